Context: an optimization exercise on an open-source flow, tuned for small area and a short achievable clock period. The choices shown serve that exercise and are no tape-out recipe. In this exercise RTL edits were held to simulation tests only and were not proved equivalent to the original. The runs stand in the order in which they began. Some may have run side by side, so a run need not build on the results above it, and the first need not be the original design. The series may have gaps, and a smaller design here may also do less where the tests do not look. No activity file was given, so power comes from the tool's default toggle rates.

**config.mk**
```make
export PLATFORM = sky130hd
export DESIGN_NAME = riscv_cpu
export DESIGN_NICKNAME = riscv_cpu
export VERILOG_FILES = /design/flow/design.v
export SDC_FILE = /design/flow/constraint.sdc
export NUM_CORES = 4
export LEC_CHECK = 0
export CAP_MARGIN = 20
export CORE_MARGIN = 2
export CORE_UTILIZATION = 40
export PLACE_DENSITY = 0.6
export SETUP_SLACK_MARGIN = 0.5
export SLEW_MARGIN = 20
```
**constraint.sdc**
```tcl
create_clock -name core_clock -period 13.0 [get_ports {clk}]
set_input_delay 2.6000 -clock core_clock [delete_from_list [all_inputs] [get_ports {clk}]]
set_output_delay 2.6000 -clock core_clock [all_outputs]
set_load 0.01 [all_outputs]
```
**design.v**
```verilog
module reset_ff #(parameter WIDTH = 8) (
    input       clk, rst,
    input       [WIDTH-1:0] d,
    output reg  [WIDTH-1:0] q
);
always @(posedge clk or posedge rst) begin
    if (rst) q <= 0;
    else     q <= d;
end
endmodule
module adder #(parameter WIDTH = 32) (
    input       [WIDTH-1:0] a, b,
    output      [WIDTH-1:0] sum
);
assign sum = a + b;
endmodule
module mux2 #(parameter WIDTH = 8) (
    input       [WIDTH-1:0] d0, d1,
    input       sel,
    output      [WIDTH-1:0] y
);
assign y = sel ? d1 : d0;
endmodule
module mux4 #(parameter WIDTH = 8) (
    input       [WIDTH-1:0] d0, d1, d2, d3,
    input       [1:0] sel,
    output      [WIDTH-1:0] y
);
assign y = sel[1] ? (sel[0] ? d3 : d2) : (sel[0] ? d1 : d0);
endmodule
module imm_extend (
    input  [31:7]     instr,
    input  [ 1:0]     immsrc,
    output reg [31:0] immext
);
always @(*) begin
    case(immsrc)
        2'b00:   immext = {{20{instr[31]}}, instr[31:20]};
        2'b01:   immext = {{20{instr[31]}}, instr[31:25], instr[11:7]};
        2'b10:   immext = {{20{instr[31]}}, instr[7], instr[30:25], instr[11:8], 1'b0};
        2'b11:   immext = {{12{instr[31]}}, instr[19:12], instr[20], instr[30:21], 1'b0};
        default: immext = 32'bx;  
    endcase
end
endmodule
module reg_file #(parameter DATA_WIDTH = 32) (
    input       clk,
    input       wr_en,
    input       [4:0] rd_addr1, rd_addr2, wr_addr,
    input       [DATA_WIDTH-1:0] wr_data,
    output      [DATA_WIDTH-1:0] rd_data1, rd_data2
);
reg [DATA_WIDTH-1:0] reg_file_arr [0:31];
always @(posedge clk) begin
    if (wr_en) reg_file_arr[wr_addr] <= wr_data;
end
assign rd_data1 = ( rd_addr1 != 0 ) ? reg_file_arr[rd_addr1] : 0;
assign rd_data2 = ( rd_addr2 != 0 ) ? reg_file_arr[rd_addr2] : 0;
endmodule
module alu #(parameter WIDTH = 32) (
    input       [WIDTH-1:0] a, b,        
    input       [3:0] alu_ctrl,          
    output reg  [WIDTH-1:0] alu_out,     
    output      zero                     
);
always @(a, b, alu_ctrl) begin
    case (alu_ctrl)
        4'b0000:  alu_out <= a + b;        
        4'b0001:  alu_out <= a + ~b + 1;   
        4'b0010:  alu_out <= a & b;        
        4'b0011:  alu_out <= a | b;        
		  4'b0110:  alu_out <= ({1'b0 , a} < {1'b0 , b}) ? 3'd1 : 3'd0;  
		  4'b0100:  alu_out <= a << b;       
		  4'b0111:  alu_out <= a ^ b;        
		  4'b0101:  alu_out <= ($signed(a)   < $signed(b)) ? 3'd1 : 3'd0;  
		  4'b1111:  alu_out <= ($signed(a)  >> $signed(b));  
		  4'b1101:  alu_out <= ($signed(a) >>> $signed(b));  
		  4'b1001:  alu_out <= a << b;  
        4'b0101:  begin                    
                     if (a[31] != b[31]) alu_out <= a[31] ? 0 : 1;
                     else alu_out <= a < b ? 1 : 0;
                 end
        default: alu_out = 0;
    endcase
end
assign zero = (alu_out == 0) ? 1'b1 : 1'b0;
endmodule
module alu_decoder (
    input            opb5,
    input [2:0]      funct3,
    input            funct7b5,
    input [1:0]      ALUOp,
    output reg [3:0] ALUControl
);
always @(*) begin
    case (ALUOp)
        2'b00: ALUControl = 4'b0000;              
        2'b01: ALUControl = 4'b0001;              
        default:
            case (funct3)  
                3'b000: begin
                    if   (funct7b5 & opb5) ALUControl = 4'b0001;  
                    else ALUControl = 4'b0000;  
                end
					 3'b001: begin
									if (!funct7b5 & !opb5) ALUControl = 4'b0100;  
							      else                   ALUControl = 4'b1001;  
								end
					 3'b101:  begin
			                  if (!funct7b5 & !opb5) ALUControl = 4'b1111;  
								   else ALUControl = 4'b1101;  
						       end 			
					 3'b100:  ALUControl = 4'b0111;  
					 3'b011:  ALUControl = 4'b0110;  
                3'b010:  ALUControl = 4'b0101;  
                3'b110:  ALUControl = 4'b0011;  
                3'b111:  ALUControl = 4'b0010;  
                default: ALUControl = 4'b0000;  
            endcase
    endcase
end
endmodule
module main_decoder (
    input  [6:0] op,
	 input  [2:0] funct3, 
	 input        Zero, ALUR31,
    output [1:0] ResultSrc,
    output       MemWrite, Branch, ALUSrc,
    output       RegWrite, Jump, Jalr,
    output [1:0] ImmSrc,
    output [1:0] ALUOp
);
reg [10:0] controls;
reg TakeBranch;
always @(*) begin
TakeBranch = 0;
    casez (op)
        7'b0000011: controls = 11'b1_00_1_0_01_00_0_0;  
        7'b0100011: controls = 11'b0_01_1_1_00_00_0_0;  
        7'b0110011: controls = 11'b1_00_0_0_00_10_0_0;  
        7'b1100011: begin  
						  controls = 11'b0_10_0_0_00_01_0_0;
							  case(funct3)
								  3'b000: TakeBranch =    Zero;
								  3'b001: TakeBranch =   !Zero;
								  3'b101: TakeBranch = !ALUR31;
								  3'b100: TakeBranch =  ALUR31;
								  3'b111: TakeBranch = !ALUR31;
								  3'b110: TakeBranch =  ALUR31;
							  endcase
						  end
        7'b0010011: controls = 11'b1_00_1_0_00_10_0_0;  
        7'b1101111: controls = 11'b1_11_0_0_10_00_1_0;  
		  7'b1100111: controls = 11'b1_00_1_0_10_00_0_1;  
		  7'b0?10111: controls = 11'b1_00_0_0_11_00_0_0;  
        default:    controls = 11'b0_00_0_0_00_00_0_0;  
    endcase
end
assign Branch = TakeBranch;
assign {RegWrite, ImmSrc, ALUSrc, MemWrite, ResultSrc, ALUOp, Jump, Jalr} = controls;
endmodule
module controller (
    input [6:0]  op,
    input [2:0]  funct3,
    input        funct7b5,
    input        Zero, ALUR31,
    output       [1:0] ResultSrc,
    output       MemWrite,
    output       PCSrc, ALUSrc,
    output       RegWrite, Jump, Jalr,
    output [1:0] ImmSrc,
    output [3:0] ALUControl
);
wire [1:0] ALUOp;
wire       Branch;
main_decoder    md (op, funct3, Zero, ALUR31, ResultSrc, MemWrite, Branch,
                    ALUSrc, RegWrite, Jump, Jalr, ImmSrc, ALUOp);
alu_decoder     ad (op[5], funct3, funct7b5, ALUOp, ALUControl);
assign PCSrc = Branch | Jump;
endmodule
module datapath (
    input         clk, reset,
    input [1:0]   ResultSrc,
    input         PCSrc, ALUSrc,
    input         RegWrite,
    input [1:0]   ImmSrc,
    input [3:0]   ALUControl,
	 input         Jalr,
    output        Zero, ALUR31,
    output [31:0] PC,
    input  [31:0] Instr,
    output [31:0] Mem_WrAddr, Mem_WrData,
    input  [31:0] ReadData,
    output [31:0] Result
);
wire [31:0] PCNext, PCJalr, PCPlus4, PCTarget, AuiPC, LAuiPC;
wire [31:0] ImmExt, SrcA, SrcB, WriteData, ALUResult;
mux2 #(32) pcmux (PCPlus4, PCTarget, PCSrc, PCNext);
mux2 #(32) jalmux (PCNext, ALUResult, Jalr, PCJalr);
reset_ff #(32) pcreg (clk, reset, PCJalr, PC);
adder pcadd4 (PC, 32'd4, PCPlus4);
adder pcaddbranch (PC, ImmExt, PCTarget);
reg_file       rf (clk, RegWrite, Instr[19:15], Instr[24:20], Instr[11:7], Result, SrcA, WriteData);
imm_extend     ext (Instr[31:7], ImmSrc, ImmExt);
mux2 #(32)     srcbmux(WriteData, ImmExt, ALUSrc, SrcB);
alu            alu (SrcA, SrcB, ALUControl, ALUResult, Zero);
adder #(32) auipcadder ({Instr[31:12], 12'b0}, PC, AuiPC);
mux2 #(32) laaipcmux (AuiPC, {Instr[31:12], 12'b0},Instr[5], LAuiPC);
mux4 #(32)     resultmux(ALUResult, ReadData, PCPlus4, LAuiPC, ResultSrc, Result);
assign ALUR31     = ALUResult[31];
assign Mem_WrData = WriteData;
assign Mem_WrAddr = ALUResult;
endmodule
module riscv_cpu (
    input         clk, reset,
    output [31:0] PC,
    input  [31:0] Instr,
    output        MemWrite,
    output [31:0] Mem_WrAddr, Mem_WrData,
    input  [31:0] ReadData,
    output [31:0] Result
);
wire        ALUSrc, RegWrite, Jump, Jalr, Zero, ALUR31;
wire [1:0]  ResultSrc, ImmSrc;
wire [3:0]  ALUControl;
controller  c   (Instr[6:0], Instr[14:12], Instr[30], Zero, ALUR31,
                ResultSrc, MemWrite, PCSrc, ALUSrc, RegWrite, Jump, Jalr,
                ImmSrc, ALUControl);
datapath    dp  (clk, reset, ResultSrc, PCSrc,
                ALUSrc, RegWrite, ImmSrc, ALUControl, Jalr,
                Zero, ALUR31, PC, Instr, Mem_WrAddr, Mem_WrData, ReadData, Result);
endmodule
```
**run.sh**
```bash
#!/bin/bash
# synth_recipe.tcl (not shown) runs the flow's synth.tcl, then flattens the netlist and writes it again
# the make line also repeats each setting of config.mk as NAME=value (left out here)
make -C /OpenROAD-flow-scripts/flow DESIGN_CONFIG=/design/flow/config.mk WORK_HOME=/design/flow/orfs CLKGATE_MAP_FILE= SYNTH_SCRIPT=/design/flow/synth_recipe.tcl finish
```
==> results of run 1 <==
-- layout make-up --
| class | count | area (um2) |
|---|---|---|
| fillers | 14200 | 84900 |
| flip-flops and latches | 1056 | 31600 |
| multi-input cells | 3510 | 30700 |
| repair buffers | 522 | 4680 |
| clock buffers | 138 | 2870 |
| well taps | 2072 | 2590 |
| clock inverters | 67 | 729 |
| inverters | 136 | 510 |
| diodes | 16 | 40.0 |
-- state kept, by name, summed over array words and instances, names as in the netlist --
signal	cells
dp.pcreg.q	32
dp.rf.reg_file_arr	1024
-- through the flow --
step / power (W) / utilization [%] / setup WS [ns]
after floorplan: 0.00642 / - / 0.307
after global placement: 0.00824 / 44.1 / 0.0892
after detailed placement: 0.00825 / 44.1 / 0.0222
after CTS: 0.0114 / 46.4 / 0.515
after global routing: 0.0119 / 46.5 / 0.501
final: 0.0116 / 46.5 / 0.373
-- what timing repair did --
| item | in CTS | in global routing |
|---|---|---|
| pin swaps | 0 | 2 |
| hold buffers | 0 | 0 |
| setup buffers | 0 | 2 |
| gates resized for setup | 7 | 15 |
| endpoints found under the setup margin | 4 | 11 |
-- worst max path at each step --
| stage | start | endpoint | slack [ns] |
|---|---|---|---|
| after floorplan | Instr[21] | Result[31] | 0.31 |
| after global placement | Instr[21] | Result[31] | 0.09 |
| after detailed placement | Instr[21] | Result[31] | 0.02 |
| after CTS | Instr[20] | Result[31] | 0.51 |
| after global routing | Instr[21] | Result[31] | 0.50 |
| final | Instr[21] | Result[12] | 0.37 |
-- per-layer routing --
metal / GRT usage [%] / vias up / share of wire, %
li1: - / 21000 / -
met1: 43.8 / 26500 / 35
met2: 52.1 / 4029 / 43
met3: 10.2 / 1011 / 13
met4: 24.4 / 20 / 8.5
met5: 0 / - / 0.045
-- cell families after synthesis --
group	count (synthesis)	share of synthesized area, %
AO/OA/AOI/OAI	1288	14.1
XOR/XNOR	75	1.03
adder cells (fa/ha/maj)	152	3.02
buffers and inverters	512	3.54
flip-flops	1056	49.4
multiplexers	863	20.5
AND/OR/NAND/NOR	1132	8.47
-- synth_stat cells, types with 21 or more instances --
| master | instances | area, um2 |
|---|---|---|
| nor4_1 | 25 | 156 |
| buf_1 | 55 | 206 |
| nor2_1 | 317 | 1190 |
| o21ai_0 | 208 | 1040 |
| o31ai_1 | 26 | 195 |
| buf_4 | 28 | 210 |
| nand2_1 | 301 | 1130 |
| mux2_2 | 37 | 417 |
| nand2b_1 | 27 | 169 |
| inv_1 | 129 | 484 |
| mux2i_1 | 476 | 4760 |
| a22o_1 | 36 | 315 |
| nand4_1 | 30 | 188 |
| dfrtp_1 | 32 | 801 |
| edfxtp_1 | 1024 | 30700 |
| a21o_1 | 41 | 308 |
| and3_1 | 35 | 219 |
| clkbuf_1 | 174 | 653 |
| a211o_1 | 26 | 228 |
| or3_1 | 33 | 206 |
| nand3_1 | 133 | 666 |
| a21oi_1 | 202 | 1010 |
| mux4_2 | 350 | 7880 |
| buf_2 | 105 | 526 |
| nor2b_1 | 36 | 225 |
| xor2_1 | 23 | 201 |
| a31oi_1 | 55 | 344 |
| xnor2_1 | 52 | 455 |
| a22oi_1 | 219 | 1640 |
| ha_1 | 148 | 1850 |
| o21a_1 | 23 | 173 |
| a211oi_1 | 55 | 413 |
| nor3_1 | 90 | 450 |
| a221o_1 | 21 | 210 |
| o211ai_1 | 75 | 563 |
| and2_1 | 33 | 206 |
| o221ai_1 | 23 | 201 |
| o22ai_1 | 48 | 300 |
| a221oi_1 | 37 | 324 |
-- worst min-delay path, stage by stage, from the launching register on --
cell      delay [ns]
dfrtp_1         0.45
nand2_1         0.09
o211ai_1        0.07
-- where the power goes --
part           leakage (nW)  internal [W]  switching, W  total (W)
logic                  14.5       0.00136       0.00266    0.00402
registers              9.58       0.00421      0.000143    0.00436
clock network          1.75       0.00181       0.00139    0.00320
==> impl_metrics.json, run 1 <==
{
  "worstSetupPathType": "input pin to output port",
  "status": "timing/DRC/antenna clean",
  "final_max_slew_viol_count": 0,
  "cp-start-kind": "input pin",
  "nets": 5554,
  "synth_async_sr_flop_share_pct": 3.03,
  "path_buf_inv": 4,
  "period_needed_ns": 12.63,
  "reg2reg_to": "dp.pcreg.q[18]",
  "syn_area_um2": 63900,
  "fp.dieW_um": 404,
  "ant_nets": 0,
  "yosys_most_used_dff": "edfxtp_1",
  "viasPerCell": 6.99,
  "syn_to_final_growth_pct": 15.4,
  "drtIter0Drc": 8198,
  "mostFrequentLayoutCells": "edfxtp_1, mux2i_1, mux4_2",
  "routed_wl_um": 291000,
  "peakVddDrop_mv": 0.139,
  "hold_start": "dp.pcreg.q[1]",
  "dieArea_um2": 163000,
  "grt_pass1_wl_um": 399000,
  "vias": 52600,
  "clock_latency_ns": 0.77,
  "worst_path_most_repeated_cell": "buf_12",
  "final-hold-violation-count": 0,
  "initial_core_util_pct": 40.3,
  "crit_path_top_delay_cell": "a21oi_1",
  "whs_ns": 0.660,
  "antenna_found_initial": 24,
  "cts_buffer_depth": 3,
  "rsz0062_at_grt": "false",
  "fin_worst_skew_ns": 0.0693,
  "synth_cell_types": 97,
  "dpl_cell_area_um2": 69900,
  "ys_warn_count": 7,
  "ys_seq_area_share_pct": 49.4,
  "synth-edff-count": 1024,
  "leakage_nw": 25.9,
  "ys_ff_latch": 1056,
  "hold_end": "dp.pcreg.q[1]",
  "ctsRootBufferMaster": "clkbuf_16",
  "cp.arrival_ns": 10.03,
  "r2r_slack_ns": 4.24,
  "grt_overflow": 0,
  "path_cells": "buf_12 -> buf_12 -> mux4_2 -> a22o_1 -> a211oi_1 -> a2111oi_4 -> a21oi_1 -> and2_1 -> and2_0 -> nand3_2 -> buf_12 -> o221ai_1 -> o21ai_0 -> o21bai_1 -> mux2i_1 -> nor2_1 -> a21o_1 -> clkdlybuf4s50_1",
  "path_clk_slew_ns": 0.06,
  "layout-drive-gt1-share_pct": 19.2,
  "firstDrtPassIters": 6,
  "min_path_type": "register to register",
  "place.gp.congestion": 1.07,
  "cts_made_buffers": 110,
  "portBuffers": 194,
  "grt_pass1_vias": 49600,
  "rr_startpoint": "dp.rf.reg_file_arr[24][0]",
  "hold_depth": 2,
  "crit_path_max_incr_delay_ns": 0.88,
  "finalCritPeriodShare_pct": 97.1,
  "p_per_area_nw_per_um2": 157,
  "cp_top_family": "compound AO/OA/AOI/OAI gates",
  "cp_max_fo": 69,
  "drc": 0,
  "cts.sinks": 1056,
  "coreArea_um2": 159000,
  "slew_headroom_pct": 13.4,
  "route.detailed.wl_per_inst_um": 38.8,
  "cts_tree": "built",
  "maxCapViolations": 0,
  "synth_nets": 5296,
  "critical_path_depth": 18,
  "fin_cells": 7517,
  "post-place-cells": 7294,
  "syn_area_per_cell_um2": 12.6,
  "die_h_um": 404,
  "place_hpwl_um": 197000,
  "h-tree-depth": 3,
  "final.setup.tns_ns": 0,
  "final_common_cell": "edfxtp_1",
  "worstPathRequired_ns": 10.40,
  "endpoint_kind": "output port",
  "fmax_ghz": 0.0792,
  "setup_viol": 0,
  "fin_area_um2": 73700,
  "grt_max_degree": 102,
  "worst_pin_slew_ns": 1.29,
  "track_usage_pct": 35.0,
  "pin_count": 195,
  "r2r_cells": 27,
  "synth_cells": 5078,
  "rows": 146
}
==> run 2, diff against run 1 <==
==> design.v (replaced) <==
module reg_file (
    input         clk,
    input         wr_en,
    input  [4:0]  rd_addr1, rd_addr2, wr_addr,
    input  [31:0] wr_data,
    output [31:0] rd_data1, rd_data2
);
reg  [31:0] regs [1:31];
wire [31:0] sel1 = 32'd1 << rd_addr1;
wire [31:0] sel2 = 32'd1 << rd_addr2;
wire [31:0] wsel = 32'd1 << wr_addr;
genvar g;
generate
    for (g = 1; g < 32; g = g + 1) begin : r
        always @(posedge clk)
            if (wr_en & wsel[g]) regs[g] <= wr_data;
    end
endgenerate
reg [31:0] d1, d2;
integer i;
always @(*) begin
    d1 = 32'd0;
    d2 = 32'd0;
    for (i = 1; i < 32; i = i + 1) begin
        d1 = d1 | ({32{sel1[i]}} & regs[i]);
        d2 = d2 | ({32{sel2[i]}} & regs[i]);
    end
end
assign rd_data1 = d1;
assign rd_data2 = d2;
endmodule
module alu (
    input  [31:0] a,           
    input  [31:0] b,           
    input         sub,         
    input         shl,         
    input         arith,       
    output [31:0] sum,
    output        lt, ltu,
    output [31:0] sll_out, sr_out,
    output [31:0] xor_out, or_out, and_out
);
wire [32:0] s = {1'b0, a} + {1'b0, b ^ {32{sub}}} + {32'd0, sub};
assign sum = s[31:0];
assign ltu = ~s[32];
assign lt  = (a[31] ^ b[31]) ? a[31] : ~s[32];
wire big = |b[31:5];
wire fill = arith & a[31];
reg [31:0] a_rev, r_rev;
integer i;
always @(*)
    for (i = 0; i < 32; i = i + 1) a_rev[i] = a[31-i];
wire [31:0] sh_in = shl ? a_rev : a;
wire [63:0] sh_ext = {{32{fill}}, sh_in} >> b[4:0];
assign sr_out = big ? {32{fill}} : sh_ext[31:0];
always @(*)
    for (i = 0; i < 32; i = i + 1) r_rev[i] = sr_out[31-i];
assign sll_out = r_rev;
assign xor_out = a ^ b;
assign or_out  = a | b;
assign and_out = a & b;
endmodule
module riscv_cpu (
    input         clk, reset,
    output [31:0] PC,
    input  [31:0] Instr,
    output        MemWrite,
    output [31:0] Mem_WrAddr, Mem_WrData,
    input  [31:0] ReadData,
    output [31:0] Result
);
wire [6:0] op = Instr[6:0];
wire [2:0] f3 = Instr[14:12];
wire is_load  = (op == 7'b0000011);
wire is_store = (op == 7'b0100011);
wire is_r     = (op == 7'b0110011);
wire is_i     = (op == 7'b0010011);
wire is_br    = (op == 7'b1100011);
wire is_jal   = (op == 7'b1101111);
wire is_jalr  = (op == 7'b1100111);
wire is_lui   = (op == 7'b0110111);
wire is_auipc = (op == 7'b0010111);
wire is_alu   = is_r | is_i;
wire RegWrite = is_load | is_alu | is_jal | is_jalr | is_lui | is_auipc;
assign MemWrite = is_store;
wire [31:0] immI = {{20{Instr[31]}}, Instr[31:20]};
wire [31:0] immS = {{20{Instr[31]}}, Instr[31:25], Instr[11:7]};
wire [31:0] immB = {{20{Instr[31]}}, Instr[7], Instr[30:25], Instr[11:8], 1'b0};
wire [31:0] immJ = {{12{Instr[31]}}, Instr[19:12], Instr[20], Instr[30:21], 1'b0};
wire [31:0] immU = {Instr[31:12], 12'b0};
wire [31:0] rs1, rs2;
reg_file rf (.clk(clk), .wr_en(RegWrite), .rd_addr1(Instr[19:15]), .rd_addr2(Instr[24:20]),
             .wr_addr(Instr[11:7]), .wr_data(Result), .rd_data1(rs1), .rd_data2(rs2));
wire use_rs2 = is_r | is_br;
wire [31:0] bsel = use_rs2 ? rs2 : (is_store ? immS : immI);
wire sub = is_br | (is_alu & ((f3 == 3'b010) | (f3 == 3'b011))) |
           (is_r & (f3 == 3'b000) & Instr[30]);
wire [31:0] sum, sll_out, sr_out, xor_out, or_out, and_out;
wire lt, ltu;
alu alu (.a(rs1), .b(bsel), .sub(sub), .shl(~f3[2]), .arith(f3[2] & (is_r | Instr[30])),
         .sum(sum), .lt(lt), .ltu(ltu), .sll_out(sll_out), .sr_out(sr_out),
         .xor_out(xor_out), .or_out(or_out), .and_out(and_out));
reg  [31:0] pc_q;
wire [31:0] pc_plus4 = {pc_q[31:2] + 30'd1, pc_q[1:0]};
wire [31:0] pc_imm   = pc_q + (is_jal ? immJ : (is_br ? immB : immU));
wire eq = (rs1 == rs2);
reg  take;
always @(*) begin
    case (f3)
        3'b000:  take = eq;
        3'b001:  take = ~eq;
        3'b100,
        3'b110:  take = sum[31];
        3'b101,
        3'b111:  take = ~sum[31];
        default: take = 1'b0;
    endcase
end
wire [31:0] pc_next = is_jalr ? sum :
                      (is_jal | (is_br & take)) ? pc_imm : pc_plus4;
always @(posedge clk or posedge reset)
    if (reset) pc_q <= 32'd0;
    else       pc_q <= pc_next;
assign PC = pc_q;
wire s_add  = is_alu & (f3 == 3'b000);
wire s_sll  = is_alu & (f3 == 3'b001);
wire s_slt  = is_alu & (f3 == 3'b010);
wire s_sltu = is_alu & (f3 == 3'b011);
wire s_xor  = is_alu & (f3 == 3'b100);
wire s_sr   = is_alu & (f3 == 3'b101);
wire s_or   = is_alu & (f3 == 3'b110);
wire s_and  = is_alu & (f3 == 3'b111);
wire s_pc4  = is_jal | is_jalr;
assign Result = ({32{s_add}}    & sum)
              | ({32{s_sll}}    & sll_out)
              | ({32{s_sr}}     & sr_out)
              | ({32{s_xor}}    & xor_out)
              | ({32{s_or}}     & or_out)
              | ({32{s_and}}    & and_out)
              | {31'd0, (s_slt & lt) | (s_sltu & ltu)}
              | ({32{is_load}}  & ReadData)
              | ({32{s_pc4}}    & pc_plus4)
              | ({32{is_lui}}   & immU)
              | ({32{is_auipc}} & pc_imm);
assign Mem_WrAddr = sum;
assign Mem_WrData = rs2;
endmodule
==> run 2 against run 1 <==
  * First-iteration DRC count up 50%
  * Via count grew 4.0%
  * Global-route usage grew 12 points
  * Design area decreased by 11%
==> impl_metrics.json, run 2 <==
{
  "status": "timing/DRC/antenna clean",
  "crit_path_top_delay_cell": "and2_1",
  "hold_buffers": 0,
  "internal-power_w": 0.00623,
  "grt_pass1_vias": 50000,
  "yosysMostFrequentCell": "edfxtp_1",
  "worst_pin_slew_ns": 1.24,
  "syn_area_um2": 55700,
  "cts_buffer_depth": 3,
  "worstPathRequired_ns": 10.40,
  "regMostFlops": "rf.regs",
  "initial_core_util_pct": 40.4,
  "final_max_slew_viol_count": 0,
  "hold_start": "pc_q[0]",
  "clock_latency_ns": 0.78,
  "fmax_ghz": 0.0793,
  "synth_nets": 5004,
  "path_cells": "buf_2 -> nor2b_4 -> buf_4 -> and2_1 -> buf_4 -> a22oi_1 -> nand3_1 -> or4_1 -> mux2i_2 -> xnor2_1 -> ha_1 -> and3_1 -> and4_1 -> or3b_1 -> a21oi_2 -> a21bo_2 -> a31o_2 -> a21oi_1 -> xnor2_2 -> a222oi_1 -> buf_4 -> nand3_1 -> buf_6 -> clkdlybuf4s50_1",
  "drc": 0,
  "cts.sinks": 1024,
  "synth_top_area_share_pct": 53.5,
  "die_h_um": 377,
  "grt_overflow": 0,
  "ant_nets": 0,
  "crit_path_max_incr_delay_ns": 0.81,
  "seq_area_um2": 30600,
  "p_per_area_nw_per_um2": 140,
  "netlist_top_cells_count": "edfxtp_1, nand3_1, a22oi_1",
  "peakVddDrop_mv": 0.118,
  "slew_headroom_pct": 17.4,
  "place.gp.congestion": 1.09,
  "layout-drive-gt1-share_pct": 15.8,
  "grt_max_degree": 46,
  "track_usage_pct": 46.8,
  "dieArea_um2": 142000,
  "mostFrequentLayoutCells": "edfxtp_1, nand3_1, a22oi_1",
  "cp.arrival_ns": 10.01,
  "ys_seq_area_share_pct": 54.9,
  "critPathLaunch": "Instr[20]",
  "power.share.switching_pct": 32.3,
  "multi_input_area_um2": 23600,
  "fp.dieW_um": 377,
  "firstDrtPassIters": 13,
  "nets": 5309,
  "place_hpwl_um": 228000,
  "cp-start-kind": "input pin",
  "ys_warn_count": 4,
  "ctsRootBufferMaster": "clkbuf_16",
  "drtIter0Drc": 12300,
  "synth_async_sr_flop_share_pct": 3.13,
  "period_needed_ns": 12.61,
  "share_seq_of_total_power_pct": 40.6,
  "ys_ff_latch": 1024,
  "synth-edff-count": 992,
  "grt_pass1_wl_um": 450000,
  "final-hold-violation-count": 0,
  "worst_path_most_repeated_cell": "buf_4",
  "routed_wl_um": 342000,
  "h-tree-depth": 3,
  "endpoint_kind": "output port",
  "finalCritPeriodShare_pct": 97.0,
  "syn_area_per_cell_um2": 11.6,
  "cts_tree": "built",
  "leakage_nw": 25.0,
  "fin_worst_skew_ns": 0.0503,
  "maxCapViolations": 0,
  "cts_made_buffers": 110,
  "final_common_cell": "edfxtp_1",
  "post-route-util_pct": 47.8,
  "fillerInstances": 12400,
  "synth_top_area_cell": "edfxtp_1",
  "p_switching_w": 0.00298,
  "total_power_w": 0.00921,
  "synth_area_leaders": "edfxtp_1, a22oi_1, and3_1",
  "pwr-share-comb_pct": 24.1,
  "path_clk_slew_ns": 0.06,
  "cp_max_fo": 32,
  "route.detailed.wl_per_inst_um": 48.6,
  "viasPerCell": 7.76,
  "largest_reg_flops": 992,
  "synth_cell_types": 92,
  "antenna_found_initial": 47,
  "setup_viol": 0,
  "clkPwrFrac_pct": 35.3,
  "top_regs": "rf.regs (992), pc_q (32)",
  "rr_startpoint": "rf.regs[12][23]",
  "worstSetupPathType": "input pin to output port",
  "synth_cells": 4810,
  "coreArea_um2": 138000,
  "syn_to_final_growth_pct": 18.4,
  "pin_count": 195,
  "yosys_most_used_dff": "edfxtp_1",
  "portBuffers": 194,
  "vias": 54600,
  "min_path_type": "register to register",
  "rows": 136,
  "rsz0062_at_grt": "true"
}
## run 2: changes by cell type after synthesis, moves of 95 or more
cell       previous run  this run
nand2_1             301       188
and3_1               35       375
a21oi_1             202        95
o21ai_0             208        67
clkbuf_1            174       319
a32oi_1               9       107
nand4_1              30       157
nand3_1             133       462
a2111oi_0            10       105
mux4_2              350        36
a22oi_1             219       425
nor2_1              317       194
mux2i_1             476       100
## run 2: timing repair
item,CTS,global route
setup buffers,3,0
pin swaps,2,2
gates resized for setup,23,23
setup endpoints to repair,11,13
## run 2: cell families (layout without fill, tap and decap cells)
logic type,after synthesis,in the layout,synth area share (%)
buffers and inverters,542,942,3.93
other,0,35,0
flip-flops,1024,1024,54.9
AND/OR/NAND/NOR,1673,1673,16.4
AO/OA/AOI/OAI,1137,1137,15.8
adder cells (fa/ha/maj),128,128,2.90
multiplexers,157,157,3.68
XOR/XNOR,149,149,2.34
## run 2: stage by stage
stage | setup slack, ns | area [um2] | hold WS [ns] | cells | setup TNS [ns]
6_report | 0.385 | 65900 | 0.615 | 7039 | 0
5_1_grt | 0.486 | 65800 | 0.617 | 7012 | 0
4_1_cts | 0.449 | 65700 | 0.597 | 7003 | 0
3_5_place_dp | 0.0476 | 62000 | 0.581 | 6793 | 0
3_3_place_gp | -0.0501 | 62000 | 0.578 | 6792 | -0.0501
2_1_floorplan | 1.25 | 55700 | 0.572 | 4810 | 0
## run 2: power groups by stage
stage	registers, W	logic, W	clock network (W)
6_report	0.00374	0.00222	0.00325
5_1_grt	0.00374	0.00226	0.00336
4_1_cts	0.00373	0.00212	0.00324
3_5_place_dp	0.00380	0.00210	0
3_3_place_gp	0.00380	0.00210	0
2_1_floorplan	0.00379	0.000994	0
## run 2: worst max-delay path: cells and delay by family
kind | cells | cell delay (ns)
xor gates and xnor gates | 2 | 0.44
AOI/OAI and AO/OA | 6 | 1.48
adders and majority gates | 1 | 0.38
muxes | 1 | 0.16
buffers and inverters | 6 | 2.26
and+or+nand+nor | 8 | 2.59
## run 2: cell type report
type                            count  area share [%]
Timing Repair Buffer              629            8.07
Clock buffer                      131            4.33
Sequential cell                  1024            46.4
Inverter                          106           0.604
Antenna cell                       35           0.133
Tap cell                         1794            3.41
Multi-Input combinational cell   3244            35.8
Clock inverter                     76            1.21
## run 2: layer usage
layer	GRT usage, %	vias to the layer above	wire length, um
met4	37.1	24	34800
met5	0.652	-	526
met1	55.9	26400	115000
li1	-	20000	-
met2	64.2	6244	135000
met3	22.1	1949	56900
## run 2: final timing paths
kind	end	slack [ns]	cells past startpoint
max reg2reg	pc_q[11]	6.39	19
min	pc_q[0]	0.62	1
min in group asynchronous	pc_q[14]	2.26	3
min reg2reg	pc_q[0]	0.62	1
max	Result[17]	0.39	24
max in group asynchronous	pc_q[3]	10.34	3
==> run 3, diff against run 2 <==
--- a/design.v
+++ b/design.v
@@ -1,2 +1,24 @@
+module aoi222 (
+    input  a0, b0, a1, b1, a2, b2,
+    output y
+);
+assign y = ~((a0 & b0) | (a1 & b1) | (a2 & b2));
+endmodule
+module sel31 (
+    input  [30:0] s,
+    input  [30:0] d,
+    output        y
+);
+wire [10:0] n;
+genvar g;
+generate
+    for (g = 0; g < 10; g = g + 1) begin : grp
+        aoi222 u (.a0(s[3*g]), .b0(d[3*g]), .a1(s[3*g+1]), .b1(d[3*g+1]),
+                  .a2(s[3*g+2]), .b2(d[3*g+2]), .y(n[g]));
+    end
+endgenerate
+assign n[10] = ~(s[30] & d[30]);
+assign y = ~&n;
+endmodule
 module reg_file (
     input         clk,
@@ -10,5 +32,5 @@
 wire [31:0] sel2 = 32'd1 << rd_addr2;
 wire [31:0] wsel = 32'd1 << wr_addr;
-genvar g;
+genvar g, b;
 generate
     for (g = 1; g < 32; g = g + 1) begin : r
@@ -16,17 +38,13 @@
             if (wr_en & wsel[g]) regs[g] <= wr_data;
     end
+    for (b = 0; b < 32; b = b + 1) begin : rd
+        wire [30:0] col;
+        for (g = 1; g < 32; g = g + 1) begin : c
+            assign col[g-1] = regs[g][b];
+        end
+        sel31 m1 (.s(sel1[31:1]), .d(col), .y(rd_data1[b]));
+        sel31 m2 (.s(sel2[31:1]), .d(col), .y(rd_data2[b]));
+    end
 endgenerate
-reg [31:0] d1, d2;
-integer i;
-always @(*) begin
-    d1 = 32'd0;
-    d2 = 32'd0;
-    for (i = 1; i < 32; i = i + 1) begin
-        d1 = d1 | ({32{sel1[i]}} & regs[i]);
-        d2 = d2 | ({32{sel2[i]}} & regs[i]);
-    end
-end
-assign rd_data1 = d1;
-assign rd_data2 = d2;
 endmodule
 module alu (
@@ -41,8 +59,8 @@
     output [31:0] xor_out, or_out, and_out
 );
-wire [32:0] s = {1'b0, a} + {1'b0, b ^ {32{sub}}} + {32'd0, sub};
-assign sum = s[31:0];
-assign ltu = ~s[32];
-assign lt  = (a[31] ^ b[31]) ? a[31] : ~s[32];
+wire [33:0] s = {1'b0, a, 1'b1} + {1'b0, b ^ {32{sub}}, sub};
+assign sum = s[32:1];
+assign ltu = ~s[33];
+assign lt  = (a[31] ^ b[31]) ? a[31] : ~s[33];
 wire big = |b[31:5];
 wire fill = arith & a[31];
@@ -52,5 +70,5 @@
     for (i = 0; i < 32; i = i + 1) a_rev[i] = a[31-i];
 wire [31:0] sh_in = shl ? a_rev : a;
-wire [63:0] sh_ext = {{32{fill}}, sh_in} >> b[4:0];
+wire [32:0] sh_ext = $signed({fill, sh_in}) >>> b[4:0];
 assign sr_out = big ? {32{fill}} : sh_ext[31:0];
 always @(*)
==> flow/run.sh (new file) <==
#!/bin/bash
# The standard ORFS layout (standard.sh), with two knobs changed:
#  - ports are buffered with buf_4 instead of the delay cell buffer_ports picks by default
#  - timing repair may swap cells of different footprints
# make's full output goes to orfs_make.log; ORFS keeps each step's log under orfs/logs/.
set -euo pipefail
bash standard.sh \
  'BUFFER_PORTS_ARGS=-buffer_cell sky130_fd_sc_hd__buf_4' \
  MATCH_CELL_FOOTPRINT=0 \
  finish > orfs_make.log 2>&1
==> standard.sh (new file) <==
#!/bin/bash
# synth_recipe.tcl (not shown) runs the flow's synth.tcl, then flattens the netlist and writes it again
# the make line also repeats each setting of config.mk as NAME=value (left out here)
make -C /OpenROAD-flow-scripts/flow DESIGN_CONFIG=/design/flow/config.mk WORK_HOME=/design/flow/orfs CLKGATE_MAP_FILE= SYNTH_SCRIPT=/design/flow/synth_recipe.tcl "${@:-finish}"
--- a/config.mk
+++ b/config.mk
@@ -10,4 +10,5 @@
 export CORE_UTILIZATION = 40
 export PLACE_DENSITY = 0.6
-export SETUP_SLACK_MARGIN = 0.5
+export SETUP_SLACK_MARGIN = 3.5
 export SLEW_MARGIN = 20
+export SYNTH_HIERARCHICAL = 1
removed: run.sh
==> run 3 against run 2 <==
  * Design area decreased by 0.45%
  * Critical path type unchanged
  * Total power increased by 0.62%
  * Clock skew up 0.0015 ns
  * Sequential share of layout area is 0.21 points higher
  * Via count is 14% lower
  * Still clean on timing, DRC and antenna
  * Synthesized area decreased by 7.7%
  * Count of clock-buffer cells in the layout down 10
  * Critical path depth grew 3
  * Die area decreased by 7.6%
==> impl_metrics.json, run 3 <==
{
  "cp.arrival_ns": 8.71,
  "dieArea_um2": 131000,
  "portBuffers": 194,
  "ys_ff_latch": 1024,
  "maxCapViolations": 0,
  "cts_tree": "built",
  "whs_ns": 0.570,
  "initial_core_util_pct": 40.3,
  "route.detailed.wl_per_inst_um": 40.8,
  "setup_viol": 0,
  "cts_made_buffers": 105,
  "min_path_type": "register to register",
  "cts.sinks": 1024,
  "synth_top_area_share_pct": 57.9,
  "netlist_top_cells_count": "edfxtp_1, a222oi_1, nand2_1",
  "worstSetupPathType": "input pin to output port",
  "final.setup.tns_ns": 0,
  "grt_max_degree": 47,
  "ys_warn_count": 10,
  "worstPathRequired_ns": 10.40,
  "synth_nets": 3956,
  "nets": 4704,
  "die_h_um": 362,
  "final_common_cell": "edfxtp_1",
  "p_per_area_nw_per_um2": 141,
  "synth_top_area_cell": "edfxtp_1",
  "antenna_found_initial": 22,
  "period_needed_ns": 11.31,
  "path_clk_slew_ns": 0.07,
  "drtIter0Drc": 13700,
  "pin_count": 195,
  "place_hpwl_um": 164000,
  "synth_area_leaders": "edfxtp_1, a222oi_1, ha_1",
  "cp_max_fo": 5,
  "fin_cells": 6270,
  "track_usage_pct": 37.4,
  "drc": 0,
  "peakVddDrop_mv": 0.122,
  "ant_nets": 0,
  "top_regs": "rf.regs (992), pc_q (32)",
  "total_power_w": 0.00926,
  "status": "timing/DRC/antenna clean",
  "h-tree-depth": 3,
  "fin_area_um2": 65600,
  "yosys_most_used_dff": "edfxtp_1",
  "rsz0062_at_grt": "true",
  "clock_latency_ns": 0.75,
  "leakage_nw": 23.9,
  "routed_wl_um": 256000,
  "synth_cell_types": 99,
  "synth_async_sr_flop_share_pct": 3.13,
  "firstDrtPassIters": 14,
  "place.gp.congestion": 1.02,
  "post-place-cells": 5674,
  "syn_to_final_growth_pct": 27.6,
  "final_max_slew_viol_count": 0,
  "rows": 131,
  "grt_pass1_vias": 42600,
  "layout-drive-gt1-share_pct": 30.3,
  "fin_worst_skew_ns": 0.0519,
  "endpoint_kind": "output port",
  "cp-start-kind": "input pin",
  "coreArea_um2": 128000,
  "ys_seq_area_share_pct": 59.5,
  "viasPerCell": 7.48,
  "vias": 46900,
  "worst_pin_slew_ns": 1.23,
  "mostFrequentLayoutCells": "edfxtp_1, a222oi_1, buf_4",
  "syn_area_um2": 51400,
  "regMostFlops": "rf.regs",
  "ctsRootBufferMaster": "clkbuf_16",
  "synth_cells": 3760,
  "fmax_ghz": 0.0884,
  "dpl_cell_area_um2": 56800,
  "finalCritPeriodShare_pct": 87.0,
  "grt_pass1_wl_um": 344000,
  "syn_area_per_cell_um2": 13.7,
  "fp.dieW_um": 362,
  "largest_reg_flops": 992,
  "synth-edff-count": 992,
  "cts_buffer_depth": 3,
  "hold_buffers": 0,
  "final-hold-violation-count": 0,
  "yosysMostFrequentCell": "edfxtp_1",
  "slew_headroom_pct": 17.7,
  "grt_overflow": 0
}
run 3: changes by cell type after synthesis, sizes merged, moves of 58 or more:
cell	delta
and3	-363
nand3	-410
a2111o	+62
a2111oi	-108
a22oi	-419
a222oi	+648
nand2	+58
a32oi	-107
clkbuf	-261
run 3: what timing repair did:
| item | in CTS | in global routing |
|---|---|---|
| gates cloned | 26 | 5 |
| pin swaps | 200 | 85 |
| resized for setup | 326 | 112 |
| buffers inserted | 277 | 81 |
| setup endpoints to repair | 63 | 62 |
run 3: where the power goes:
group / switching, W / leakage [nW] / internal (W)
sequential: 0.0000947 / 9.80 / 0.00365
combinational: 0.00153 / 12.4 / 0.000905
clock: 0.00135 / 1.68 / 0.00174
total: 0.00297 / 23.9 / 0.00629
run 3: final cells by class:
cell class | instances | area [um2]
Sequential cell | 1024 | 30600
Fill cell | 10800 | 61900
Clock buffer | 121 | 2710
Timing Repair Buffer | 772 | 6950
Antenna cell | 14 | 35.0
Multi-Input combinational cell | 2480 | 22000
Tap cell | 1662 | 2080
Inverter | 125 | 484
Clock inverter | 72 | 754
run 3: modules after synthesis (local to each module, per instance):
module	cell area, um2	copies in the design
alu	6100	1
riscv_cpu	6700	1
reg_file	30400	1
sel31	27.5	64
aoi222	10.0	640
run 3: cells by family after synthesis:
kind of cell / count (synthesis) / share of synthesized area [%]
xor gates and xnor gates: 145 / 2.47
buffers and inverters: 278 / 2.51
DFF: 1024 / 59.5
adders and majority gates: 130 / 3.18
AOI/OAI and AO/OA: 1211 / 21.2
and+or+nand+nor: 841 / 8.08
muxes: 131 / 3.09
run 3: final timing paths:
check / slack, ns / to / cells past startpoint / start
max: 1.69 / Result[25] / 27 / Instr[20]
min: 0.57 / pc_q[0] / 1 / pc_q[0]
max reg2reg: 6.30 / pc_q[28] / 22 / rf.regs[25][8]
min reg2reg: 0.57 / pc_q[0] / 1 / pc_q[0]
max in group asynchronous: 10.64 / pc_q[31] / 3 / reset
min in group asynchronous: 1.96 / pc_q[0] / 3 / reset
run 3: worst max-delay path, cell delays in order:
cell and delay (ns):
buf_12 0.12, or3b_4 0.25, buf_12 0.14, nor2_4 0.08, a222oi_1 0.49, nand4_1 0.48, a2111o_1 0.60, nand2_1 0.11
o21ai_2 0.12, xor2_1 0.20, ha_2 0.39, nand4_1 0.11, o211ai_2 0.24, and4_4 0.29, o211ai_4 0.12, buf_6 0.15
a211oi_4 0.28, nor2b_2 0.09, o21ai_2 0.13, xor2_1 0.08, buf_4 0.17, a222oi_1 0.48, nand3_1 0.17, a21oi_2 0.24
o211ai_1 0.20, buf_6 0.23, buf_6 0.13
run 3: layer usage:
layer | track usage (%) | part of all wire [%] | vias to the layer above
met3 | 14.4 | 16 | 945
li1 | - | - | 18200
met5 | 1.18 | 0.12 | -
met2 | 53.9 | 41 | 4635
met1 | 47.9 | 35 | 23100
met4 | 21.1 | 7.5 | 16
run 3: stage by stage:
| stage | setup WS [ns] | util (%) |
|---|---|---|
| floorplan | 2.86 | - |
| global placement | 0.926 | 44.5 |
| detailed placement | 0.986 | 44.5 |
| CTS | 1.99 | 50.4 |
| global route | 1.62 | 51.4 |
| finish | 1.69 | 51.5 |
==> run 4, diff against run 3 <==
--- a/design.v
+++ b/design.v
@@ -1,2 +1,72 @@
+module xor32 (
+    input  [31:0] a, b,
+    output [31:0] y
+);
+assign y = a ^ b;
+endmodule
+module and32 (
+    input  [31:0] a, b,
+    output [31:0] y
+);
+assign y = a & b;
+endmodule
+module ks_prefix32 (
+    input  [31:0] p, g,
+    input         cin,
+    output [31:0] c,
+    output        cout
+);
+wire [31:0] gl [0:5];
+wire [31:0] pl [0:5];
+assign gl[0] = {g[31:1], g[0] | (p[0] & cin)};
+assign pl[0] = {p[31:1], 1'b0};
+genvar k, i;
+generate
+    for (k = 0; k < 5; k = k + 1) begin : lvl
+        for (i = 0; i < 32; i = i + 1) begin : n
+            if (i >= (1 << k)) begin : m
+                assign gl[k+1][i] = gl[k][i] | (pl[k][i] & gl[k][i-(1<<k)]);
+                assign pl[k+1][i] = pl[k][i] & pl[k][i-(1<<k)];
+            end else begin : t
+                assign gl[k+1][i] = gl[k][i];
+                assign pl[k+1][i] = pl[k][i];
+            end
+        end
+    end
+endgenerate
+assign c    = {gl[5][30:0], cin};
+assign cout = gl[5][31];
+endmodule
+module adder (
+    input  [31:0] a, b,
+    input         cin,
+    output [31:0] sum,
+    output        cout,
+    output [31:0] p, g       
+);
+wire [31:0] c;
+xor32       up (.a(a), .b(b), .y(p));
+and32       ug (.a(a), .b(b), .y(g));
+ks_prefix32 uk (.p(p), .g(g), .cin(cin), .c(c), .cout(cout));
+xor32       us (.a(p), .b(c), .y(sum));
+endmodule
+module mux2 (
+    input  d0, d1, s,
+    output y
+);
+assign y = s ? d1 : d0;
+endmodule
+module ao221 (
+    input  a0, b0, a1, b1, c,
+    output y
+);
+assign y = (a0 & b0) | (a1 & b1) | c;
+endmodule
+module ao2211 (
+    input  a0, b0, a1, b1, c, d,
+    output y
+);
+assign y = (a0 & b0) | (a1 & b1) | c | d;
+endmodule
 module aoi222 (
     input  a0, b0, a1, b1, a2, b2,
@@ -4,4 +74,22 @@
 );
 assign y = ~((a0 & b0) | (a1 & b1) | (a2 & b2));
+endmodule
+module nand4m (
+    input  a, b, c, d,
+    output y
+);
+assign y = ~(a & b & c & d);
+endmodule
+module nand3m (
+    input  a, b, c,
+    output y
+);
+assign y = ~(a & b & c);
+endmodule
+module or3m (
+    input  a, b, c,
+    output y
+);
+assign y = a | b | c;
 endmodule
 module sel31 (
@@ -19,5 +107,9 @@
 endgenerate
 assign n[10] = ~(s[30] & d[30]);
-assign y = ~&n;
+wire [2:0] o;
+nand4m u0 (.a(n[0]), .b(n[1]), .c(n[2]), .d(n[3]), .y(o[0]));
+nand4m u1 (.a(n[4]), .b(n[5]), .c(n[6]), .d(n[7]), .y(o[1]));
+nand3m u2 (.a(n[8]), .b(n[9]), .c(n[10]), .y(o[2]));
+or3m   u3 (.a(o[0]), .b(o[1]), .c(o[2]), .y(y));
 endmodule
 module reg_file (
@@ -51,16 +143,14 @@
     input  [31:0] a,           
     input  [31:0] b,           
-    input         sub,         
+    input         sub,
     input         shl,         
     input         arith,       
     output [31:0] sum,
-    output        lt, ltu,
-    output [31:0] sll_out, sr_out,
+    output        cout,
+    output [31:0] sh_out,      
     output [31:0] xor_out, or_out, and_out
 );
-wire [33:0] s = {1'b0, a, 1'b1} + {1'b0, b ^ {32{sub}}, sub};
-assign sum = s[32:1];
-assign ltu = ~s[33];
-assign lt  = (a[31] ^ b[31]) ? a[31] : ~s[33];
+wire [31:0] p, g;
+adder add (.a(a), .b(b), .cin(sub), .sum(sum), .cout(cout), .p(p), .g(g));
 wire big = |b[31:5];
 wire fill = arith & a[31];
@@ -71,11 +161,11 @@
 wire [31:0] sh_in = shl ? a_rev : a;
 wire [32:0] sh_ext = $signed({fill, sh_in}) >>> b[4:0];
-assign sr_out = big ? {32{fill}} : sh_ext[31:0];
+wire [31:0] sr_out = big ? {32{fill}} : sh_ext[31:0];
 always @(*)
     for (i = 0; i < 32; i = i + 1) r_rev[i] = sr_out[31-i];
-assign sll_out = r_rev;
-assign xor_out = a ^ b;
-assign or_out  = a | b;
-assign and_out = a & b;
+assign sh_out = shl ? r_rev : sr_out;
+assign xor_out = p;
+assign or_out  = p | g;
+assign and_out = g;
 endmodule
 module riscv_cpu (
@@ -102,4 +192,14 @@
 wire RegWrite = is_load | is_alu | is_jal | is_jalr | is_lui | is_auipc;
 assign MemWrite = is_store;
+wire b6 = Instr[6], b5 = Instr[5], b4 = Instr[4], b2 = Instr[2];
+wire d_alu   = b4 & ~b2;                  
+wire d_r     = b5 & b4 & ~b2;             
+wire d_br    = b6 & ~b2;                  
+wire d_store = ~b6 & b5 & ~b4;            
+wire d_load  = ~b6 & ~b5 & ~b4;           
+wire d_lui   = b5 & b4 & b2;              
+wire d_auipc = ~b5 & b4 & b2;             
+wire d_pc4   = b6 & b2;                   
+wire d_rs2   = b5 & ~b2 & (b4 | b6);      
 wire [31:0] immI = {{20{Instr[31]}}, Instr[31:20]};
 wire [31:0] immS = {{20{Instr[31]}}, Instr[31:25], Instr[11:7]};
@@ -110,12 +210,20 @@
 reg_file rf (.clk(clk), .wr_en(RegWrite), .rd_addr1(Instr[19:15]), .rd_addr2(Instr[24:20]),
              .wr_addr(Instr[11:7]), .wr_data(Result), .rd_data1(rs1), .rd_data2(rs2));
-wire use_rs2 = is_r | is_br;
-wire [31:0] bsel = use_rs2 ? rs2 : (is_store ? immS : immI);
-wire sub = is_br | (is_alu & ((f3 == 3'b010) | (f3 == 3'b011))) |
-           (is_r & (f3 == 3'b000) & Instr[30]);
-wire [31:0] sum, sll_out, sr_out, xor_out, or_out, and_out;
-wire lt, ltu;
-alu alu (.a(rs1), .b(bsel), .sub(sub), .shl(~f3[2]), .arith(f3[2] & (is_r | Instr[30])),
-         .sum(sum), .lt(lt), .ltu(ltu), .sll_out(sll_out), .sr_out(sr_out),
+wire use_rs2 = d_rs2;
+wire sub = d_br | (d_alu & ~f3[2] & f3[1]) | (d_r & (f3 == 3'b000) & Instr[30]);
+wire [31:0] imm  = d_store ? immS : immI;
+wire [31:0] b_one  = use_rs2 ? {32{~sub}} : (imm ^ {32{sub}});
+wire [31:0] b_zero = use_rs2 ? {32{ sub}} : (imm ^ {32{sub}});
+wire [31:0] bsel;
+genvar gb;
+generate
+    for (gb = 0; gb < 32; gb = gb + 1) begin : bm
+        mux2 m (.d0(b_zero[gb]), .d1(b_one[gb]), .s(rs2[gb]), .y(bsel[gb]));
+    end
+endgenerate
+wire [31:0] sum, sh_out, xor_out, or_out, and_out;
+wire cout;
+alu alu (.a(rs1), .b(bsel), .sub(sub), .shl(~f3[2]), .arith(f3[2] & (b5 | Instr[30])),
+         .sum(sum), .cout(cout), .sh_out(sh_out),
          .xor_out(xor_out), .or_out(or_out), .and_out(and_out));
 reg  [31:0] pc_q;
@@ -141,24 +249,30 @@
     else       pc_q <= pc_next;
 assign PC = pc_q;
-wire s_add  = is_alu & (f3 == 3'b000);
-wire s_sll  = is_alu & (f3 == 3'b001);
-wire s_slt  = is_alu & (f3 == 3'b010);
-wire s_sltu = is_alu & (f3 == 3'b011);
-wire s_xor  = is_alu & (f3 == 3'b100);
-wire s_sr   = is_alu & (f3 == 3'b101);
-wire s_or   = is_alu & (f3 == 3'b110);
-wire s_and  = is_alu & (f3 == 3'b111);
-wire s_pc4  = is_jal | is_jalr;
-assign Result = ({32{s_add}}    & sum)
-              | ({32{s_sll}}    & sll_out)
-              | ({32{s_sr}}     & sr_out)
-              | ({32{s_xor}}    & xor_out)
-              | ({32{s_or}}     & or_out)
-              | ({32{s_and}}    & and_out)
-              | {31'd0, (s_slt & lt) | (s_sltu & ltu)}
-              | ({32{is_load}}  & ReadData)
-              | ({32{s_pc4}}    & pc_plus4)
-              | ({32{is_lui}}   & immU)
-              | ({32{is_auipc}} & pc_imm);
+wire s_add  = d_alu & (f3 == 3'b000);
+wire s_sh   = d_alu & (f3[1:0] == 2'b01);
+wire s_slt  = d_alu & (f3 == 3'b010);
+wire s_sltu = d_alu & (f3 == 3'b011);
+wire s_xor  = d_alu & (f3 == 3'b100);
+wire s_or   = d_alu & (f3 == 3'b110);
+wire s_and  = d_alu & (f3 == 3'b111);
+wire sdiff  = rs1[31] ^ ~bsel[31];
+wire cmp1   = s_slt & sdiff & rs1[31];
+wire cmp0   = s_sltu | (s_slt & (~sdiff | rs1[31]));
+wire cmp;
+mux2 cmpm (.d0(cmp0), .d1(cmp1), .s(cout), .y(cmp));
+wire [31:0] early = ({32{s_xor}}    & xor_out)
+                  | ({32{s_or}}     & or_out)
+                  | ({32{s_and}}    & and_out)
+                  | ({32{d_load}}   & ReadData)
+                  | ({32{d_pc4}}    & pc_plus4)
+                  | ({32{d_lui}}    & immU)
+                  | ({32{d_auipc}}  & pc_imm);
+ao2211 m0 (.a0(s_add), .b0(sum[0]), .a1(s_sh), .b1(sh_out[0]), .c(early[0]), .d(cmp), .y(Result[0]));
+genvar gr;
+generate
+    for (gr = 1; gr < 32; gr = gr + 1) begin : rm
+        ao221 m (.a0(s_add), .b0(sum[gr]), .a1(s_sh), .b1(sh_out[gr]), .c(early[gr]), .y(Result[gr]));
+    end
+endgenerate
 assign Mem_WrAddr = sum;
 assign Mem_WrData = rs2;
--- a/config.mk
+++ b/config.mk
@@ -10,5 +10,5 @@
 export CORE_UTILIZATION = 40
 export PLACE_DENSITY = 0.6
-export SETUP_SLACK_MARGIN = 3.5
+export SETUP_SLACK_MARGIN = 2.5
 export SLEW_MARGIN = 20
 export SYNTH_HIERARCHICAL = 1
==> run 4 against run 3 <==
  * Register-to-register slack improved by 0.81 ns
  * Utilization decreased by 2.6 points
  * Count of clock-buffer cells in the layout up 6
  * Setup slack improved by 0.53 ns
  * Via count fell by 4.2%
  * Non-clock buffer count fell by 281
  * Global-route usage shrank 1.4 points
  * Total power rose by 10%
  * Critical endpoint is now Result[15]
==> impl_metrics.json, run 4 <==
{
  "antenna_found_initial": 11,
  "path_cells": "buf_4 -> or3b_4 -> nor2_4 -> buf_4 -> a222oi_1 -> nand4_1 -> or3_1 -> xor2_2 -> o2111a_1 -> o21a_1 -> nor2_1 -> o21ai_0 -> xor2_1 -> a221o_2 -> buf_4",
  "final_max_slew_viol_count": 0,
  "worstPathRequired_ns": 10.40,
  "crit_path_top_delay_cell": "or3_1",
  "grt_pass1_wl_um": 329000,
  "p_switching_w": 0.00361,
  "drt-met1-wl_um": 84000,
  "grt_max_degree": 68,
  "highest_layer": "met5",
  "synth_top_area_cell": "edfxtp_1",
  "synth_async_sr_flop_share_pct": 3.13,
  "synth_cells": 3627,
  "clock_latency_ns": 0.77,
  "peakVddDrop_mv": 0.110,
  "place_hpwl_um": 158000,
  "netlist_top_cells_count": "edfxtp_1, a222oi_1, nand2_1",
  "cts_buffer_depth": 3,
  "worst_pin_slew_ns": 1.03,
  "power.share.switching_pct": 35.3,
  "nets": 4257,
  "synth_area_leaders": "edfxtp_1, a222oi_1, xor2_1",
  "track_usage_pct": 36.0,
  "cp.arrival_ns": 8.18,
  "top_regs": "rf.regs (992), pc_q (32)",
  "dpl_cell_area_um2": 55700,
  "finalCritPeriodShare_pct": 82.9,
  "fp.dieW_um": 360,
  "fin_worst_skew_ns": 0.0705,
  "synth_nets": 3726,
  "multi_input_area_um2": 21500,
  "cts_tree": "built",
  "slew_headroom_pct": 31.3,
  "synth_top_area_share_pct": 58.7,
  "hold_buffers": 0,
  "synth_cell_types": 102,
  "portBuffers": 194,
  "rows": 130,
  "mostFrequentLayoutCells": "edfxtp_1, a222oi_1, buf_4",
  "syn_area_um2": 50700,
  "final.setup.tns_ns": 0,
  "regMostFlops": "rf.regs",
  "worst_path_most_repeated_cell": "buf_4",
  "whs_ns": 0.560,
  "r2r_slack_ns": 7.11,
  "period_needed_ns": 10.78,
  "ant_nets": 0,
  "final_common_cell": "edfxtp_1",
  "status": "timing/DRC/antenna clean",
  "h-tree-depth": 3,
  "layout-drive-gt1-share_pct": 25.3,
  "drtIter0Drc": 11600,
  "viasPerCell": 7.62,
  "pin_count": 195,
  "ys_warn_count": 11,
  "fmax_ghz": 0.0928,
  "cts_made_buffers": 104,
  "die_h_um": 360,
  "grt_pass1_vias": 41100,
  "largest_reg_flops": 992,
  "setup_viol": 0,
  "synth-edff-count": 992,
  "firstDrtPassIters": 11,
  "route.detailed.wl_per_inst_um": 41.6,
  "share_seq_of_total_power_pct": 39.6,
  "ys_seq_area_share_pct": 60.3,
  "pwr-share-comb_pct": 32.4,
  "coreArea_um2": 126000,
  "syn_to_final_growth_pct": 21.2,
  "drc": 0,
  "leakage_nw": 20.7,
  "cp-start-kind": "input pin",
  "ys_ff_latch": 1024,
  "final-hold-violation-count": 0,
  "path_clk_slew_ns": 0.04,
  "yosys_most_used_dff": "edfxtp_1",
  "yosysMostFrequentCell": "edfxtp_1",
  "wl_met3_um": 37200,
  "endpoint_kind": "output port",
  "grt_overflow": 0,
  "clkPwrFrac_pct": 28.0,
  "initial_core_util_pct": 40.3,
  "cts.sinks": 1024,
  "syn_area_per_cell_um2": 14.0,
  "dieArea_um2": 130000,
  "min_path_type": "register to register",
  "worstSetupPathType": "input pin to output port",
  "routed_wl_um": 245000,
  "fin_area_um2": 61400,
  "rsz0062_at_grt": "true",
  "cp_max_fo": 13,
  "crit_path_max_incr_delay_ns": 0.85,
  "vias": 45000,
  "maxCapViolations": 0,
  "seq_area_um2": 30600,
  "fillerInstances": 10900,
  "place.gp.congestion": 1.04,
  "p_per_area_nw_per_um2": 166,
  "wl_met2_um": 103000,
  "ctsRootBufferMaster": "clkbuf_16",
  "internal-power_w": 0.00660
}
## run 4: changes by cell type in the layout (fill, tap and decap cells not counted), moves of 39 or more
cell | before | now
and2_1 | 11 | 50
or3_4 | 2 | 47
buf_6 | 88 | 15
a2111o_1 | 44 | 1
nand3_1 | 44 | 115
ha_1 | 121 | 32
inv_1 | 118 | 25
buf_4 | 618 | 458
## run 4: worst max-delay path: cells and delay by family
| kind | cells | cell delay [ns] |
|---|---|---|
| AOI/OAI and AO/OA | 5 | 1.70 |
| and+or+nand+nor | 5 | 2.14 |
| buffers and inverters | 3 | 0.63 |
| xor gates and xnor gates | 2 | 1.04 |
## run 4: power by group through the flow
| stage | sequential [W] | clock, W | combinational, W |
|---|---|---|---|
| 3_5_place_dp | 0.00411 | 0 | 0.00296 |
| 3_3_place_gp | 0.00411 | 0 | 0.00296 |
| 5_1_grt | 0.00404 | 0.00300 | 0.00339 |
| 2_1_floorplan | 0.00410 | 0 | 0.00157 |
| 4_1_cts | 0.00404 | 0.00287 | 0.00310 |
| 6_report | 0.00404 | 0.00285 | 0.00331 |
## run 4: layout make-up
type	count	area share, %
sequential	1024	49.8
multi-input combinational	2505	35.0
timing repair buffer	491	6.42
clock buffer	127	4.41
tap	1650	3.36
clock inverter	61	0.762
inverter	31	0.202
antenna	7	0.0285
timing repair inverter	1	0.00815
## run 4: what timing repair did
item	4_1_cts	5_1_grt
resized for setup	156	75
pin swaps	55	81
setup buffers	64	59
cloned	20	12
endpoints found under the setup margin	59	33
## run 4: Yosys stat by module, one instance, submodules excluded, a selection
module	flip-flops and latches	cell area (um2)	copies in the design
alu	0	3840	1
and32	0	200	1
ao221	0	10.0	31
ao2211	0	15.0	1
aoi222	0	10.0	640
ks_prefix32	0	825	1
mux2	0	15.0	33
nand3m	0	5.00	64
or3m	0	6.26	64
reg_file	992	30400	1
riscv_cpu	32	5860	1
sel31	0	3.75	64
xor32	0	280	2
## run 4: layer usage
| metal | vias to the layer above | GRT usage (%) |
|---|---|---|
| met5 | - | 0 |
| met4 | 6 | 24.2 |
| met2 | 4374 | 52.4 |
| met1 | 22200 | 46.0 |
| li1 | 17400 | - |
| met3 | 929 | 11.0 |
## run 4: metrics by stage
| stage | std cells | total power (W) | setup WS [ns] | utilization (%) |
|---|---|---|---|---|
| final | 5897 | 0.0102 | 2.22 | 48.9 |
| after global routing | 5890 | 0.0104 | 2.48 | 48.8 |
| after CTS | 5819 | 0.0100 | 2.47 | 48.1 |
| after detailed placement | 5547 | 0.00706 | 0.977 | 44.3 |
| after global placement | 5546 | 0.00707 | 0.998 | 44.3 |
| after floorplan | 3627 | 0.00566 | 2.59 | - |
## run 4: worst paths after layout
path / cells after the start / end / start
max: 15 / Result[15] / Instr[18]
min: 2 / pc_q[0] / pc_q[0]
max reg2reg: 17 / pc_q[5] / rf.regs[10][27]
min reg2reg: 2 / pc_q[0] / pc_q[0]
max in group asynchronous: 3 / pc_q[27] / reset
min in group asynchronous: 3 / pc_q[10] / reset
## run 4: logic make-up (layout without fill, tap and decap cells)
group | Yosys count | in the layout | synth area share (%)
buffers and inverters | 129 | 711 | 1.24
XOR/XNOR | 176 | 176 | 3.04
adder cells (fa/ha/maj) | 33 | 33 | 0.829
AND/OR/NAND/NOR | 955 | 979 | 9.68
AO/OA/AOI/OAI | 1135 | 1136 | 19.9
multiplexers | 175 | 181 | 4.96
other | 0 | 7 | 0
flip-flops | 1024 | 1024 | 60.3
==> run 5, diff against run 4 <==
--- a/design.v
+++ b/design.v
@@ -11,30 +11,27 @@
 assign y = a & b;
 endmodule
-module ks_prefix32 (
-    input  [31:0] p, g,
-    input         cin,
-    output [31:0] c,
-    output        cout
-);
-wire [31:0] gl [0:5];
-wire [31:0] pl [0:5];
-assign gl[0] = {g[31:1], g[0] | (p[0] & cin)};
-assign pl[0] = {p[31:1], 1'b0};
-genvar k, i;
-generate
-    for (k = 0; k < 5; k = k + 1) begin : lvl
-        for (i = 0; i < 32; i = i + 1) begin : n
-            if (i >= (1 << k)) begin : m
-                assign gl[k+1][i] = gl[k][i] | (pl[k][i] & gl[k][i-(1<<k)]);
-                assign pl[k+1][i] = pl[k][i] & pl[k][i-(1<<k)];
-            end else begin : t
-                assign gl[k+1][i] = gl[k][i];
-                assign pl[k+1][i] = pl[k][i];
-            end
-        end
-    end
-endgenerate
-assign c    = {gl[5][30:0], cin};
-assign cout = gl[5][31];
+module pf_inv (input a, output y);
+assign y = ~a;
+endmodule
+module pf_a21o (input a1, a2, b1, output y);
+assign y = (a1 & a2) | b1;
+endmodule
+module pf_a21oi (input a1, a2, b1, output y);
+assign y = ~((a1 & a2) | b1);
+endmodule
+module pf_o21ai (input a1, a2, b1, output y);
+assign y = ~((a1 | a2) & b1);
+endmodule
+module pf_nand2 (input a, b, output y);
+assign y = ~(a & b);
+endmodule
+module pf_nor2 (input a, b, output y);
+assign y = ~(a | b);
+endmodule
+module pf_xor2 (input a, b, output y);
+assign y = a ^ b;
+endmodule
+module pf_xnor2 (input a, b, output y);
+assign y = ~(a ^ b);
 endmodule
 module adder (
@@ -45,9 +42,511 @@
     output [31:0] p, g       
 );
-wire [31:0] c;
-xor32       up (.a(a), .b(b), .y(p));
-and32       ug (.a(a), .b(b), .y(g));
-ks_prefix32 uk (.p(p), .g(g), .cin(cin), .c(c), .cout(cout));
-xor32       us (.a(p), .b(c), .y(sum));
+xor32 up (.a(a), .b(b), .y(p));
+and32 ug (.a(a), .b(b), .y(g));
+wire g0_0;
+wire G1_1;
+wire G1_2;
+wire P1_2;
+wire G1_3;
+wire P1_3;
+wire G1_4;
+wire P1_4;
+wire G1_5;
+wire P1_5;
+wire G1_6;
+wire P1_6;
+wire G1_7;
+wire P1_7;
+wire G1_8;
+wire P1_8;
+wire G1_9;
+wire P1_9;
+wire G1_10;
+wire P1_10;
+wire G1_11;
+wire P1_11;
+wire G1_12;
+wire P1_12;
+wire G1_13;
+wire P1_13;
+wire G1_14;
+wire P1_14;
+wire G1_15;
+wire P1_15;
+wire G1_16;
+wire P1_16;
+wire G1_17;
+wire P1_17;
+wire G1_18;
+wire P1_18;
+wire G1_19;
+wire P1_19;
+wire G1_20;
+wire P1_20;
+wire G1_21;
+wire P1_21;
+wire G1_22;
+wire P1_22;
+wire G1_23;
+wire P1_23;
+wire G1_24;
+wire P1_24;
+wire G1_25;
+wire P1_25;
+wire G1_26;
+wire P1_26;
+wire G1_27;
+wire P1_27;
+wire G1_28;
+wire P1_28;
+wire G1_29;
+wire P1_29;
+wire G1_30;
+wire P1_30;
+wire G1_31;
+wire P1_31;
+wire i_0;
+wire G2_2;
+wire G2_3;
+wire G2_4;
+wire P2_4;
+wire G2_5;
+wire P2_5;
+wire G2_6;
+wire P2_6;
+wire G2_7;
+wire P2_7;
+wire G2_8;
+wire P2_8;
+wire G2_9;
+wire P2_9;
+wire G2_10;
+wire P2_10;
+wire G2_11;
+wire P2_11;
+wire G2_12;
+wire P2_12;
+wire G2_13;
+wire P2_13;
+wire G2_14;
+wire P2_14;
+wire G2_15;
+wire P2_15;
+wire G2_16;
+wire P2_16;
+wire G2_17;
+wire P2_17;
+wire G2_18;
+wire P2_18;
+wire G2_19;
+wire P2_19;
+wire G2_20;
+wire P2_20;
+wire G2_21;
+wire P2_21;
+wire G2_22;
+wire P2_22;
+wire G2_23;
+wire P2_23;
+wire G2_24;
+wire P2_24;
+wire G2_25;
+wire P2_25;
+wire G2_26;
+wire P2_26;
+wire G2_27;
+wire P2_27;
+wire G2_28;
+wire P2_28;
+wire G2_29;
+wire P2_29;
+wire G2_30;
+wire P2_30;
+wire G2_31;
+wire P2_31;
+wire G3_4;
+wire i_1;
+wire G3_5;
+wire G3_6;
+wire G3_7;
+wire G3_8;
+wire P3_8;
+wire G3_9;
+wire P3_9;
+wire G3_10;
+wire P3_10;
+wire G3_11;
+wire P3_11;
+wire G3_12;
+wire P3_12;
+wire G3_13;
+wire P3_13;
+wire G3_14;
+wire P3_14;
+wire G3_15;
+wire P3_15;
+wire G3_16;
+wire P3_16;
+wire G3_17;
+wire P3_17;
+wire G3_18;
+wire P3_18;
+wire G3_19;
+wire P3_19;
+wire G3_20;
+wire P3_20;
+wire G3_21;
+wire P3_21;
+wire G3_22;
+wire P3_22;
+wire G3_23;
+wire P3_23;
+wire G3_24;
+wire P3_24;
+wire G3_25;
+wire P3_25;
+wire G3_26;
+wire P3_26;
+wire G3_27;
+wire P3_27;
+wire G3_28;
+wire P3_28;
+wire G3_29;
+wire P3_29;
+wire G3_30;
+wire P3_30;
+wire G3_31;
+wire P3_31;
+wire G4_8;
+wire G4_9;
+wire i_2;
+wire G4_10;
+wire i_3;
+wire G4_11;
+wire G4_12;
+wire G4_13;
+wire G4_14;
+wire G4_15;
+wire G4_16;
+wire P4_16;
+wire G4_17;
+wire P4_17;
+wire G4_18;
+wire P4_18;
+wire G4_19;
+wire P4_19;
+wire G4_20;
+wire P4_20;
+wire G4_21;
+wire P4_21;
+wire G4_22;
+wire P4_22;
+wire G4_23;
+wire P4_23;
+wire G4_24;
+wire P4_24;
+wire G4_25;
+wire P4_25;
+wire G4_26;
+wire P4_26;
+wire G4_27;
+wire P4_27;
+wire G4_28;
+wire P4_28;
+wire G4_29;
+wire P4_29;
+wire G4_30;
+wire P4_30;
+wire G4_31;
+wire P4_31;
+wire G5_16;
+wire G5_17;
+wire G5_18;
+wire G5_19;
+wire i_4;
+wire G5_20;
+wire i_5;
+wire G5_21;
+wire i_6;
+wire G5_22;
+wire i_7;
+wire G5_23;
+wire G5_24;
+wire G5_25;
+wire G5_26;
+wire G5_27;
+wire G5_28;
+wire G5_29;
+wire G5_30;
+wire G5_31;
+pf_a21o u1 (.a1(p[0]), .a2(cin), .b1(g[0]), .y(g0_0));
+pf_a21oi u2 (.a1(p[1]), .a2(g0_0), .b1(g[1]), .y(G1_1));
+pf_a21oi u3 (.a1(p[2]), .a2(g[1]), .b1(g[2]), .y(G1_2));
+pf_nand2 u4 (.a(p[2]), .b(p[1]), .y(P1_2));
+pf_a21oi u5 (.a1(p[3]), .a2(g[2]), .b1(g[3]), .y(G1_3));
+pf_nand2 u6 (.a(p[3]), .b(p[2]), .y(P1_3));
+pf_a21oi u7 (.a1(p[4]), .a2(g[3]), .b1(g[4]), .y(G1_4));
+pf_nand2 u8 (.a(p[4]), .b(p[3]), .y(P1_4));
+pf_a21oi u9 (.a1(p[5]), .a2(g[4]), .b1(g[5]), .y(G1_5));
+pf_nand2 u10 (.a(p[5]), .b(p[4]), .y(P1_5));
+pf_a21oi u11 (.a1(p[6]), .a2(g[5]), .b1(g[6]), .y(G1_6));
+pf_nand2 u12 (.a(p[6]), .b(p[5]), .y(P1_6));
+pf_a21oi u13 (.a1(p[7]), .a2(g[6]), .b1(g[7]), .y(G1_7));
+pf_nand2 u14 (.a(p[7]), .b(p[6]), .y(P1_7));
+pf_a21oi u15 (.a1(p[8]), .a2(g[7]), .b1(g[8]), .y(G1_8));
+pf_nand2 u16 (.a(p[8]), .b(p[7]), .y(P1_8));
+pf_a21oi u17 (.a1(p[9]), .a2(g[8]), .b1(g[9]), .y(G1_9));
+pf_nand2 u18 (.a(p[9]), .b(p[8]), .y(P1_9));
+pf_a21oi u19 (.a1(p[10]), .a2(g[9]), .b1(g[10]), .y(G1_10));
+pf_nand2 u20 (.a(p[10]), .b(p[9]), .y(P1_10));
+pf_a21oi u21 (.a1(p[11]), .a2(g[10]), .b1(g[11]), .y(G1_11));
+pf_nand2 u22 (.a(p[11]), .b(p[10]), .y(P1_11));
+pf_a21oi u23 (.a1(p[12]), .a2(g[11]), .b1(g[12]), .y(G1_12));
+pf_nand2 u24 (.a(p[12]), .b(p[11]), .y(P1_12));
+pf_a21oi u25 (.a1(p[13]), .a2(g[12]), .b1(g[13]), .y(G1_13));
+pf_nand2 u26 (.a(p[13]), .b(p[12]), .y(P1_13));
+pf_a21oi u27 (.a1(p[14]), .a2(g[13]), .b1(g[14]), .y(G1_14));
+pf_nand2 u28 (.a(p[14]), .b(p[13]), .y(P1_14));
+pf_a21oi u29 (.a1(p[15]), .a2(g[14]), .b1(g[15]), .y(G1_15));
+pf_nand2 u30 (.a(p[15]), .b(p[14]), .y(P1_15));
+pf_a21oi u31 (.a1(p[16]), .a2(g[15]), .b1(g[16]), .y(G1_16));
+pf_nand2 u32 (.a(p[16]), .b(p[15]), .y(P1_16));
+pf_a21oi u33 (.a1(p[17]), .a2(g[16]), .b1(g[17]), .y(G1_17));
+pf_nand2 u34 (.a(p[17]), .b(p[16]), .y(P1_17));
+pf_a21oi u35 (.a1(p[18]), .a2(g[17]), .b1(g[18]), .y(G1_18));
+pf_nand2 u36 (.a(p[18]), .b(p[17]), .y(P1_18));
+pf_a21oi u37 (.a1(p[19]), .a2(g[18]), .b1(g[19]), .y(G1_19));
+pf_nand2 u38 (.a(p[19]), .b(p[18]), .y(P1_19));
+pf_a21oi u39 (.a1(p[20]), .a2(g[19]), .b1(g[20]), .y(G1_20));
+pf_nand2 u40 (.a(p[20]), .b(p[19]), .y(P1_20));
+pf_a21oi u41 (.a1(p[21]), .a2(g[20]), .b1(g[21]), .y(G1_21));
+pf_nand2 u42 (.a(p[21]), .b(p[20]), .y(P1_21));
+pf_a21oi u43 (.a1(p[22]), .a2(g[21]), .b1(g[22]), .y(G1_22));
+pf_nand2 u44 (.a(p[22]), .b(p[21]), .y(P1_22));
+pf_a21oi u45 (.a1(p[23]), .a2(g[22]), .b1(g[23]), .y(G1_23));
+pf_nand2 u46 (.a(p[23]), .b(p[22]), .y(P1_23));
+pf_a21oi u47 (.a1(p[24]), .a2(g[23]), .b1(g[24]), .y(G1_24));
+pf_nand2 u48 (.a(p[24]), .b(p[23]), .y(P1_24));
+pf_a21oi u49 (.a1(p[25]), .a2(g[24]), .b1(g[25]), .y(G1_25));
+pf_nand2 u50 (.a(p[25]), .b(p[24]), .y(P1_25));
+pf_a21oi u51 (.a1(p[26]), .a2(g[25]), .b1(g[26]), .y(G1_26));
+pf_nand2 u52 (.a(p[26]), .b(p[25]), .y(P1_26));
+pf_a21oi u53 (.a1(p[27]), .a2(g[26]), .b1(g[27]), .y(G1_27));
+pf_nand2 u54 (.a(p[27]), .b(p[26]), .y(P1_27));
+pf_a21oi u55 (.a1(p[28]), .a2(g[27]), .b1(g[28]), .y(G1_28));
+pf_nand2 u56 (.a(p[28]), .b(p[27]), .y(P1_28));
+pf_a21oi u57 (.a1(p[29]), .a2(g[28]), .b1(g[29]), .y(G1_29));
+pf_nand2 u58 (.a(p[29]), .b(p[28]), .y(P1_29));
+pf_a21oi u59 (.a1(p[30]), .a2(g[29]), .b1(g[30]), .y(G1_30));
+pf_nand2 u60 (.a(p[30]), .b(p[29]), .y(P1_30));
+pf_a21oi u61 (.a1(p[31]), .a2(g[30]), .b1(g[31]), .y(G1_31));
+pf_nand2 u62 (.a(p[31]), .b(p[30]), .y(P1_31));
+pf_inv u63 (.a(g0_0), .y(i_0));
+pf_o21ai u64 (.a1(P1_2), .a2(i_0), .b1(G1_2), .y(G2_2));
+pf_o21ai u65 (.a1(P1_3), .a2(G1_1), .b1(G1_3), .y(G2_3));
+pf_o21ai u66 (.a1(P1_4), .a2(G1_2), .b1(G1_4), .y(G2_4));
+pf_nor2 u67 (.a(P1_4), .b(P1_2), .y(P2_4));
+pf_o21ai u68 (.a1(P1_5), .a2(G1_3), .b1(G1_5), .y(G2_5));
+pf_nor2 u69 (.a(P1_5), .b(P1_3), .y(P2_5));
+pf_o21ai u70 (.a1(P1_6), .a2(G1_4), .b1(G1_6), .y(G2_6));
+pf_nor2 u71 (.a(P1_6), .b(P1_4), .y(P2_6));
+pf_o21ai u72 (.a1(P1_7), .a2(G1_5), .b1(G1_7), .y(G2_7));
+pf_nor2 u73 (.a(P1_7), .b(P1_5), .y(P2_7));
+pf_o21ai u74 (.a1(P1_8), .a2(G1_6), .b1(G1_8), .y(G2_8));
+pf_nor2 u75 (.a(P1_8), .b(P1_6), .y(P2_8));
+pf_o21ai u76 (.a1(P1_9), .a2(G1_7), .b1(G1_9), .y(G2_9));
+pf_nor2 u77 (.a(P1_9), .b(P1_7), .y(P2_9));
+pf_o21ai u78 (.a1(P1_10), .a2(G1_8), .b1(G1_10), .y(G2_10));
+pf_nor2 u79 (.a(P1_10), .b(P1_8), .y(P2_10));
+pf_o21ai u80 (.a1(P1_11), .a2(G1_9), .b1(G1_11), .y(G2_11));
+pf_nor2 u81 (.a(P1_11), .b(P1_9), .y(P2_11));
+pf_o21ai u82 (.a1(P1_12), .a2(G1_10), .b1(G1_12), .y(G2_12));
+pf_nor2 u83 (.a(P1_12), .b(P1_10), .y(P2_12));
+pf_o21ai u84 (.a1(P1_13), .a2(G1_11), .b1(G1_13), .y(G2_13));
+pf_nor2 u85 (.a(P1_13), .b(P1_11), .y(P2_13));
+pf_o21ai u86 (.a1(P1_14), .a2(G1_12), .b1(G1_14), .y(G2_14));
+pf_nor2 u87 (.a(P1_14), .b(P1_12), .y(P2_14));
+pf_o21ai u88 (.a1(P1_15), .a2(G1_13), .b1(G1_15), .y(G2_15));
+pf_nor2 u89 (.a(P1_15), .b(P1_13), .y(P2_15));
+pf_o21ai u90 (.a1(P1_16), .a2(G1_14), .b1(G1_16), .y(G2_16));
+pf_nor2 u91 (.a(P1_16), .b(P1_14), .y(P2_16));
+pf_o21ai u92 (.a1(P1_17), .a2(G1_15), .b1(G1_17), .y(G2_17));
+pf_nor2 u93 (.a(P1_17), .b(P1_15), .y(P2_17));
+pf_o21ai u94 (.a1(P1_18), .a2(G1_16), .b1(G1_18), .y(G2_18));
+pf_nor2 u95 (.a(P1_18), .b(P1_16), .y(P2_18));
+pf_o21ai u96 (.a1(P1_19), .a2(G1_17), .b1(G1_19), .y(G2_19));
+pf_nor2 u97 (.a(P1_19), .b(P1_17), .y(P2_19));
+pf_o21ai u98 (.a1(P1_20), .a2(G1_18), .b1(G1_20), .y(G2_20));
+pf_nor2 u99 (.a(P1_20), .b(P1_18), .y(P2_20));
+pf_o21ai u100 (.a1(P1_21), .a2(G1_19), .b1(G1_21), .y(G2_21));
+pf_nor2 u101 (.a(P1_21), .b(P1_19), .y(P2_21));
+pf_o21ai u102 (.a1(P1_22), .a2(G1_20), .b1(G1_22), .y(G2_22));
+pf_nor2 u103 (.a(P1_22), .b(P1_20), .y(P2_22));
+pf_o21ai u104 (.a1(P1_23), .a2(G1_21), .b1(G1_23), .y(G2_23));
+pf_nor2 u105 (.a(P1_23), .b(P1_21), .y(P2_23));
+pf_o21ai u106 (.a1(P1_24), .a2(G1_22), .b1(G1_24), .y(G2_24));
+pf_nor2 u107 (.a(P1_24), .b(P1_22), .y(P2_24));
+pf_o21ai u108 (.a1(P1_25), .a2(G1_23), .b1(G1_25), .y(G2_25));
+pf_nor2 u109 (.a(P1_25), .b(P1_23), .y(P2_25));
+pf_o21ai u110 (.a1(P1_26), .a2(G1_24), .b1(G1_26), .y(G2_26));
+pf_nor2 u111 (.a(P1_26), .b(P1_24), .y(P2_26));
+pf_o21ai u112 (.a1(P1_27), .a2(G1_25), .b1(G1_27), .y(G2_27));
+pf_nor2 u113 (.a(P1_27), .b(P1_25), .y(P2_27));
+pf_o21ai u114 (.a1(P1_28), .a2(G1_26), .b1(G1_28), .y(G2_28));
+pf_nor2 u115 (.a(P1_28), .b(P1_26), .y(P2_28));
+pf_o21ai u116 (.a1(P1_29), .a2(G1_27), .b1(G1_29), .y(G2_29));
+pf_nor2 u117 (.a(P1_29), .b(P1_27), .y(P2_29));
+pf_o21ai u118 (.a1(P1_30), .a2(G1_28), .b1(G1_30), .y(G2_30));
+pf_nor2 u119 (.a(P1_30), .b(P1_28), .y(P2_30));
+pf_o21ai u120 (.a1(P1_31), .a2(G1_29), .b1(G1_31), .y(G2_31));
+pf_nor2 u121 (.a(P1_31), .b(P1_29), .y(P2_31));
+pf_a21oi u122 (.a1(P2_4), .a2(g0_0), .b1(G2_4), .y(G3_4));
+pf_inv u123 (.a(G1_1), .y(i_1));
+pf_a21oi u124 (.a1(P2_5), .a2(i_1), .b1(G2_5), .y(G3_5));
+pf_a21oi u125 (.a1(P2_6), .a2(G2_2), .b1(G2_6), .y(G3_6));
+pf_a21oi u126 (.a1(P2_7), .a2(G2_3), .b1(G2_7), .y(G3_7));
+pf_a21oi u127 (.a1(P2_8), .a2(G2_4), .b1(G2_8), .y(G3_8));
+pf_nand2 u128 (.a(P2_8), .b(P2_4), .y(P3_8));
+pf_a21oi u129 (.a1(P2_9), .a2(G2_5), .b1(G2_9), .y(G3_9));
+pf_nand2 u130 (.a(P2_9), .b(P2_5), .y(P3_9));
+pf_a21oi u131 (.a1(P2_10), .a2(G2_6), .b1(G2_10), .y(G3_10));
+pf_nand2 u132 (.a(P2_10), .b(P2_6), .y(P3_10));
+pf_a21oi u133 (.a1(P2_11), .a2(G2_7), .b1(G2_11), .y(G3_11));
+pf_nand2 u134 (.a(P2_11), .b(P2_7), .y(P3_11));
+pf_a21oi u135 (.a1(P2_12), .a2(G2_8), .b1(G2_12), .y(G3_12));
+pf_nand2 u136 (.a(P2_12), .b(P2_8), .y(P3_12));
+pf_a21oi u137 (.a1(P2_13), .a2(G2_9), .b1(G2_13), .y(G3_13));
+pf_nand2 u138 (.a(P2_13), .b(P2_9), .y(P3_13));
+pf_a21oi u139 (.a1(P2_14), .a2(G2_10), .b1(G2_14), .y(G3_14));
+pf_nand2 u140 (.a(P2_14), .b(P2_10), .y(P3_14));
+pf_a21oi u141 (.a1(P2_15), .a2(G2_11), .b1(G2_15), .y(G3_15));
+pf_nand2 u142 (.a(P2_15), .b(P2_11), .y(P3_15));
+pf_a21oi u143 (.a1(P2_16), .a2(G2_12), .b1(G2_16), .y(G3_16));
+pf_nand2 u144 (.a(P2_16), .b(P2_12), .y(P3_16));
+pf_a21oi u145 (.a1(P2_17), .a2(G2_13), .b1(G2_17), .y(G3_17));
+pf_nand2 u146 (.a(P2_17), .b(P2_13), .y(P3_17));
+pf_a21oi u147 (.a1(P2_18), .a2(G2_14), .b1(G2_18), .y(G3_18));
+pf_nand2 u148 (.a(P2_18), .b(P2_14), .y(P3_18));
+pf_a21oi u149 (.a1(P2_19), .a2(G2_15), .b1(G2_19), .y(G3_19));
+pf_nand2 u150 (.a(P2_19), .b(P2_15), .y(P3_19));
+pf_a21oi u151 (.a1(P2_20), .a2(G2_16), .b1(G2_20), .y(G3_20));
+pf_nand2 u152 (.a(P2_20), .b(P2_16), .y(P3_20));
+pf_a21oi u153 (.a1(P2_21), .a2(G2_17), .b1(G2_21), .y(G3_21));
+pf_nand2 u154 (.a(P2_21), .b(P2_17), .y(P3_21));
+pf_a21oi u155 (.a1(P2_22), .a2(G2_18), .b1(G2_22), .y(G3_22));
+pf_nand2 u156 (.a(P2_22), .b(P2_18), .y(P3_22));
+pf_a21oi u157 (.a1(P2_23), .a2(G2_19), .b1(G2_23), .y(G3_23));
+pf_nand2 u158 (.a(P2_23), .b(P2_19), .y(P3_23));
+pf_a21oi u159 (.a1(P2_24), .a2(G2_20), .b1(G2_24), .y(G3_24));
+pf_nand2 u160 (.a(P2_24), .b(P2_20), .y(P3_24));
+pf_a21oi u161 (.a1(P2_25), .a2(G2_21), .b1(G2_25), .y(G3_25));
+pf_nand2 u162 (.a(P2_25), .b(P2_21), .y(P3_25));
+pf_a21oi u163 (.a1(P2_26), .a2(G2_22), .b1(G2_26), .y(G3_26));
+pf_nand2 u164 (.a(P2_26), .b(P2_22), .y(P3_26));
+pf_a21oi u165 (.a1(P2_27), .a2(G2_23), .b1(G2_27), .y(G3_27));
+pf_nand2 u166 (.a(P2_27), .b(P2_23), .y(P3_27));
+pf_a21oi u167 (.a1(P2_28), .a2(G2_24), .b1(G2_28), .y(G3_28));
+pf_nand2 u168 (.a(P2_28), .b(P2_24), .y(P3_28));
+pf_a21oi u169 (.a1(P2_29), .a2(G2_25), .b1(G2_29), .y(G3_29));
+pf_nand2 u170 (.a(P2_29), .b(P2_25), .y(P3_29));
+pf_a21oi u171 (.a1(P2_30), .a2(G2_26), .b1(G2_30), .y(G3_30));
+pf_nand2 u172 (.a(P2_30), .b(P2_26), .y(P3_30));
+pf_a21oi u173 (.a1(P2_31), .a2(G2_27), .b1(G2_31), .y(G3_31));
+pf_nand2 u174 (.a(P2_31), .b(P2_27), .y(P3_31));
+pf_o21ai u175 (.a1(P3_8), .a2(i_0), .b1(G3_8), .y(G4_8));
+pf_o21ai u176 (.a1(P3_9), .a2(G1_1), .b1(G3_9), .y(G4_9));
+pf_inv u177 (.a(G2_2), .y(i_2));
+pf_o21ai u178 (.a1(P3_10), .a2(i_2), .b1(G3_10), .y(G4_10));
+pf_inv u179 (.a(G2_3), .y(i_3));
+pf_o21ai u180 (.a1(P3_11), .a2(i_3), .b1(G3_11), .y(G4_11));
+pf_o21ai u181 (.a1(P3_12), .a2(G3_4), .b1(G3_12), .y(G4_12));
+pf_o21ai u182 (.a1(P3_13), .a2(G3_5), .b1(G3_13), .y(G4_13));
+pf_o21ai u183 (.a1(P3_14), .a2(G3_6), .b1(G3_14), .y(G4_14));
+pf_o21ai u184 (.a1(P3_15), .a2(G3_7), .b1(G3_15), .y(G4_15));
+pf_o21ai u185 (.a1(P3_16), .a2(G3_8), .b1(G3_16), .y(G4_16));
+pf_nor2 u186 (.a(P3_16), .b(P3_8), .y(P4_16));
+pf_o21ai u187 (.a1(P3_17), .a2(G3_9), .b1(G3_17), .y(G4_17));
+pf_nor2 u188 (.a(P3_17), .b(P3_9), .y(P4_17));
+pf_o21ai u189 (.a1(P3_18), .a2(G3_10), .b1(G3_18), .y(G4_18));
+pf_nor2 u190 (.a(P3_18), .b(P3_10), .y(P4_18));
+pf_o21ai u191 (.a1(P3_19), .a2(G3_11), .b1(G3_19), .y(G4_19));
+pf_nor2 u192 (.a(P3_19), .b(P3_11), .y(P4_19));
+pf_o21ai u193 (.a1(P3_20), .a2(G3_12), .b1(G3_20), .y(G4_20));
+pf_nor2 u194 (.a(P3_20), .b(P3_12), .y(P4_20));
+pf_o21ai u195 (.a1(P3_21), .a2(G3_13), .b1(G3_21), .y(G4_21));
+pf_nor2 u196 (.a(P3_21), .b(P3_13), .y(P4_21));
+pf_o21ai u197 (.a1(P3_22), .a2(G3_14), .b1(G3_22), .y(G4_22));
+pf_nor2 u198 (.a(P3_22), .b(P3_14), .y(P4_22));
+pf_o21ai u199 (.a1(P3_23), .a2(G3_15), .b1(G3_23), .y(G4_23));
+pf_nor2 u200 (.a(P3_23), .b(P3_15), .y(P4_23));
+pf_o21ai u201 (.a1(P3_24), .a2(G3_16), .b1(G3_24), .y(G4_24));
+pf_nor2 u202 (.a(P3_24), .b(P3_16), .y(P4_24));
+pf_o21ai u203 (.a1(P3_25), .a2(G3_17), .b1(G3_25), .y(G4_25));
+pf_nor2 u204 (.a(P3_25), .b(P3_17), .y(P4_25));
+pf_o21ai u205 (.a1(P3_26), .a2(G3_18), .b1(G3_26), .y(G4_26));
+pf_nor2 u206 (.a(P3_26), .b(P3_18), .y(P4_26));
+pf_o21ai u207 (.a1(P3_27), .a2(G3_19), .b1(G3_27), .y(G4_27));
+pf_nor2 u208 (.a(P3_27), .b(P3_19), .y(P4_27));
+pf_o21ai u209 (.a1(P3_28), .a2(G3_20), .b1(G3_28), .y(G4_28));
+pf_nor2 u210 (.a(P3_28), .b(P3_20), .y(P4_28));
+pf_o21ai u211 (.a1(P3_29), .a2(G3_21), .b1(G3_29), .y(G4_29));
+pf_nor2 u212 (.a(P3_29), .b(P3_21), .y(P4_29));
+pf_o21ai u213 (.a1(P3_30), .a2(G3_22), .b1(G3_30), .y(G4_30));
+pf_nor2 u214 (.a(P3_30), .b(P3_22), .y(P4_30));
+pf_o21ai u215 (.a1(P3_31), .a2(G3_23), .b1(G3_31), .y(G4_31));
+pf_nor2 u216 (.a(P3_31), .b(P3_23), .y(P4_31));
+pf_a21oi u217 (.a1(P4_16), .a2(g0_0), .b1(G4_16), .y(G5_16));
+pf_a21oi u218 (.a1(P4_17), .a2(i_1), .b1(G4_17), .y(G5_17));
+pf_a21oi u219 (.a1(P4_18), .a2(G2_2), .b1(G4_18), .y(G5_18));
+pf_a21oi u220 (.a1(P4_19), .a2(G2_3), .b1(G4_19), .y(G5_19));
+pf_inv u221 (.a(G3_4), .y(i_4));
+pf_a21oi u222 (.a1(P4_20), .a2(i_4), .b1(G4_20), .y(G5_20));
+pf_inv u223 (.a(G3_5), .y(i_5));
+pf_a21oi u224 (.a1(P4_21), .a2(i_5), .b1(G4_21), .y(G5_21));
+pf_inv u225 (.a(G3_6), .y(i_6));
+pf_a21oi u226 (.a1(P4_22), .a2(i_6), .b1(G4_22), .y(G5_22));
+pf_inv u227 (.a(G3_7), .y(i_7));
+pf_a21oi u228 (.a1(P4_23), .a2(i_7), .b1(G4_23), .y(G5_23));
+pf_a21oi u229 (.a1(P4_24), .a2(G4_8), .b1(G4_24), .y(G5_24));
+pf_a21oi u230 (.a1(P4_25), .a2(G4_9), .b1(G4_25), .y(G5_25));
+pf_a21oi u231 (.a1(P4_26), .a2(G4_10), .b1(G4_26), .y(G5_26));
+pf_a21oi u232 (.a1(P4_27), .a2(G4_11), .b1(G4_27), .y(G5_27));
+pf_a21oi u233 (.a1(P4_28), .a2(G4_12), .b1(G4_28), .y(G5_28));
+pf_a21oi u234 (.a1(P4_29), .a2(G4_13), .b1(G4_29), .y(G5_29));
+pf_a21oi u235 (.a1(P4_30), .a2(G4_14), .b1(G4_30), .y(G5_30));
+pf_a21oi u236 (.a1(P4_31), .a2(G4_15), .b1(G4_31), .y(G5_31));
+pf_xor2 u237 (.a(p[0]), .b(cin), .y(sum[0]));
+pf_xor2 u238 (.a(p[1]), .b(g0_0), .y(sum[1]));
+pf_xnor2 u239 (.a(p[2]), .b(G1_1), .y(sum[2]));
+pf_xor2 u240 (.a(p[3]), .b(G2_2), .y(sum[3]));
+pf_xor2 u241 (.a(p[4]), .b(G2_3), .y(sum[4]));
+pf_xnor2 u242 (.a(p[5]), .b(G3_4), .y(sum[5]));
+pf_xnor2 u243 (.a(p[6]), .b(G3_5), .y(sum[6]));
+pf_xnor2 u244 (.a(p[7]), .b(G3_6), .y(sum[7]));
+pf_xnor2 u245 (.a(p[8]), .b(G3_7), .y(sum[8]));
+pf_xor2 u246 (.a(p[9]), .b(G4_8), .y(sum[9]));
+pf_xor2 u247 (.a(p[10]), .b(G4_9), .y(sum[10]));
+pf_xor2 u248 (.a(p[11]), .b(G4_10), .y(sum[11]));
+pf_xor2 u249 (.a(p[12]), .b(G4_11), .y(sum[12]));
+pf_xor2 u250 (.a(p[13]), .b(G4_12), .y(sum[13]));
+pf_xor2 u251 (.a(p[14]), .b(G4_13), .y(sum[14]));
+pf_xor2 u252 (.a(p[15]), .b(G4_14), .y(sum[15]));
+pf_xor2 u253 (.a(p[16]), .b(G4_15), .y(sum[16]));
+pf_xnor2 u254 (.a(p[17]), .b(G5_16), .y(sum[17]));
+pf_xnor2 u255 (.a(p[18]), .b(G5_17), .y(sum[18]));
+pf_xnor2 u256 (.a(p[19]), .b(G5_18), .y(sum[19]));
+pf_xnor2 u257 (.a(p[20]), .b(G5_19), .y(sum[20]));
+pf_xnor2 u258 (.a(p[21]), .b(G5_20), .y(sum[21]));
+pf_xnor2 u259 (.a(p[22]), .b(G5_21), .y(sum[22]));
+pf_xnor2 u260 (.a(p[23]), .b(G5_22), .y(sum[23]));
+pf_xnor2 u261 (.a(p[24]), .b(G5_23), .y(sum[24]));
+pf_xnor2 u262 (.a(p[25]), .b(G5_24), .y(sum[25]));
+pf_xnor2 u263 (.a(p[26]), .b(G5_25), .y(sum[26]));
+pf_xnor2 u264 (.a(p[27]), .b(G5_26), .y(sum[27]));
+pf_xnor2 u265 (.a(p[28]), .b(G5_27), .y(sum[28]));
+pf_xnor2 u266 (.a(p[29]), .b(G5_28), .y(sum[29]));
+pf_xnor2 u267 (.a(p[30]), .b(G5_29), .y(sum[30]));
+pf_xnor2 u268 (.a(p[31]), .b(G5_30), .y(sum[31]));
+pf_inv u269 (.a(G5_31), .y(cout));
 endmodule
 module mux2 (
@@ -113,4 +612,10 @@
 or3m   u3 (.a(o[0]), .b(o[1]), .c(o[2]), .y(y));
 endmodule
+module hold_mux (
+    input  we, wen, d, q,
+    output y
+);
+assign y = (we & d) | (wen & q);
+endmodule
 module reg_file (
     input         clk,
@@ -127,6 +632,12 @@
 generate
     for (g = 1; g < 32; g = g + 1) begin : r
+        wire we  = wr_en & wsel[g];
+        wire wen = ~we;
+        wire [31:0] nxt;
+        for (b = 0; b < 32; b = b + 1) begin : h
+            hold_mux m (.we(we), .wen(wen), .d(wr_data[b]), .q(regs[g][b]), .y(nxt[b]));
+        end
         always @(posedge clk)
-            if (wr_en & wsel[g]) regs[g] <= wr_data;
+            regs[g] <= nxt;
     end
     for (b = 0; b < 32; b = b + 1) begin : rd
--- a/config.mk
+++ b/config.mk
@@ -9,4 +9,6 @@
 export CORE_MARGIN = 2
 export CORE_UTILIZATION = 40
+export CTS_CLUSTER_DIAMETER = 100
+export CTS_CLUSTER_SIZE = 22
 export PLACE_DENSITY = 0.6
 export SETUP_SLACK_MARGIN = 2.5
==> run 5 against run 4 <==
  * Synthesized area down 0.67%
  * Via count rose by 24%
  * Combinational power decreased by 26%
  * Sequential share of layout area fell by 15 points
  * Sequential power is 12% lower
  * Count of clock-buffer cells in the layout fell by 70
  * Clock power down 31%
  * Critical path depth unchanged
  * Critical path type unchanged
  * Largest power group unchanged
==> impl_metrics.json, run 5 <==
{
  "cts.sinks": 1024,
  "place_hpwl_um": 188000,
  "dpl_cell_area_um2": 55400,
  "synth-edff-count": 0,
  "synth_xor_area_share_pct": 3.04,
  "cp-start-kind": "input pin",
  "status": "timing/DRC/antenna clean",
  "endpoint_kind": "output port",
  "cts_made_buffers": 56,
  "syn_area_um2": 50400,
  "synth_mux_area_share_pct": 4.97,
  "fmax_ghz": 0.0935,
  "largest_reg_flops": 992,
  "routed_wl_um": 298000,
  "coreArea_um2": 125000,
  "synth_cells": 4814,
  "synth_top_area_cell": "dfxtp_1",
  "rows": 130,
  "antenna_found_initial": 35,
  "syn_area_per_cell_um2": 10.5,
  "clock_latency_ns": 0.76,
  "grt_pass1_vias": 49500,
  "setup_viol": 0,
  "rsz0062_at_grt": "false",
  "hold_buffers": 0,
  "cts_tree": "built",
  "synth_top_family_by_area": "compound AO/OA/AOI/OAI gates",
  "share_seq_of_total_power_pct": 44.5,
  "yosysMostFrequentCell": "a22o_1",
  "ys_seq_area_share_pct": 41.0,
  "regMostFlops": "rf.regs",
  "finalCritPeriodShare_pct": 82.3,
  "yosys_most_used_dff": "dfxtp_1",
  "die_h_um": 359,
  "fin_cells": 6980,
  "vias": 55900,
  "worst_pin_slew_ns": 1.33,
  "path_clk_slew_ns": 0.09,
  "track_usage_pct": 43.2,
  "post-place-cells": 6723,
  "worstSetupPathType": "input pin to output port",
  "synth-compound-area-share_pct": 38.0,
  "synth_async_sr_flop_share_pct": 3.13,
  "p_switching_w": 0.00303,
  "portBuffers": 194,
  "power.share.switching_pct": 38.1,
  "grt_pass1_wl_um": 404000,
  "synth_top_area_share_pct": 39.4,
  "internal-power_w": 0.00493,
  "cts_buffer_depth": 3,
  "place.gp.congestion": 1.09,
  "synth_cell_types": 99,
  "netlist_top_cells_count": "a22o_1, dfxtp_1, a222oi_1",
  "ctsRootBufferMaster": "clkbuf_16",
  "pwr-share-comb_pct": 30.9,
  "nets": 5398,
  "final-hold-violation-count": 0,
  "synthAdderAreaFrac_pct": 0.835,
  "synth_area_leaders": "dfxtp_1, a22o_1, a222oi_1",
  "dieArea_um2": 129000,
  "fp.dieW_um": 359,
  "synthSimpleGateAreaFrac_pct": 10.8,
  "cp.arrival_ns": 8.10,
  "synth_nets": 4913,
  "viasPerCell": 8.00,
  "peakVddDrop_mv": 0.119,
  "final_max_slew_viol_count": 0,
  "clkPwrFrac_pct": 24.6,
  "fin_worst_skew_ns": 0.0700,
  "drc": 0,
  "mostFrequentLayoutCells": "a22o_1, dfxtp_1, a222oi_1",
  "top_regs": "rf.regs (992), pc_q (32)",
  "cp_max_fo": 32,
  "syn_to_final_growth_pct": 19.1,
  "fin_area_um2": 60000,
  "final.setup.tns_ns": 0,
  "maxCapViolations": 0,
  "p_per_area_nw_per_um2": 133,
  "period_needed_ns": 10.70,
  "ys_ff_latch": 1024,
  "h-tree-depth": 2,
  "initial_core_util_pct": 40.2,
  "route.detailed.wl_per_inst_um": 42.7,
  "worstPathRequired_ns": 10.40,
  "grt_max_degree": 62,
  "min_path_type": "register to register",
  "pin_count": 195,
  "firstDrtPassIters": 17,
  "layout-drive-gt1-share_pct": 21.4,
  "ant_nets": 0,
  "grt_overflow": 0,
  "ys_warn_count": 11,
  "final_common_cell": "a22o_1",
  "drtIter0Drc": 15800,
  "slew_headroom_pct": 11.4,
  "leakage_nw": 22.2
}
[run 5: cell types whose count changed after synthesis, sizes merged, moves of 14 or more]
cell	before	now
o21ai	82	117
a21o	60	38
nand2	210	319
a22o	12	998
nor2	190	230
xnor2	53	94
a21oi	73	142
a22oi	34	15
a221o	55	38
dfxtp	0	992
xor2	123	81
edfxtp	992	0
o221ai	8	22
[run 5: layout make-up]
type                       instances  area, um2
sequential                      1024      20700
inverter                          38        154
antenna                           21       52.6
fill                           11700      65300
clock inverter                    11        165
clock buffer                      57       1410
tap                             1650       2060
multi-input combinational       3674      31100
timing repair buffer             505       4340
[run 5: power groups by stage]
stage	clock network, W	registers, W	logic [W]
after global placement	0	0.00360	0.00221
after floorplan	0	0.00355	0.00123
after global routing	0.00205	0.00356	0.00251
final	0.00196	0.00354	0.00246
after CTS	0.00195	0.00353	0.00231
after detailed placement	0	0.00360	0.00221
[run 5: kinds of logic (layout without fill, tap and decap cells)]
| kind of cell | after synthesis | after routing |
|---|---|---|
| compound gates | 2178 | 2178 |
| xor+xnor | 175 | 175 |
| fa+ha+maj | 33 | 33 |
| buf+inv | 143 | 611 |
| flops | 1024 | 1024 |
| mux | 173 | 175 |
| other cells | 0 | 21 |
| simple gates | 1088 | 1113 |
[run 5: per-module statistics from Yosys (local to each module, per instance), a selection]
module,flops+latches,cells
pf_a21o,0,1
hold_mux,0,1
pf_nor2,0,1
alu,0,470
pf_xor2,0,1
pf_a21oi,0,1
reg_file,992,1180
xor32,0,32
sel31,0,1
mux2,0,1
aoi222,0,1
ao221,0,1
ao2211,0,3
pf_xnor2,0,1
[run 5: critical path, cell delays in order]
cell	delay, ns
buf_6	0.16
nand2b_4	0.23
buf_4	0.25
nor2_4	0.24
a222oi_1	0.48
nand4_1	0.79
or3_4	0.74
mux4_2	0.55
nand2_1	0.13
o21ai_1	0.09
mux4_2	0.54
a221oi_2	0.35
mux2i_1	0.24
a221o_2	0.49
buf_4	0.18
[run 5: worst paths after layout]
kind | start | endpoint | slack [ns] | cells after the start
max reg2reg | rf.regs[1][30] | pc_q[27] | 6.47 | 18
min reg2reg | rf.regs[26][3] | rf.regs[26][3] | 0.50 | 1
min in group asynchronous | reset | pc_q[9] | 1.75 | 2
min | rf.regs[26][3] | rf.regs[26][3] | 0.50 | 1
max | Instr[15] | Result[3] | 2.30 | 15
max in group asynchronous | reset | pc_q[1] | 10.55 | 3
[run 5: per-stage QoR]
step / power [W] / setup slack (ns) / utilization, % / hold WS [ns]
after floorplan: 0.00477 / 2.85 / - / 0.460
final: 0.00796 / 2.30 / 47.9 / 0.502
after global placement: 0.00581 / 0.743 / 44.2 / 0.472
after global routing: 0.00812 / 2.48 / 47.8 / 0.515
after detailed placement: 0.00581 / 0.780 / 44.3 / 0.475
after CTS: 0.00779 / 2.46 / 47.0 / 0.504
[run 5: what timing repair did]
| item | in CTS | in global routing |
|---|---|---|
| endpoints found under the setup margin | 60 | 45 |
| buffers inserted | 69 | 70 |
| gates resized for setup | 181 | 62 |
| pin swaps | 69 | 59 |
| hold endpoints to repair | 0 | 0 |
| cloned | 21 | 6 |
[run 5: routing by layer]
metal / global-route usage [%] / routed length (um) / up-vias / part of all wire (%)
met5: 0.814 / 432 / - / 0.14
met4: 29.6 / 27200 / 28 / 9.1
met3: 18.7 / 49500 / 1276 / 17
met2: 59.8 / 116000 / 5386 / 39
met1: 53.8 / 105000 / 27300 / 35
li1: - / - / 21900 / -
==> run 6, diff against run 5 <==
--- a/design.v
+++ b/design.v
@@ -654,4 +654,5 @@
     input  [31:0] a,           
     input  [31:0] b,           
+    input  [4:0]  shamt,       
     input         sub,
     input         shl,         
@@ -671,5 +672,5 @@
     for (i = 0; i < 32; i = i + 1) a_rev[i] = a[31-i];
 wire [31:0] sh_in = shl ? a_rev : a;
-wire [32:0] sh_ext = $signed({fill, sh_in}) >>> b[4:0];
+wire [32:0] sh_ext = $signed({fill, sh_in}) >>> shamt;
 wire [31:0] sr_out = big ? {32{fill}} : sh_ext[31:0];
 always @(*)
@@ -719,6 +720,7 @@
 wire [31:0] immU = {Instr[31:12], 12'b0};
 wire [31:0] rs1, rs2;
+wire [31:0] wdata;    
 reg_file rf (.clk(clk), .wr_en(RegWrite), .rd_addr1(Instr[19:15]), .rd_addr2(Instr[24:20]),
-             .wr_addr(Instr[11:7]), .wr_data(Result), .rd_data1(rs1), .rd_data2(rs2));
+             .wr_addr(Instr[11:7]), .wr_data(wdata), .rd_data1(rs1), .rd_data2(rs2));
 wire use_rs2 = d_rs2;
 wire sub = d_br | (d_alu & ~f3[2] & f3[1]) | (d_r & (f3 == 3'b000) & Instr[30]);
@@ -733,7 +735,13 @@
     end
 endgenerate
+wire [4:0] shamt;
+generate
+    for (gb = 0; gb < 5; gb = gb + 1) begin : sm
+        mux2 m (.d0(b_zero[gb]), .d1(b_one[gb]), .s(rs2[gb]), .y(shamt[gb]));
+    end
+endgenerate
 wire [31:0] sum, sh_out, xor_out, or_out, and_out;
 wire cout;
-alu alu (.a(rs1), .b(bsel), .sub(sub), .shl(~f3[2]), .arith(f3[2] & (b5 | Instr[30])),
+alu alu (.a(rs1), .b(bsel), .shamt(shamt), .sub(sub), .shl(~f3[2]), .arith(f3[2] & (b5 | Instr[30])),
          .sum(sum), .cout(cout), .sh_out(sh_out),
          .xor_out(xor_out), .or_out(or_out), .and_out(and_out));
@@ -780,8 +788,10 @@
                   | ({32{d_auipc}}  & pc_imm);
 ao2211 m0 (.a0(s_add), .b0(sum[0]), .a1(s_sh), .b1(sh_out[0]), .c(early[0]), .d(cmp), .y(Result[0]));
+ao2211 w0 (.a0(s_add), .b0(sum[0]), .a1(s_sh), .b1(sh_out[0]), .c(early[0]), .d(cmp), .y(wdata[0]));
 genvar gr;
 generate
     for (gr = 1; gr < 32; gr = gr + 1) begin : rm
         ao221 m (.a0(s_add), .b0(sum[gr]), .a1(s_sh), .b1(sh_out[gr]), .c(early[gr]), .y(Result[gr]));
+        ao221 w (.a0(s_add), .b0(sum[gr]), .a1(s_sh), .b1(sh_out[gr]), .c(early[gr]), .y(wdata[gr]));
     end
 endgenerate
--- a/config.mk
+++ b/config.mk
@@ -12,5 +12,5 @@
 export CTS_CLUSTER_SIZE = 22
 export PLACE_DENSITY = 0.6
-export SETUP_SLACK_MARGIN = 2.5
+export SETUP_SLACK_MARGIN = 3.0
 export SLEW_MARGIN = 20
 export SYNTH_HIERARCHICAL = 1
==> run 6 against run 5 <==
  * Final cell count increased by 2.7%
  * Die area increased by 0.78%
  * Utilization increased by 2.4 points
  * Total power increased by 1.3%
  * Sequential share of layout area decreased by 1.8 points
  * Setup slack improved by 0.11 ns
  * Worst hold slack improved by 0.0011 ns
  * Non-clock buffer count increased by 158
  * Synthesized area increased by 0.79%
  * Design area increased by 5.4%
  * Via count increased by 2.9%
  * Clock power about the same
  * Critical endpoint is now Result[13]
==> impl_metrics.json, run 6 <==
{
  "cts.sinks": 1024,
  "top_regs": "rf.regs (992), pc_q (32)",
  "worst_pin_slew_ns": 1.22,
  "synth_top_family_by_area": "compound AO/OA/AOI/OAI gates",
  "place.gp.congestion": 1.06,
  "cts_buffer_depth": 3,
  "route.detailed.wl_per_inst_um": 42.3,
  "netlist_top_cells_count": "a22o_1, dfxtp_1, a222oi_1",
  "grt_overflow": 0,
  "final-hold-violation-count": 0,
  "synth-compound-area-share_pct": 38.4,
  "endpoint_kind": "output port",
  "ys_ff_latch": 1024,
  "ant_nets": 0,
  "grt_pass1_wl_um": 412000,
  "drtIter0Drc": 15000,
  "coreArea_um2": 126000,
  "maxCapViolations": 0,
  "vias": 57500,
  "firstDrtPassIters": 14,
  "regMostFlops": "rf.regs",
  "antenna_found_initial": 25,
  "pin_count": 195,
  "routed_wl_um": 303000,
  "p_per_area_nw_per_um2": 128,
  "synth_async_sr_flop_share_pct": 3.13,
  "worstSetupPathType": "input pin to output port",
  "nets": 5594,
  "viasPerCell": 8.02,
  "synth_nets": 4952,
  "mostFrequentLayoutCells": "a22o_1, dfxtp_1, a222oi_1",
  "final.setup.tns_ns": 0,
  "syn_area_um2": 50800,
  "fin_worst_skew_ns": 0.0307,
  "grt_pass1_vias": 51300,
  "synthAdderAreaFrac_pct": 0.828,
  "fmax_ghz": 0.0945,
  "cp_max_fo": 15,
  "rsz0062_at_grt": "true",
  "cp-start-kind": "input pin",
  "min_path_type": "register to register",
  "die_h_um": 360,
  "portBuffers": 194,
  "ctsRootBufferMaster": "clkbuf_16",
  "place_hpwl_um": 192000,
  "fp.dieW_um": 360,
  "synth_cells": 4853,
  "worstPathRequired_ns": 10.40,
  "h-tree-depth": 2,
  "cts_tree": "built",
  "drc": 0,
  "synth_mux_area_share_pct": 5.08,
  "dieArea_um2": 130000,
  "yosysMostFrequentCell": "a22o_1",
  "synth_area_leaders": "dfxtp_1, a22o_1, a222oi_1",
  "period_needed_ns": 10.59,
  "yosys_most_used_dff": "dfxtp_1",
  "final_common_cell": "a22o_1",
  "finalCritPeriodShare_pct": 81.4,
  "ys_warn_count": 11,
  "leakage_nw": 23.4,
  "cts_made_buffers": 55,
  "hold_buffers": 0,
  "ys_seq_area_share_pct": 40.7,
  "setup_viol": 0,
  "clock_latency_ns": 0.72,
  "slew_headroom_pct": 18.6,
  "synth_xor_area_share_pct": 3.02,
  "status": "timing/DRC/antenna clean",
  "rows": 130,
  "peakVddDrop_mv": 0.117,
  "path_clk_slew_ns": 0.09,
  "track_usage_pct": 43.8,
  "synth-edff-count": 0,
  "synth_top_area_cell": "dfxtp_1",
  "syn_to_final_growth_pct": 24.5,
  "r2r_slack_ns": 6.83,
  "synth_top_area_share_pct": 39.1,
  "largest_reg_flops": 992,
  "cp.arrival_ns": 7.99,
  "initial_core_util_pct": 40.4,
  "synth_cell_types": 99,
  "layout-drive-gt1-share_pct": 25.1,
  "grt_max_degree": 65,
  "final_max_slew_viol_count": 0,
  "post-route-util_pct": 50.3,
  "syn_area_per_cell_um2": 10.5,
  "synthSimpleGateAreaFrac_pct": 10.7
}
[run 6: cell types whose count changed after synthesis, sizes merged]
cell    previous run  this run
a221o             38        69
nand2            319       321
mux2              70        75
a211oi            11        12
[run 6: cell families after synthesis]
kind of cell | count (synthesis)
buffers and inverters | 143
adder cells (fa/ha/maj) | 33
AO/OA/AOI/OAI | 2210
multiplexers | 178
flip-flops | 1024
AND/OR/NAND/NOR | 1090
XOR/XNOR | 175
[run 6: area by class of cell]
| class | instances | area [um2] |
|---|---|---|
| multi-input combinational | 3712 | 32600 |
| inverter | 38 | 154 |
| timing repair inverter | 1 | 5.00 |
| antenna | 19 | 47.5 |
| clock inverter | 8 | 119 |
| fill | 11400 | 62500 |
| clock buffer | 56 | 1400 |
| sequential | 1024 | 20700 |
| timing repair buffer | 663 | 6190 |
| tap | 1650 | 2060 |
[run 6: worst max-delay path: stages]
cell and delay [ns]:
buf_16 0.13, or3b_4 0.34, buf_4 0.16, nor2_4 0.04, buf_12 0.15, a222oi_1 0.40
nand3_1 0.46, or3_4 0.60, mux2_4 0.46, mux2i_1 0.16, a22oi_1 0.65, o21ai_4 0.21
o211ai_1 0.49, a311oi_1 0.18, a31oi_1 0.49, a221o_1 0.29, buf_4 0.14
[run 6: where the power goes]
| group | internal [W] | switching [W] |
|---|---|---|
| Combinational | 0.000898 | 0.00169 |
| Clock | 0.000787 | 0.00114 |
| Sequential | 0.00332 | 0.000225 |
[run 6: final timing paths]
path / startpoint / to / depth (start not counted)
setup reg to reg: rf.regs[16][1] / pc_q[29] / 18
setup / recovery: Instr[22] / Result[13] / 17
hold / removal: rf.regs[31][17] / rf.regs[31][17] / 1
hold reg to reg: rf.regs[31][17] / rf.regs[31][17] / 1
max in group asynchronous: reset / pc_q[26] / 3
min in group asynchronous: reset / pc_q[2] / 3
[run 6: routing by layer]
layer | track usage, % | routed length [um] | vias to the layer above
met3 | 19.9 | 50500 | 1381
met2 | 60.8 | 118000 | 5561
met1 | 53.6 | 106000 | 28100
met5 | 2.55 | 791 | -
li1 | - | - | 22400
met4 | 29.8 | 27700 | 28
[run 6: repair_timing]
item / CTS / global route
resized for setup: 273 / 184
cloned: 34 / 4
setup endpoints to repair: 63 / 45
pin swaps: 159 / 114
setup buffers: 168 / 80
[run 6: stage by stage]
stage	instance area, um2	std cells	total power (W)	hold WS (ns)	worst slack [ns]
after floorplan	50900	4853	0.00482	0.460	2.87
after CTS	61300	7065	0.00785	0.505	2.91
after detailed placement	56400	6799	0.00583	0.475	1.40
final	63200	7171	0.00807	0.503	2.41
after global routing	63200	7157	0.00823	0.519	2.40
after global placement	56100	6785	0.00583	0.472	1.36
[run 6: modules after synthesis, one instance, submodules excluded, a selection]
| module | cells | times used |
|---|---|---|
| alu | 470 | 1 |
| and32 | 32 | 1 |
| ao221 | 1 | 62 |
| hold_mux | 1 | 992 |
| pf_nor2 | 1 | 44 |
| pf_o21ai | 1 | 54 |
| pf_xnor2 | 1 | 20 |
| sel31 | 1 | 64 |
==> run 7, diff against run 6 <==
--- a/design.v
+++ b/design.v
@@ -612,10 +612,4 @@
 or3m   u3 (.a(o[0]), .b(o[1]), .c(o[2]), .y(y));
 endmodule
-module hold_mux (
-    input  we, wen, d, q,
-    output y
-);
-assign y = (we & d) | (wen & q);
-endmodule
 module reg_file (
     input         clk,
@@ -632,12 +626,6 @@
 generate
     for (g = 1; g < 32; g = g + 1) begin : r
-        wire we  = wr_en & wsel[g];
-        wire wen = ~we;
-        wire [31:0] nxt;
-        for (b = 0; b < 32; b = b + 1) begin : h
-            hold_mux m (.we(we), .wen(wen), .d(wr_data[b]), .q(regs[g][b]), .y(nxt[b]));
-        end
         always @(posedge clk)
-            regs[g] <= nxt;
+            if (wr_en & wsel[g]) regs[g] <= wr_data;
     end
     for (b = 0; b < 32; b = b + 1) begin : rd
==> run 7 against run 6 <==
  * Global-route usage decreased by 9.2 points
  * Sequential share of layout area rose by 16 points
  * Die area rose by 1.7%
  * Still clean on timing, DRC and antenna
  * Worst hold slack gained 0.11 ns
  * Total power rose by 18%
  * Count of clock-buffer cells in the layout increased by 3
  * Largest power group unchanged
==> impl_metrics.json, run 7 <==
{
  "status": "timing/DRC/antenna clean",
  "period_needed_ns": 10.48,
  "post-route-util_pct": 49.1,
  "path_clk_slew_ns": 0.09,
  "fin_area_um2": 62800,
  "pwr-share-comb_pct": 38.3,
  "endpoint_kind": "output port",
  "worstSetupPathType": "input pin to output port",
  "finalCritPeriodShare_pct": 80.6,
  "hold_depth": 2,
  "cp-start-kind": "input pin",
  "p_per_area_nw_per_um2": 151,
  "r2r_cells": 13,
  "synthAdderAreaFrac_pct": 0.814,
  "fillerInstances": 11000,
  "yosys_most_used_dff": "edfxtp_1",
  "fin_cells": 6051,
  "grt_overflow": 0,
  "initial_core_util_pct": 40.4,
  "route.detailed.wl_per_inst_um": 39.9,
  "syn_area_um2": 51600,
  "path_cells": "buf_12 -> nand2b_4 -> buf_6 -> nor2_4 -> buf_6 -> buf_4 -> a222oi_1 -> nand4_1 -> or3_1 -> mux2_4 -> nor4_4 -> and4_1 -> and3_2 -> nand2_1 -> o32a_1 -> a32oi_2 -> a221o_1 -> buf_4",
  "cp_max_fo": 14,
  "hold_start": "pc_q[0]",
  "ctsRootBufferMaster": "clkbuf_16",
  "power.share.switching_pct": 37.5,
  "crit_path_max_incr_delay_ns": 0.65,
  "synth_top_family_by_area": "compound AO/OA/AOI/OAI gates",
  "drc": 0,
  "die_h_um": 363,
  "nets": 4471,
  "syn_area_per_cell_um2": 13.6,
  "leakage_nw": 20.9,
  "portBuffers": 194,
  "synth_area_leaders": "edfxtp_1, a222oi_1, nand2_1",
  "h-tree-depth": 2,
  "largest_reg_flops": 992,
  "ys_warn_count": 10,
  "synth-compound-area-share_pct": 21.0,
  "hold_buffers": 0,
  "synth-edff-count": 992,
  "post-place-cells": 5708,
  "cp_top_family": "simple AND/OR/NAND/NOR gates",
  "r2r_slack_ns": 7.41,
  "peakVddDrop_mv": 0.106,
  "cts_tree": "built",
  "vias": 46300,
  "ys_ff_latch": 1024,
  "viasPerCell": 7.64,
  "grt_max_degree": 65,
  "netlist_top_cells_count": "edfxtp_1, a222oi_1, nand2_1",
  "cts_buffer_depth": 3,
  "path_buf_inv": 5,
  "synth_top_area_share_pct": 57.7,
  "setup_viol": 0,
  "pin_count": 195,
  "synth_nets": 3899,
  "hold_end": "pc_q[0]",
  "final.setup.tns_ns": 0,
  "min_path_type": "register to register",
  "slew_headroom_pct": 25.6,
  "grt_pass1_vias": 41800,
  "cp.arrival_ns": 7.88,
  "synth_top_area_cell": "edfxtp_1",
  "firstDrtPassIters": 14,
  "final-hold-violation-count": 0,
  "dpl_cell_area_um2": 57000,
  "whs_ns": 0.611,
  "ys_seq_area_share_pct": 59.2,
  "fmax_ghz": 0.0954,
  "p_switching_w": 0.00356,
  "worst_pin_slew_ns": 1.11,
  "rsz0062_at_grt": "true",
  "clock_latency_ns": 0.72,
  "mostFrequentLayoutCells": "edfxtp_1, a222oi_1, buf_4",
  "reg2reg_to": "rf.regs[14][0]",
  "synth_mux_area_share_pct": 4.77,
  "top_regs": "rf.regs (992), pc_q (32)",
  "coreArea_um2": 128000,
  "clkPwrFrac_pct": 19.1,
  "grt_pass1_wl_um": 324000,
  "synth_async_sr_flop_share_pct": 3.13,
  "maxCapViolations": 0,
  "drtIter0Drc": 12200,
  "place.gp.congestion": 1.07,
  "synth_cell_types": 93,
  "routed_wl_um": 242000,
  "share_seq_of_total_power_pct": 42.6,
  "place_hpwl_um": 156000,
  "internal-power_w": 0.00593,
  "track_usage_pct": 34.6,
  "final_max_slew_viol_count": 0,
  "dieArea_um2": 132000,
  "regMostFlops": "rf.regs",
  "fp.dieW_um": 363,
  "synth_cells": 3800,
  "ant_nets": 0,
  "rr_startpoint": "rf.regs[16][9]",
  "cts_made_buffers": 53,
  "synth_xor_area_share_pct": 2.97,
  "fin_worst_skew_ns": 0.0406,
  "final_common_cell": "edfxtp_1",
  "rows": 131,
  "syn_to_final_growth_pct": 21.7,
  "synthSimpleGateAreaFrac_pct": 10.0,
  "antenna_found_initial": 4,
  "crit_path_top_delay_cell": "or3_1",
  "layout-drive-gt1-share_pct": 28.4,
  "yosysMostFrequentCell": "edfxtp_1",
  "worstPathRequired_ns": 10.40,
  "cts.sinks": 1024
}
==> run 7: changes by cell type after synthesis, moves of 10 or more <==
cell | before | now
mux2_2 | 26 | 12
xor2_1 | 81 | 108
a22oi_1 | 14 | 37
a221o_1 | 69 | 83
dfxtp_1 | 992 | 0
xnor2_1 | 94 | 67
buf_2 | 33 | 22
clkbuf_1 | 56 | 68
edfxtp_1 | 0 | 992
nor2_1 | 230 | 240
a22o_1 | 998 | 8
nand2_1 | 321 | 265
o221ai_1 | 22 | 2
==> run 7: cells by family after synthesis <==
family	after synthesis
AO/OA/AOI/OAI	1227
XOR/XNOR	175
adder cells (fa/ha/maj)	33
buffers and inverters	137
flip-flops	1024
multiplexers	168
AND/OR/NAND/NOR	1036
==> run 7: layout make-up <==
class | instances | area [um2] | area share, %
clock buffer | 59 | 1350 | 2.15
timing repair buffer | 584 | 5140 | 8.18
antenna | 5 | 12.5 | 0.0199
inverter | 34 | 135 | 0.215
clock inverter | 8 | 95.1 | 0.151
tap | 1662 | 2080 | 3.31
sequential | 1024 | 30600 | 48.7
multi-input combinational | 2675 | 23400 | 37.3
==> run 7: worst max-delay path by stage <==
| stage | start | depth (start not counted) | to |
|---|---|---|---|
| 4_1_cts | Instr[20] | 18 | Result[0] |
| 2_1_floorplan | Instr[2] | 15 | Result[20] |
| 6_report | Instr[23] | 18 | Result[26] |
| 3_3_place_gp | Instr[23] | 16 | Result[0] |
| 3_5_place_dp | Instr[23] | 16 | Result[0] |
| 5_1_grt | Instr[23] | 21 | Result[21] |
==> run 7: worst register-to-register path, cell delays in order (launching register included) <==
cell      delay [ns]
edfxtp_1        0.43
a222oi_1        0.42
nand4_1         0.57
or3_1           0.65
mux2_4          0.39
nor4_4          0.25
nand4_1         0.16
buf_6           0.18
or3_4           0.44
o31a_1          0.30
nor2_1          0.19
a31oi_4         0.09
a211oi_1        0.27
nand2_1         0.68
==> run 7: layer usage <==
metal	routed length [um]	track usage [%]	part of all wire (%)
met1	82400	43.6	34
met2	103000	51.7	42
met3	36800	10.4	15
met4	19600	22.3	8.1
met5	283	1.63	0.12
==> run 7: timing repair <==
action                     CTS  global route
gates cloned                26            12
resized for setup          224           119
buffers inserted           128           105
setup endpoints to repair   61            36
pin swaps                  104           121
==> run 7: power groups by stage <==
stage | Sequential [W] | Clock [W] | Combinational (W)
3_5_place_dp | 0.00412 | 0 | 0.00316
2_1_floorplan | 0.00410 | 0 | 0.00177
6_report | 0.00405 | 0.00181 | 0.00364
4_1_cts | 0.00404 | 0.00181 | 0.00335
3_3_place_gp | 0.00412 | 0 | 0.00316
5_1_grt | 0.00405 | 0.00192 | 0.00374
==> run 7: stage by stage <==
stage	worst slack (ns)	total power, W
3_5_place_dp	1.49	0.00727
5_1_grt	2.71	0.00971
2_1_floorplan	2.40	0.00587
3_3_place_gp	1.44	0.00728
6_report	2.52	0.00949
4_1_cts	3.00	0.00920
==> run 7: per-module statistics from Yosys, one instance, submodules excluded, a selection <==
module    times used  flip-flops and latches  area [um2]
nand3m            64                       0        5.00
pf_a21oi          75                       0        8.76
ao2211             2                       0        15.0
aoi222           640                       0        10.0
pf_a21o            1                       0        7.51
nand4m           128                       0        6.26
pf_nand2          54                       0        3.75
==> run 8, diff against run 7 <==
--- a/design.v
+++ b/design.v
@@ -612,4 +612,10 @@
 or3m   u3 (.a(o[0]), .b(o[1]), .c(o[2]), .y(y));
 endmodule
+module hold_mux (
+    input  we, wen, d, q,
+    output y
+);
+assign y = (we & d) | (wen & q);
+endmodule
 module reg_file (
     input         clk,
@@ -626,6 +632,12 @@
 generate
     for (g = 1; g < 32; g = g + 1) begin : r
+        wire we  = wr_en & wsel[g];
+        wire wen = ~we;
+        wire [31:0] nxt;
+        for (b = 0; b < 32; b = b + 1) begin : h
+            hold_mux m (.we(we), .wen(wen), .d(wr_data[b]), .q(regs[g][b]), .y(nxt[b]));
+        end
         always @(posedge clk)
-            if (wr_en & wsel[g]) regs[g] <= wr_data;
+            regs[g] <= nxt;
     end
     for (b = 0; b < 32; b = b + 1) begin : rd
--- a/config.mk
+++ b/config.mk
@@ -12,5 +12,5 @@
 export CTS_CLUSTER_SIZE = 22
 export PLACE_DENSITY = 0.6
-export SETUP_SLACK_MARGIN = 3.0
+export SETUP_SLACK_MARGIN = 2.5
 export SLEW_MARGIN = 20
 export SYNTH_HIERARCHICAL = 1
==> run 8 against run 7 <==
  * Register-to-register slack got worse by 0.49 ns
  * Sequential power is 13% lower
  * Worst hold slack lost 0.11 ns
  * Critical path type unchanged
  * Combinational power decreased by 34%
  * Die area shrank 1.7%
  * Wire length up 18%
  * Clock skew grew 0.030 ns
  * Via count grew 21%
  * Sequential cell count stayed put
  * Non-clock buffer count is 134 lower
  * Largest cell class is now multi-input combinational cells
  * Critical path depth is 1 lower
  * Largest power group unchanged
==> impl_metrics.json, run 8 <==
{
  "netlist_top_cells_count": "a22o_1, dfxtp_1, a222oi_1",
  "routed_wl_um": 285000,
  "finalCritPeriodShare_pct": 82.7,
  "antenna_found_initial": 19,
  "rows": 130,
  "multi_input_area_um2": 31200,
  "grt_max_degree": 65,
  "final_common_cell": "a22o_1",
  "endpoint_kind": "output port",
  "final_max_slew_viol_count": 0,
  "synth_nets": 4952,
  "dieArea_um2": 130000,
  "viasPerCell": 8.05,
  "r2r_slack_ns": 6.92,
  "ant_nets": 0,
  "leakage_nw": 21.8,
  "synthAdderAreaFrac_pct": 0.828,
  "syn_area_um2": 50800,
  "initial_core_util_pct": 40.4,
  "peakVddDrop_mv": 0.115,
  "cp-start-kind": "input pin",
  "cts.sinks": 1024,
  "crit_path_top_delay_cell": "or3_4",
  "firstDrtPassIters": 21,
  "hold_buffers": 0,
  "ys_warn_count": 11,
  "cts_buffer_depth": 3,
  "hold_start": "rf.regs[26][18]",
  "fmax_ghz": 0.0930,
  "slew_headroom_pct": 12.6,
  "nets": 5374,
  "grt_pass1_vias": 49700,
  "cp_top_family": "simple AND/OR/NAND/NOR gates",
  "syn_to_final_growth_pct": 17.1,
  "top_regs": "rf.regs (992), pc_q (32)",
  "mostFrequentLayoutCells": "a22o_1, dfxtp_1, a222oi_1",
  "rsz0062_at_grt": "true",
  "vias": 56000,
  "route.detailed.wl_per_inst_um": 40.9,
  "min_path_type": "register to register",
  "synth-edff-count": 0,
  "syn_area_per_cell_um2": 10.5,
  "yosysMostFrequentCell": "a22o_1",
  "clock_latency_ns": 0.76,
  "worstPathRequired_ns": 10.40,
  "synth_cell_types": 99,
  "synth_area_leaders": "dfxtp_1, a22o_1, a222oi_1",
  "final.setup.tns_ns": 0,
  "ctsRootBufferMaster": "clkbuf_16",
  "synthSimpleGateAreaFrac_pct": 10.7,
  "cp.arrival_ns": 8.15,
  "worst_pin_slew_ns": 1.31,
  "synth_top_family_by_area": "compound AO/OA/AOI/OAI gates",
  "period_needed_ns": 10.75,
  "rr_startpoint": "rf.regs[4][0]",
  "maxCapViolations": 0,
  "portBuffers": 194,
  "track_usage_pct": 40.9,
  "worstSetupPathType": "input pin to output port",
  "largest_reg_flops": 992,
  "coreArea_um2": 126000,
  "path_cells": "buf_6 -> nand2b_4 -> buf_4 -> nor2_4 -> buf_4 -> a222oi_1 -> nand4_1 -> or3_4 -> mux2_4 -> clkinvlp_4 -> nor4_1 -> buf_4 -> a22oi_1 -> a31oi_1 -> a211oi_2 -> nand2_1 -> buf_4",
  "die_h_um": 360,
  "p_per_area_nw_per_um2": 133,
  "synth_top_area_share_pct": 39.1,
  "hold_end": "rf.regs[26][18]",
  "regMostFlops": "rf.regs",
  "hold_depth": 1,
  "final-hold-violation-count": 0,
  "cts_made_buffers": 56,
  "seq_area_um2": 20700,
  "layout-drive-gt1-share_pct": 19.6,
  "cts_tree": "built",
  "ys_ff_latch": 1024,
  "place.gp.congestion": 1.10,
  "synth_cells": 4853,
  "fin_worst_skew_ns": 0.0707,
  "grt_overflow": 0,
  "yosys_most_used_dff": "dfxtp_1",
  "synth_async_sr_flop_share_pct": 3.13,
  "total_power_w": 0.00789,
  "fp.dieW_um": 360,
  "drc": 0,
  "h-tree-depth": 2,
  "path_clk_slew_ns": 0.09,
  "ys_seq_area_share_pct": 40.7,
  "r2r_cells": 18,
  "synth-compound-area-share_pct": 38.4,
  "worst_path_most_repeated_cell": "buf_4",
  "synth_top_area_cell": "dfxtp_1",
  "synth_xor_area_share_pct": 3.02,
  "cp_max_fo": 30,
  "reg2reg_to": "pc_q[29]",
  "pin_count": 195,
  "status": "timing/DRC/antenna clean",
  "fillerInstances": 11700,
  "synth_mux_area_share_pct": 5.08,
  "crit_path_max_incr_delay_ns": 0.66,
  "grt_pass1_wl_um": 389000,
  "path_buf_inv": 6,
  "drtIter0Drc": 14800,
  "setup_viol": 0,
  "place_hpwl_um": 182000
}
-- run 8: cell count changes in the layout (fill, tap and decap cells not counted), moves of 21 or more --
cell and change:
buf_4 -80, xnor2_1 +33, a22o_1 +990, dfxtp_1 +992, nand2_1 +58, buf_12 -27, buf_6 -26, edfxtp_1 -992
a22oi_1 -21
-- run 8: worst max-delay path by stage --
stage,slack [ns],cells after the start,from,to
after floorplan,2.50,16,Instr[2],Result[25]
after global placement,1.32,18,Instr[24],Result[0]
after detailed placement,1.41,16,Instr[24],Result[15]
after CTS,2.47,16,Instr[21],Result[15]
after global routing,2.34,19,Instr[22],Result[0]
final,2.25,17,Instr[23],Result[0]
-- run 8: cell type report --
cell class	count	area share, %
Clock inverter	12	0.314
Sequential cell	1024	34.8
Inverter	38	0.259
Clock buffer	56	2.36
Timing Repair Buffer	450	6.24
Antenna cell	20	0.0842
Tap cell	1650	3.47
Multi-Input combinational cell	3705	52.5
-- run 8: kinds of logic after synthesis --
kind of cell               after synthesis
AOI/OAI and AO/OA                     2210
and+or+nand+nor                       1090
DFF                                   1024
muxes                                  178
xor gates and xnor gates               175
buffers and inverters                  143
adders and majority gates               33
-- run 8: metrics by stage --
stage,hold slack (ns),util [%],cell area (um2),instances,worst slack [ns]
6_report,0.499,47.3,59400,6955,2.25
5_1_grt,0.514,47.2,59400,6937,2.34
4_1_cts,0.503,46.5,58500,6882,2.47
3_5_place_dp,0.475,44.5,55900,6769,1.41
3_3_place_gp,0.473,44.4,55800,6763,1.32
2_1_floorplan,0.460,-,50800,4853,2.50
-- run 8: power breakdown --
group / total [W] / internal, W / switching, W
clock network: 0.00196 / 0.000795 / 0.00116
logic: 0.00239 / 0.000798 / 0.00160
registers: 0.00354 / 0.00332 / 0.000221
-- run 8: metal layers --
metal	wire [um]	track usage [%]	up-vias
li1	-	-	21900
met1	101000	50.9	27200
met2	111000	56.5	5538
met3	48500	17.7	1285
met4	24500	27.7	12
met5	176	0	-
-- run 8: per-module statistics from Yosys, one instance, submodules excluded, a selection --
module	flops+latches	copies in the design	cell area (um2)	cells
riscv_cpu	32	1	5980	812
alu	0	1	3840	470
xor32	0	1	280	32
and32	0	1	200	32
mux2	0	38	15.0	1
pf_xnor2	0	20	8.76	1
hold_mux	0	992	8.76	1
pf_xor2	0	12	8.76	1
pf_a21o	0	1	7.51	1
or3m	0	64	6.26	1
nand4m	0	128	6.26	1
nand3m	0	64	5.00	1
pf_inv	0	9	3.75	1
pf_nor2	0	44	3.75	1
sel31	0	64	3.75	1
-- run 8: timing repair --
action / in CTS / in global routing
gates resized for setup: 100 / 67
gates cloned: 9 / 10
endpoints found under the setup margin: 58 / 39
setup buffers: 36 / 39
pin swaps: 30 / 46

[what the ideal ports hide]
The results above use ideal ports. As a check the final layouts listed here were re-extracted and re-timed, cells and wires unchanged.
Step 1 assumes that a clkbuf_16 drives the clock port and a buf_2 every other input.
Step 2 moves the port delays by t, midway between the first and last clock arrival at a register: inputs arrive t later, outputs are due t later. That takes back most of the time a late clock gives input paths.
a / b / c = no drivers / after step 1 / after step 2; a / b = the first two.
run | t (ns) | setup WS [ns] | hold WS [ns] | clock arrival spread, ns | worst data-port slew with drivers (ns)
run 1 | 0.818 | 0.373 / 0.308 / 0.308 | 0.660 / 0.660 / 0.660 | 0.070 / 0.069 | 0.13
run 2 | 0.828 | 0.385 / 0.361 / 0.361 | 0.615 / 0.615 / 0.615 | 0.050 / 0.050 | 0.16
run 3 | 0.795 | 1.692 / 1.511 / 1.511 | 0.570 / 0.570 / 0.570 | 0.052 / 0.052 | 0.18
run 4 | 0.809 | 2.219 / 2.190 / 2.190 | 0.560 / 0.560 / 0.560 | 0.071 / 0.071 | 0.10
run 5 | 0.811 | 2.305 / 2.262 / 2.262 | 0.502 / 0.502 / 0.502 | 0.070 / 0.070 | 0.06
run 6 | 0.792 | 2.413 / 2.248 / 2.248 | 0.503 / 0.503 / 0.503 | 0.031 / 0.031 | 0.22
run 7 | 0.776 | 2.516 / 2.449 / 2.449 | 0.611 / 0.611 / 0.611 | 0.041 / 0.041 | 0.09
run 8 | 0.804 | 2.250 / 2.200 / 2.200 | 0.499 / 0.499 / 0.499 | 0.070 / 0.071 | 0.05
After both steps setup and hold are still met in every run listed. For run 3, which loses most, drivers alone change the setup slack by -0.181 ns; drivers and shift together by -0.181 ns.
